This design comes from an exercise in tuning for small area on the open sky130 flow, not from production work. Function was checked by simulation only, so behaviour that the tests miss may differ from the original. The runs stand in the order in which they began. Some may have run side by side, so a run need not build on the results above it, and the first need not be the original design. Some runs may be left out. An edit can pass the tests and still lose a function that they never use. Power and IR drop assume default switching activity.

`run.sh`:
```
#!/bin/bash
# synth_recipe.tcl (not shown) runs the flow's synth.tcl, then flattens the netlist and writes it again
# the make line also repeats each setting of config.mk as NAME=value (left out here)
make -C /OpenROAD-flow-scripts/flow DESIGN_CONFIG=/design/flow/config.mk WORK_HOME=/design/flow/orfs CLKGATE_MAP_FILE= SYNTH_SCRIPT=/design/flow/synth_recipe.tcl finish
```
`config.mk`:
```
export PLATFORM = sky130hd
export DESIGN_NAME = getOperand
export DESIGN_NICKNAME = getOperand
export VERILOG_FILES = /design/flow/design.v
export SDC_FILE = /design/flow/constraint.sdc
export NUM_CORES = 4
export LEC_CHECK = 0
export CAP_MARGIN = 20
export CORE_MARGIN = 2
export CORE_UTILIZATION = 30
export SETUP_SLACK_MARGIN = 0.3
export SLEW_MARGIN = 20
```
`constraint.sdc`:
```
create_clock -name core_clock -period 6.0 [get_ports {clk}]
set_input_delay 1.2000 -clock core_clock [delete_from_list [all_inputs] [get_ports {clk}]]
set_output_delay 1.2000 -clock core_clock [all_outputs]
set_load 0.01 [all_outputs]
```
`design.v`:
```
`timescale 1ns / 1ps
module registerfile(
 input clock, reset, regwrite,
input [4:0] RA, RB , RW,
input [31:0] busw,
output reg [31:0] busa,busb);
(* mem2reg *) reg [31:0] Registers [0:31];   
always@ (*)
begin
busa= (RA == 5'd0) ? 32'd0 : Registers[RA];   
busb= (RB == 5'd0) ? 32'd0 : Registers[RB];
end
integer i;
always @ (posedge clock)
begin
if (reset)
   for ( i=1 ; i <= 31 ; i=i+1)
        Registers[i]<= 32'd0;
else
if(regwrite)
Registers[RW] <= busw;
end
endmodule
`timescale 1ns / 1ps
module getOperand(
output [31:0] operand1,
output reg [31:0] operand2,
input [31:0] instruction,write_data,
input RegDst, clk,reset,extendopt, regwrite,ALUsrc
);
reg [4:0] mux1;
wire [31:0] ALUsrc0;
reg [31:0] extend_out;
registerfile reg1(clk,reset,regwrite,instruction[25:21],instruction[20:16],mux1,write_data,operand1,ALUsrc0);
always@(*)
begin
	if(extendopt)
		extend_out = {{16{instruction[15]}},instruction[15:0]};
	else
		extend_out = {16'd0,instruction[15:0]};
	if(RegDst)
		mux1 = instruction[15:11];
	else
		mux1 = instruction[20:16];
	if(ALUsrc)
		operand2 = extend_out;
	else 
		operand2 = ALUsrc0;
end
endmodule
```
==> impl_metrics.csv, run 1 <==
group,metric,value,unit
synthesis,avgSynthCellArea,7.60,um^2
synthesis,synth-xor-area-share,0,
pwr,leakage,19.1,nW
clock_network,clockBufferDepth,3,
timing,fmaxAchievable,172,MHz
floorplan,rows,146,
hold_path,hold_class,"reg2reg",
floorplan,core_area,159000,um^2
timing,fin_crit,5.81,ns
pwr,p_total,0.0156,W
floorplan,die_w,404,um
timing,slew_violations,0,
synthesis,synth_simple_gate_area_frac,0.214,
critical_path,critPathRequiredTime,4.80,ns
pwr,power.density,268,nW/um^2
route,drt-initial-drc-count,12187,
synthesis,synth.area.mux_share,0.0615,
clock_network,cts.sinks,992,
floorplan,io_pins,134,
route,vias,57452,
grt,grt_pass1_wl,452,mm
synthesis,syn_area,47900,um^2
synthesis,synth_compound_area_frac,0.252,
route,avgViaCountPerCell,6.71,
route,drc_errors,0,
critical_path,arrival,4.61,ns
final_layout,regMostFlops,"reg1.Registers",
route,wl_per_cell,40.1,um
place,gp_congestion,1.04,
timing,hold_viol_final,0,
clock_network,cts_root_buffer,"clkbuf_16",
critical_path,worst_setup_path_end_kind,"output pin",
route,ant_nets,0,
place,post-dp-hpwl,215,mm
grt,grt_use_met1,0.503,
floorplan,die_area,163000,um^2
clock_network,path_clk_slew,0.06,ns
final_layout,largestRegisters,"reg1.Registers (992)",
synthesis,synth_edf_count,0,
timing,fin_worst_skew,0,ns
grt,overflow,0,
synthesis,syn_nets,6377,
timing,holdWs,0.471,ns
clock_network,cts_buffers,112,
pwr,ir_worst_vdd,0.000243,V
final_layout,nets,6429,
grt,grt_max_degree,169,
synthesis,synth_top_family_by_area,"compound AO/OA/AOI/OAI gates",
clock_network,htreeDepth,3,
grt,met2_usage,0.538,
synthesis,synth.distinct_cells,73,
timing,grt_setup_unrepaired,"true",
outcome,status,"finished clean",
clock_network,cts_tree,"yes",
final_layout,fillCellCount,16353,
floorplan,die_h,404,um
final_layout,syn2layout_area_growth,21.7,%
flow_run,drv_cap,0,
critical_path,path_class,"in2out",
critical_path,start_kind,"input port",
timing,worst_pin_slew,1.18,ns
grt,antenna_found_initial,38,
route,wirelength,343,mm
grt,grt_pass1_vias,51429,
critical_path,cp-startpoint,"instruction[25]",
synthesis,ys_warn_count,2,
hold_path,worstHoldStart,"reg1.Registers[22][3]",
synthesis,synthCells,6307,
final_layout,largest_reg_flops,992,
synthesis,synthFlopType,"dfxtp_1",
route,drtPass1Iterations,13,
grt,top_usage_layer,"met2",
synthesis,ys_seq_elements,992,
synthesis,seq_area_frac_synth,0.415,
clock_network,hold_buffers,0,
final_layout,drive_gt1_frac,0.127,
floorplan,initial_core_util,0.302,
synthesis,ys_async_sr_fraction,0,
place,portBuffers,127,
final_layout,final_core_util,0.368,
grt,gr-usage-met3,0.169,
timing,fin_crit_sh,0.968,
synthesis,yosys.area_share.adder,0,
critical_path,r2r_start,"reg1.Registers[6][30]",
critical_path,cp_max_fo,22,
timing,max_slew_margin,0.211,
timing,setup_viol,0,
grt,track_usage,0.404,
clock_network,clk_latency,0.80,ns
## critical path: stages
cell,delay [ns]
clkdlybuf4s50_1,0.51
buf_12,0.22
nand2b_2,0.36
buf_4,0.22
nor3_4,0.05
buf_4,0.35
a22oi_1,0.22
nand2_1,0.07
nor4_1,0.54
a21oi_1,0.26
clkdlybuf4s50_1,0.55
## where the power goes
group	leakage (nW)	internal [W]	total, W	switching, W
clock	1.92	0.00431	0.00755	0.00325
sequential	7.99	0.00664	0.00670	0.0000576
combinational	9.14	0.000330	0.00139	0.00106
total	19.1	0.0113	0.0156	0.00436
## layout by cell type (no fill, tap or decap), types with 8 or more instances in the layout
master,n
clkinvlp_4,11
clkbuf_8,18
a22o_1,32
mux2_2,20
bufinv_16,14
a211oi_1,9
a2111oi_0,19
buf_4,334
a21oi_1,886
or2_2,28
inv_1,12
buf_12,108
o21ai_0,53
nand3b_1,11
dfxtp_1,992
clkbuf_1,18
nor4_1,20
a31oi_1,16
clkbuf_16,113
nand4_1,97
nor2_1,292
nand2b_1,12
clkdlybuf4s50_1,105
a222oi_1,30
nor2_4,78
o22ai_1,10
nand2_1,1751
clkinv_2,28
nor3_1,70
a22oi_1,727
a32oi_1,17
a221oi_1,26
and3_1,26
diode_2,27
nand3_1,47
buf_2,17
a221o_1,8
mux2i_1,272
## final timing paths
kind,endpoint,slack (ns),depth (start not counted)
max reg2reg,reg1.Registers[6][30],5.16,2
min,reg1.Registers[22][3],0.47,2
max,operand1[20],0.19,11
min reg2reg,reg1.Registers[22][3],0.47,2
## synth_stat cells (26+ instances only)
| cell type | count | share of area |
|---|---|---|
| nand2_1 | 1753 | 0.14 |
| dfxtp_1 | 992 | 0.41 |
| a21oi_1 | 888 | 0.093 |
| a22oi_1 | 727 | 0.11 |
| clkbuf_1 | 397 | 0.031 |
| nor2_1 | 353 | 0.028 |
| mux2i_1 | 272 | 0.057 |
| buf_2 | 181 | 0.019 |
| nand4_1 | 97 | 0.013 |
| nor3_1 | 76 | 0.0079 |
| o21ai_0 | 53 | 0.0055 |
| nand3_1 | 47 | 0.0049 |
| buf_4 | 39 | 0.0061 |
| a22o_1 | 32 | 0.0059 |
| a222oi_1 | 30 | 0.0063 |
| and3_1 | 27 | 0.0035 |
| or2_2 | 27 | 0.0035 |
| a221oi_1 | 26 | 0.0048 |
## per-stage QoR
stage	setup WS [ns]	std cells	instance area [um^2]	setup TNS (ns)
after floorplan	1.96	6307	47900	0
after global placement	-0.0471	8306	54200	-0.0471
after detailed placement	-0.111	8307	54100	-0.111
after CTS	0.309	8523	58200	0
after global routing	0.268	8531	58200	0
final	0.189	8556	58300	0
## layout make-up
class | instances | area, um^2 | share of cell area
Multi-Input combinational cell | 4673 | 25900 | 0.445
Sequential cell | 992 | 19900 | 0.341
Timing Repair Buffer | 568 | 5850 | 0.100
Clock buffer | 149 | 3140 | 0.0539
Tap cell | 2072 | 2590 | 0.0445
Clock inverter | 63 | 806 | 0.0138
Antenna cell | 27 | 67.6 | 0.00116
Inverter | 12 | 45.0 | 0.000773
## what timing repair did
action                                  in CTS  in global routing
hold endpoints to repair                     0                  0
gates resized for setup                      8                 12
endpoints found under the setup margin      12                 22
buffers inserted                             4                  6
pin swaps                                    1                  1
## per-layer routing
| layer | vias up | wire, um |
|---|---|---|
| met3 | 1760 | 55200 |
| met5 | - | 240 |
| met1 | 27429 | 124000 |
| met2 | 5864 | 131000 |
| met4 | 22 | 32600 |
| li1 | 22377 | - |
## cell families (layout without fill, tap and decap cells)
kind of cell	Yosys count	after routing
buffers and inverters	642	792
AOI/OAI and AO/OA	1890	1890
other	0	27
DFF	992	992
and+or+nand+nor	2491	2491
muxes	292	292
==> run 2, diff against run 1 <==
==> design.v (replaced) <==
module rf_aoi222(input a1, a2, b1, b2, c1, c2, output y);
  assign y = ~((a1 & a2) | (b1 & b2) | (c1 & c2));
endmodule
module rf_aoi22(input a1, a2, b1, b2, output y);
  assign y = ~((a1 & a2) | (b1 & b2));
endmodule
module rf_nand2(input a, b, output y);
  assign y = ~(a & b);
endmodule
module rf_nand11(input [10:0] n, output y);
  assign y = ~&n;
endmodule
module rf_readbit(input [31:1] sel, input [31:1] d, input x1, x2, output y);
  wire [10:0] n;
  genvar g;
  generate
    for (g = 0; g < 10; g = g + 1) begin : g_aoi
      rf_aoi222 u(.a1(sel[3*g+1]), .a2(d[3*g+1]),
                  .b1(sel[3*g+2]), .b2(d[3*g+2]),
                  .c1(sel[3*g+3]), .c2(d[3*g+3]), .y(n[g]));
    end
  endgenerate
  rf_aoi22 u_last(.a1(sel[31]), .a2(d[31]), .b1(x1), .b2(x2), .y(n[10]));
  rf_nand11 u_or(.n(n), .y(y));
endmodule
module rf_readbit_a(input [31:1] sel, input [31:1] d, output y);
  wire [10:0] n;
  genvar g;
  generate
    for (g = 0; g < 10; g = g + 1) begin : g_aoi
      rf_aoi222 u(.a1(sel[3*g+1]), .a2(d[3*g+1]),
                  .b1(sel[3*g+2]), .b2(d[3*g+2]),
                  .c1(sel[3*g+3]), .c2(d[3*g+3]), .y(n[g]));
    end
  endgenerate
  rf_nand2 u_last(.a(sel[31]), .b(d[31]), .y(n[10]));
  rf_nand11 u_or(.n(n), .y(y));
endmodule
module getOperand(
  output [31:0] operand1,
  output [31:0] operand2,
  input  [31:0] instruction, write_data,
  input         RegDst, clk, reset, extendopt, regwrite, ALUsrc
);
  wire [4:0]  rs   = instruction[25:21];
  wire [4:0]  rt   = instruction[20:16];
  wire [4:0]  wreg = RegDst ? instruction[15:11] : instruction[20:16];
  wire [31:0] imm  = {{16{extendopt & instruction[15]}}, instruction[15:0]};
  wire [31:0] wdata = reset ? 32'd0 : write_data;
  reg  [31:0] Registers [1:31];
  wire [31:1] selA, selB;
  wire [31:1] col [0:31];
  genvar i, b;
  generate
    for (i = 1; i < 32; i = i + 1) begin : g_reg
      wire wen = reset | (regwrite & (wreg == i));
      always @(posedge clk)
        if (wen) Registers[i] <= wdata;
      assign selA[i] = (rs == i);
      assign selB[i] = (rt == i) & ~ALUsrc;
      for (b = 0; b < 32; b = b + 1) begin : g_col
        assign col[b][i] = Registers[i][b];
      end
    end
    for (b = 0; b < 32; b = b + 1) begin : g_bit
      rf_readbit_a u_a(.sel(selA), .d(col[b]), .y(operand1[b]));
      rf_readbit   u_b(.sel(selB), .d(col[b]), .x1(ALUsrc), .x2(imm[b]),
                       .y(operand2[b]));
    end
  endgenerate
endmodule
--- a/config.mk
+++ b/config.mk
@@ -7,6 +7,6 @@
 export LEC_CHECK = 0
 export CAP_MARGIN = 20
 export CORE_MARGIN = 2
-export CORE_UTILIZATION = 30
-export SETUP_SLACK_MARGIN = 0.3
+export CORE_UTILIZATION = 50
 export SLEW_MARGIN = 20
+export SYNTH_HIERARCHICAL = 1
==> run 2 against run 1 <==
Net effect: worst setup slack worse by 0.13 ns; via count fell by 50%; sequential share of layout area up 29 points; still clean on timing, DRC and antenna; clock-buffer cell count decreased by 25; routed wire length decreased by 59%; sequential cell count stayed put; hold slack improved by 0.90 ns; combinational power decreased by about 10%; area after synthesis is 18% lower; critical path depth decreased by 3; critical path type unchanged.
==> impl_metrics.csv, run 2 <==
group,metric,value,unit
floorplan,rows,102,
floorplan,die_area,81100,um^2
final_layout,fillCellCount,5685,
synthesis,syn_area,39400,um^2
synthesis,yosys-top-cells-area,"edfxtp_1 76%, a222oi_1 16%, nand4_1 2.0%",
timing,fin_crit_sh,0.989,
final_layout,largestRegisters,"Registers (992)",
synthesis,yosysMostFrequentCell,"edfxtp_1",
clock_network,cts.sinks,992,
synthesis,seq_area_frac_synth,0.755,
flow_run,drv_cap,0,
timing,worst_pin_slew,1.15,ns
timing,fmaxAchievable,168,MHz
synthesis,synth_top_area_frac,0.755,
outcome,status,"finished clean",
final_layout,drive_gt1_frac,0.170,
final_layout,final_area,47100,um^2
pwr,switching_power,0.00374,W
clock_network,cts_tree,"yes",
synthesis,ys_seq_elements,992,
timing,fin_crit,5.94,ns
synthesis,ys_top_cells_by_count,"992 x edfxtp_1, 640 x a222oi_1, 128 x nand4_1",
place,place_area,43700,um^2
final_layout,largest_reg_flops,992,
pwr,pwr-share-comb,0.078,
final_layout,layout_common_cells,"992 x edfxtp_1, 640 x a222oi_1, 128 x nand4_1",
critical_path,arrival,4.74,ns
timing,hold_viol_final,0,
clock_network,cts_resized,0,
clock_network,htreeDepth,3,
timing,holdWs,1.37,ns
clock_network,hold_buffers,0,
synthesis,synthCells,2149,
floorplan,core_area,77700,um^2
timing,grt_setup_unrepaired,"false",
route,wl_per_cell,39.4,um
place,preCtsSetupSlack,0.151,ns
pwr,power.share.switching,0.232,
route,drt-initial-drc-count,7758,
synthesis,yosysTopAreaCell,"edfxtp_1",
synthesis,syn_nets,2219,
timing,slew_violations,0,
final_layout,final_core_util,0.606,
critical_path,path_class,"in2out",
critical_path,worst_setup_path_end_kind,"output pin",
final_layout,final_common_cell,"edfxtp_1",
critical_path,cp_max_fo,26,
pwr,p_int,0.0123,W
route,drtPass1Iterations,11,
grt,grt_max_degree,44,
pwr,p_seq_frac,0.535,
clock_network,clockBufferDepth,3,
timing,tns,0,ns
hold_path,hold_class,"in2reg",
synthesis,ys_warn_count,9,
place,portBuffers,127,
route,avgViaCountPerCell,7.94,
clock_network,cts_buffers,101,
floorplan,io_pins,134,
route,drc_errors,0,
final_layout,regMostFlops,"Registers",
route,ant_nets,0,
floorplan,initial_core_util,0.507,
final_layout,syn2layout_area_growth,19.4,%
grt,antenna_found_initial,3,
route,wirelength,142,mm
synthesis,avgSynthCellArea,18.4,um^2
pwr,leakage,15.2,nW
place,post-dp-hpwl,83.4,mm
grt,grt_pass1_vias,27529,
timing,max_slew_margin,0.232,
clock_network,path_clk_slew,0.06,ns
synthesis,synth.distinct_cells,30,
floorplan,die_h,285,um
pwr,clockPowerShare,0.387,
timing,setup_viol,0,
pwr,power.density,341,nW/um^2
synthesis,synthFlopType,"edfxtp_1",
clock_network,cts_root_buffer,"clkbuf_16",
critical_path,critPathRequiredTime,4.80,ns
clock_network,cts_setup_buffers,0,
grt,overflow,0,
timing,setup_slack,0.0635,ns
synthesis,ys_async_sr_fraction,0,
critical_path,start_kind,"input port",
grt,track_usage,0.341,
pwr,ir_worst_vdd,0.000217,V
grt,grt_pass1_wl,197,mm
synthesis,synth_edf_count,992,
place,gp_congestion,0.963,
floorplan,die_w,285,um
route,vias,28655,
final_layout,nets,2557,
==> run 2: changes by cell type in the layout (fill, tap and decap cells not counted), moves of 288 or more <==
cell | previous run | this run
nand2_1 | 1751 | 45
nor2_1 | 292 | 4
edfxtp_1 | 0 | 992
dfxtp_1 | 992 | 0
a222oi_1 | 30 | 640
a21oi_1 | 886 | 0
a22oi_1 | 727 | 0
==> run 2: stage by stage <==
stage,power [W],instances
floorplan,0.00916,2149
global placement,0.00987,3420
detailed placement,0.00994,3421
CTS,0.0161,3604
global route,0.0165,3607
finish,0.0161,3608
==> run 2: layer usage <==
layer	vias to the layer above	routed length [um]	track usage
met3	368	19900	0.0724
met5	-	23	0.00349
met1	14377	51900	0.480
met4	4	8530	0.182
li1	11360	-	-
met2	2546	61800	0.500
==> run 2: cells by family after synthesis <==
family	share of synthesized area
buf+inv	0.00292
compound gates	0.183
flops	0.755
simple gates	0.0581
mux	0.000254
==> run 2: power groups by stage <==
stage / registers [W] / logic, W / clock network [W]
after global placement: 0.00868 / 0.00118 / 0
after floorplan: 0.00865 / 0.000509 / 0
after global routing: 0.00866 / 0.00127 / 0.00653
final: 0.00861 / 0.00125 / 0.00622
after CTS: 0.00859 / 0.00121 / 0.00626
after detailed placement: 0.00874 / 0.00120 / 0
==> run 2: area by class of cell <==
type / count / area, um^2 / area share
Sequential cell: 992 / 29800 / 0.633
Multi-Input combinational cell: 1133 / 10100 / 0.215
Clock buffer: 124 / 2680 / 0.0569
Timing Repair Buffer: 255 / 2600 / 0.0552
Tap cell: 1040 / 1300 / 0.0276
Clock inverter: 59 / 562 / 0.0119
Inverter: 4 / 15.0 / 0.000319
Antenna cell: 1 / 2.50 / 0.0000531
==> run 2: worst paths after layout <==
check	end	cells after the start	slack, ns	startpoint
max	operand1[2]	8	0.06	instruction[25]
min	Registers[18][12]	2	1.37	write_data[12]
==> run 2: per-module statistics from Yosys, one instance, submodules excluded, a selection <==
module / copies in the design / cells inside / flip-flops and latches
getOperand: 1 / 1189 / 992
rf_aoi22: 32 / 1 / 0
rf_aoi222: 640 / 1 / 0
rf_nand11: 64 / 4 / 0
rf_nand2: 32 / 1 / 0
==> run 2: worst max-delay path: stages <==
cell,delay [ns]
clkdlybuf4s50_1,0.56
or3_1,0.60
nor2_4,0.86
buf_4,0.34
a222oi_1,0.15
nand4_1,0.28
or3_1,0.18
clkdlybuf4s50_1,0.54
==> run 3, diff against run 2 <==
==> flow/run.sh (new file) <==
#!/bin/bash
# Standard layout, with the smallest port buffers and a clock tree of
# clkbuf_8 leaf clusters without dummy loads.
set -euo pipefail
bash standard.sh \
  "BUFFER_PORTS_ARGS=-buffer_cell sky130_fd_sc_hd__buf_1" \
  "CTS_ARGS=-sink_clustering_enable -repair_clock_nets -dont_use_dummy_load -buf_list sky130_fd_sc_hd__clkbuf_8 -sink_clustering_size 15 -sink_clustering_max_diameter 80" \
  finish > make_finish.log 2>&1
==> standard.sh (new file) <==
#!/bin/bash
# synth_recipe.tcl (not shown) runs the flow's synth.tcl, then flattens the netlist and writes it again
# the make line also repeats each setting of config.mk as NAME=value (left out here)
make -C /OpenROAD-flow-scripts/flow DESIGN_CONFIG=/design/flow/config.mk WORK_HOME=/design/flow/orfs CLKGATE_MAP_FILE= SYNTH_SCRIPT=/design/flow/synth_recipe.tcl "${@:-finish}"
removed: run.sh
==> run 3 against run 2 <==
Net effect: worst setup slack better by 0.47 ns; total power is 20% lower; global-route usage is 0.28 points higher; sequential cell count stayed put; area after synthesis stayed put; critical endpoint is now operand2[9]; combinational power is about 10% lower; critical path depth is 1 higher; clock-buffer cell count is 48 lower; largest power group unchanged; cell area is 7.1% lower; still clean; die area stayed put.
==> impl_metrics.csv, run 3 <==
group,metric,value,unit
outcome,status,"finished clean",
synthesis,seq_area_frac_synth,0.755,
critical_path,path_common_cell,"buf_1",
floorplan,io_pins,134,
floorplan,die_w,285,um
timing,hold_viol_final,0,
synthesis,synthCells,2149,
pwr,p_total,0.0129,W
timing,tns,0,ns
grt,grt_pass1_wl,198,mm
hold_path,hold_class,"in2reg",
timing,max_slew_margin,0.247,
timing,setup_viol,0,
clock_network,cts_tree,"yes",
pwr,leakage,13.7,nW
grt,gr-usage-met3,0.0795,
final_layout,regMostFlops,"Registers",
synthesis,yosys-top-cells-area,"edfxtp_1 76%, a222oi_1 16%, nand4_1 2.0%",
final_layout,layout_common_cells,"992 x edfxtp_1, 640 x a222oi_1, 128 x nand4_1",
synthesis,avgSynthCellArea,18.4,um^2
place,post-dp-hpwl,84.3,mm
final_layout,largestRegisters,"Registers (992)",
clock_network,clockBufferDepth,3,
route,wirelength,143,mm
clock_network,hold_buffers,0,
synthesis,synthFlopType,"edfxtp_1",
route,vias,28484,
final_layout,final_core_util,0.563,
clock_network,cts_buffers,76,
synthesis,ys_top_cells_by_count,"992 x edfxtp_1, 640 x a222oi_1, 128 x nand4_1",
critical_path,arrival,4.27,ns
critical_path,path_class,"in2out",
final_layout,syn2layout_area_growth,11.0,%
clock_network,cts_resized,0,
synthesis,ys_async_sr_fraction,0,
grt,grt_pass1_vias,27017,
critical_path,path_delay_family,"simple AND/OR/NAND/NOR gates",
floorplan,die_area,81100,um^2
grt,antenna_found_initial,4,
synthesis,yosysMostFrequentCell,"edfxtp_1",
grt,track_usage,0.343,
critical_path,worst_setup_path_end_kind,"output pin",
grt,overflow,0,
flow_run,drv_cap,0,
place,portBuffers,127,
synthesis,synth_edf_count,992,
final_layout,final_common_cell,"edfxtp_1",
place,gp_congestion,1.02,
clock_network,cts.sinks,992,
critical_path,start_kind,"input port",
floorplan,rows,102,
grt,grt_use_met1,0.488,
grt,met2_usage,0.504,
timing,worst_pin_slew,1.13,ns
synthesis,syn_area,39400,um^2
floorplan,die_h,285,um
route,drt-initial-drc-count,7386,
route,wl_per_cell,41.1,um
floorplan,initial_core_util,0.507,
final_layout,nets,2521,
clock_network,path_clk_slew,0.10,ns
timing,fin_crit,5.47,ns
critical_path,critPathRequiredTime,4.80,ns
critical_path,cp_max_fo,22,
synthesis,synth.distinct_cells,30,
route,drtPass1Iterations,12,
route,avgViaCountPerCell,8.15,
route,ant_nets,0,
synthesis,syn_nets,2219,
floorplan,core_area,77700,um^2
grt,grt_max_degree,43,
timing,grt_setup_unrepaired,"false",
critical_path,path_buf_inv,3,
critical_path,crit_path_top_delay_cell,"nor2_4",
timing,fin_crit_sh,0.911,
final_layout,drive_gt1_frac,0.148,
timing,slew_violations,0,
synthesis,yosysTopAreaCell,"edfxtp_1",
grt,top_usage_layer,"met2",
final_layout,largest_reg_flops,992,
clock_network,cts_root_buffer,"clkbuf_8",
route,drc_errors,0,
clock_network,cts_setup_buffers,0,
critical_path,cpPeakStageDelay,0.83,ns
synthesis,synth_top_area_frac,0.755,
critical_path,worstPathCellList,"buf_1 -> nor2b_1 -> nand2_1 -> nor2_4 -> buf_4 -> a222oi_1 -> nand4_1 -> or3_1 -> buf_1",
pwr,ir_worst_vdd,0.000171,V
synthesis,ys_seq_elements,992,
synthesis,ys_warn_count,9,
timing,fmaxAchievable,183,MHz
clock_network,htreeDepth,3,
pwr,power.density,296,nW/um^2
-- run 3: cell count changes in the layout (fill, tap and decap cells not counted), sizes merged --
cell           before  now
clkdlybuf4s50     125    0
buf               130  242
clkbuf            124   78
clkinv             45    0
bufinv             11    0
diode               1    4
inv                 7    4
-- run 3: per-stage QoR --
| step | area (um^2) | setup WS (ns) | instances | hold WS (ns) |
|---|---|---|---|---|
| final | 43800 | 0.531 | 3493 | 0.974 |
| after global routing | 43800 | 0.531 | 3492 | 0.951 |
| after CTS | 43500 | 0.553 | 3485 | 0.947 |
| after detailed placement | 42500 | 0.565 | 3409 | 1.71 |
| after global placement | 42500 | 0.604 | 3409 | 1.83 |
| after floorplan | 39400 | 0.895 | 2149 | 1.74 |
-- run 3: kinds of logic (layout without fill, tap and decap cells) --
| logic type | after synthesis | in the layout | share of synthesized area |
|---|---|---|---|
| AND/OR/NAND/NOR | 421 | 421 | 0.0581 |
| multiplexers | 1 | 1 | 0.000254 |
| flip-flops | 992 | 992 | 0.755 |
| other | 0 | 4 | 0 |
| buffers and inverters | 24 | 324 | 0.00292 |
| AO/OA/AOI/OAI | 711 | 711 | 0.183 |
-- run 3: power by group --
part	internal, W	switching (W)	total, W
Clock	0.00114	0.00210	0.00323
Combinational	0.000278	0.000842	0.00112
Sequential	0.00829	0.000292	0.00859
Total	0.00971	0.00323	0.0129
-- run 3: worst paths after layout --
kind                        start                 to  slack (ns)  cells after the start
setup / recovery  instruction[18]        operand2[9]        0.53                      9
hold / removal     write_data[23]  Registers[18][23]        0.97                      2
-- run 3: final cells by class --
class | instances | area [um^2]
antenna | 4 | 10.0
clock buffer | 76 | 1050
tap | 1040 | 1300
fill | 6003 | 34000
multi-input combinational | 1133 | 10200
timing repair buffer | 244 | 1450
sequential | 992 | 29800
inverter | 4 | 15.0
-- run 3: layer usage --
layer	part of all wire	vias to the layer above
met2	0.44	2649
met3	0.15	361
met5	0.00052	-
li1	-	11154
met1	0.36	14314
met4	0.055	6
-- run 3: per-module statistics from Yosys, one instance, submodules excluded, excerpt --
module,cell area [um^2],copies in the design,flops+latches,cells inside
getOperand,31000,1,992,1189
rf_aoi222,10.0,640,0,1
rf_nand11,23.8,64,0,4
rf_aoi22,12.5,32,0,1
rf_nand2,3.75,32,0,1
==> run 4, diff against run 3 <==
==> design.v (replaced) <==
module rf_aoi222(input a1, a2, b1, b2, c1, c2, output y);
  assign y = ~((a1 & a2) | (b1 & b2) | (c1 & c2));
endmodule
module rf_aoi22(input a1, a2, b1, b2, output y);
  assign y = ~((a1 & a2) | (b1 & b2));
endmodule
module rf_nand2(input a, b, output y);
  assign y = ~(a & b);
endmodule
module rf_nand4(input a, b, c, d, output y);
  assign y = ~(a & b & c & d);
endmodule
module rf_nor2(input a, b, output y);
  assign y = ~(a | b);
endmodule
module rf_nor3(input a, b, c, output y);
  assign y = ~(a | b | c);
endmodule
module rf_and2(input a, b, output y);
  assign y = a & b;
endmodule
module rf_ao21(input a1, a2, b1, output y);
  assign y = (a1 & a2) | b1;
endmodule
module rf_predec2(input [1:0] a, output [3:0] y);
  assign y = 4'b0001 << a;
endmodule
module rf_predec2e(input [1:0] a, input en, output [3:0] y);
  assign y = {3'd0, en} << a;
endmodule
module rf_predec3(input [2:0] a, output [7:0] y);
  assign y = 8'b00000001 << a;
endmodule
module rf_predec3e(input [2:0] a, input en, output [7:0] y);
  assign y = {7'd0, en} << a;
endmodule
module rf_dec5(input [4:0] a, output [31:1] sel);
  wire [3:0] lo;
  wire [7:0] hi;
  rf_predec2 u_lo(.a(a[1:0]), .y(lo));
  rf_predec3 u_hi(.a(a[4:2]), .y(hi));
  genvar i;
  generate
    for (i = 1; i < 32; i = i + 1) begin : g_sel
      rf_and2 u(.a(lo[i % 4]), .b(hi[i / 4]), .y(sel[i]));
    end
  endgenerate
endmodule
module rf_dec5e(input [4:0] a, input en, output [31:1] sel);
  wire [3:0] lo;
  wire [7:0] hi;
  rf_predec2  u_lo(.a(a[1:0]), .y(lo));
  rf_predec3e u_hi(.a(a[4:2]), .en(en), .y(hi));
  genvar i;
  generate
    for (i = 1; i < 32; i = i + 1) begin : g_sel
      rf_and2 u(.a(lo[i % 4]), .b(hi[i / 4]), .y(sel[i]));
    end
  endgenerate
endmodule
module rf_wdec5(input [4:0] a, input en, input rst, output [31:1] wen);
  wire [3:0] lo;
  wire [7:0] hi;
  rf_predec2e u_lo(.a(a[1:0]), .en(en), .y(lo));
  rf_predec3  u_hi(.a(a[4:2]), .y(hi));
  genvar i;
  generate
    for (i = 1; i < 32; i = i + 1) begin : g_wen
      rf_ao21 u(.a1(lo[i % 4]), .a2(hi[i / 4]), .b1(rst), .y(wen[i]));
    end
  endgenerate
endmodule
module rf_groups(input [31:1] sel, input [31:1] d, output [9:0] n);
  genvar g;
  generate
    for (g = 0; g < 10; g = g + 1) begin : g_aoi
      rf_aoi222 u(.a1(sel[3*g+1]), .a2(d[3*g+1]),
                  .b1(sel[3*g+2]), .b2(d[3*g+2]),
                  .c1(sel[3*g+3]), .c2(d[3*g+3]), .y(n[g]));
    end
  endgenerate
endmodule
module rf_or_tree(input [9:0] n, input n10, input x, output y);
  wire x0, x1, a;
  rf_nand4 u0(.a(n[0]), .b(n[1]), .c(n[2]), .d(n[3]), .y(x0));
  rf_nand4 u1(.a(n[4]), .b(n[5]), .c(n[6]), .d(n[7]), .y(x1));
  rf_nor3  u2(.a(x0), .b(x1), .c(x), .y(a));
  rf_nand4 u3(.a(a), .b(n[8]), .c(n[9]), .d(n10), .y(y));
endmodule
module rf_or_tree2(input [9:0] n, input n10, output y);
  wire x0, x1, a;
  rf_nand4 u0(.a(n[0]), .b(n[1]), .c(n[2]), .d(n[3]), .y(x0));
  rf_nand4 u1(.a(n[4]), .b(n[5]), .c(n[6]), .d(n[7]), .y(x1));
  rf_nor2  u2(.a(x0), .b(x1), .y(a));
  rf_nand4 u3(.a(a), .b(n[8]), .c(n[9]), .d(n10), .y(y));
endmodule
module getOperand(
  output [31:0] operand1,
  output [31:0] operand2,
  input  [31:0] instruction, write_data,
  input         RegDst, clk, reset, extendopt, regwrite, ALUsrc
);
  wire [4:0]  rs   = instruction[25:21];
  wire [4:0]  rt   = instruction[20:16];
  wire [4:0]  wreg = RegDst ? instruction[15:11] : instruction[20:16];
  wire        se   = ALUsrc & extendopt & instruction[15];
  wire [31:0] wdata = reset ? 32'd0 : write_data;
  reg  [31:0] Registers [1:31];
  wire [31:1] selA, selB, wen;
  wire [31:1] col [0:31];
  rf_wdec5 u_wdec(.a(wreg), .en(regwrite), .rst(reset), .wen(wen));
  rf_dec5  u_deca(.a(rs), .sel(selA));
  rf_dec5e u_decb(.a(rt), .en(~ALUsrc), .sel(selB));
  genvar i, b;
  generate
    for (i = 1; i < 32; i = i + 1) begin : g_reg
      always @(posedge clk)
        if (wen[i]) Registers[i] <= wdata;
      for (b = 0; b < 32; b = b + 1) begin : g_col
        assign col[b][i] = Registers[i][b];
      end
    end
    for (b = 0; b < 32; b = b + 1) begin : g_bit
      wire [9:0] na, nb;
      wire       na10, nb10;
      rf_groups u_ga(.sel(selA), .d(col[b]), .n(na));
      rf_groups u_gb(.sel(selB), .d(col[b]), .n(nb));
      rf_nand2  u_la(.a(selA[31]), .b(col[b][31]), .y(na10));
      rf_or_tree2 u_oa(.n(na), .n10(na10), .y(operand1[b]));
      if (b < 16) begin : g_lo
        rf_aoi22 u_lb(.a1(selB[31]), .a2(col[b][31]), .b1(ALUsrc),
                      .b2(instruction[b]), .y(nb10));
        rf_or_tree2 u_ob(.n(nb), .n10(nb10), .y(operand2[b]));
      end else begin : g_hi
        rf_nand2 u_lb(.a(selB[31]), .b(col[b][31]), .y(nb10));
        rf_or_tree u_ob(.n(nb), .n10(nb10), .x(se), .y(operand2[b]));
      end
    end
  endgenerate
endmodule
==> flow/run.sh (replaced) <==
#!/bin/bash
# Standard layout, with the smallest port buffers, high-fanout drivers
# upsized before placement, and a clock tree of clkbuf_8 leaf clusters
# without dummy loads. Global placement keeps none of its own repair
# changes (GPL_KEEP_OVERFLOW=0): the resize step repairs the final placement.
set -euo pipefail
bash standard.sh \
  "BUFFER_PORTS_ARGS=-buffer_cell sky130_fd_sc_hd__buf_1" \
  "PRE_GLOBAL_PLACE_TCL=$(pwd)/flow/upsize.tcl" \
  "CTS_ARGS=-sink_clustering_enable -repair_clock_nets -dont_use_dummy_load -buf_list sky130_fd_sc_hd__clkbuf_8 -sink_clustering_size 15 -sink_clustering_max_diameter 80" \
  GPL_KEEP_OVERFLOW=0 ${TARGET:-finish} > make_finish.log 2>&1
==> flow/upsize.tcl (new file) <==
# Before global placement: give the high-fanout nets a driver strong enough
# for their load, so that repair does not buffer them, and return single-load
# gates that synthesis sized up to the smallest size.
set upsize_map {
  sky130_fd_sc_hd__and2_0  sky130_fd_sc_hd__and2_2
  sky130_fd_sc_hd__and2_1  sky130_fd_sc_hd__and2_2
  sky130_fd_sc_hd__nor2b_1 sky130_fd_sc_hd__nor2b_2
  sky130_fd_sc_hd__a31o_1  sky130_fd_sc_hd__a31o_2
  sky130_fd_sc_hd__a21o_1  sky130_fd_sc_hd__a21o_2
}
# and single-load gates that synthesis sized up, back to the smallest size
set downsize_map {
  sky130_fd_sc_hd__a22oi_2 sky130_fd_sc_hd__a22oi_1
  sky130_fd_sc_hd__nor3_2  sky130_fd_sc_hd__nor3_1
}
set upsized 0
set downsized 0
foreach inst [[ord::get_db_block] getInsts] {
  set master [[$inst getMaster] getName]
  if {![dict exists $upsize_map $master] && ![dict exists $downsize_map $master]} continue
  set fanout 0
  foreach it [$inst getITerms] {
    if {[$it isOutputSignal] && [$it getNet] != "NULL"} {
      set fanout [expr {[llength [[$it getNet] getITerms]] - 1}]
    }
  }
  if {[dict exists $upsize_map $master] && $fanout >= 20} {
    replace_cell [$inst getName] [dict get $upsize_map $master]
    incr upsized
  } elseif {[dict exists $downsize_map $master] && $fanout == 1} {
    replace_cell [$inst getName] [dict get $downsize_map $master]
    incr downsized
  }
}
puts "upsize.tcl: upsized $upsized high-fanout drivers, downsized $downsized gates"
--- a/config.mk
+++ b/config.mk
@@ -5,8 +5,8 @@
 export SDC_FILE = /design/flow/constraint.sdc
 export NUM_CORES = 4
 export LEC_CHECK = 0
-export CAP_MARGIN = 20
+export CAP_MARGIN = 0
 export CORE_MARGIN = 2
-export CORE_UTILIZATION = 50
-export SLEW_MARGIN = 20
+export CORE_UTILIZATION = 60
+export SLEW_MARGIN = 0
 export SYNTH_HIERARCHICAL = 1
==> run 4 against run 3 <==
Net effect: the layout now fails its checks (max-capacitance violations, max-slew violations); die area is 17% lower; sequential share of layout area up 2.8 points; largest power group unchanged; total power down 0.42%; global-route usage up 7.0 points; routed wire length decreased by 0.98%; cell area is 3.9% lower.
==> impl_metrics.csv, run 4 <==
group,metric,value,unit
outcome,status,"failed layout checks",
outcome,so.violations,"max-capacitance violations, max-slew violations",
grt,grt_max_degree,47,
critical_path,cp_max_fo,32,
final_layout,regMostFlops,"Registers",
route,drtPass1Iterations,13,
synthesis,synth_edf_count,992,
timing,fin_crit,5.78,ns
synthesis,synthFlopType,"edfxtp_1",
critical_path,worst_setup_path_end_kind,"output pin",
critical_path,start_kind,"input port",
clock_network,clockBufferDepth,3,
grt,overflow,0,
clock_network,cts_root_buffer,"clkbuf_8",
synthesis,syn_area,39300,um^2
route,wirelength,142,mm
grt,grt_pass1_vias,27900,
route,ant_nets,0,
final_layout,final_core_util,0.651,
critical_path,cp-startpoint,"ALUsrc",
synthesis,yosys-top-cells-area,"edfxtp_1 76%, a222oi_1 16%, nand4_1 3.1%",
final_layout,largest_reg_flops,992,
timing,fmaxAchievable,173,MHz
pwr,power.density,306,nW/um^2
synthesis,ys_top_cells_by_count,"992 x edfxtp_1, 640 x a222oi_1, 192 x nand4_1",
final_layout,final_common_cell,"edfxtp_1",
pwr,leakage,12.9,nW
synthesis,synth_top_area_frac,0.757,
final_layout,fillCellCount,4538,
critical_path,path_class,"in2out",
clock_network,cts_setup_buffers,0,
pwr,ir_worst_vdd,0.000250,V
final_layout,largestRegisters,"Registers (992)",
final_layout,drive_gt1_frac,0.0984,
route,met1_length,46.5,mm
grt,track_usage,0.414,
floorplan,io_pins,134,
synthesis,ys_async_sr_fraction,0,
place,post-dp-hpwl,72.9,mm
timing,holdWs,0.997,ns
synthesis,seq_area_frac_synth,0.757,
pwr,p_total,0.0129,W
timing,worst_pin_slew,1.51,ns
final_layout,syn2layout_area_growth,6.92,%
timing,slew_violations,92,
synthesis,yosysTopAreaCell,"edfxtp_1",
route,met2_length,61.4,mm
clock_network,cts.sinks,992,
route,route.met3.wl,26.5,mm
floorplan,die_w,260,um
synthesis,synth.distinct_cells,26,
clock_network,cts_tree,"yes",
route,drt-initial-drc-count,7748,
critical_path,critPathRequiredTime,4.80,ns
grt,grt_pass1_wl,195,mm
critical_path,arrival,4.58,ns
synthesis,yosysMostFrequentCell,"edfxtp_1",
route,drc_errors,0,
timing,max_slew_margin,-0.0104,
timing,hold_viol_final,0,
floorplan,die_h,260,um
timing,fin_crit_sh,0.963,
synthesis,avgSynthCellArea,18.5,um^2
hold_path,hold_class,"in2reg",
place,gp_congestion,0.888,
timing,setup_viol,0,
clock_network,htreeDepth,3,
route,vias,28501,
synthesis,synthCells,2123,
route,highest_layer,"met5",
floorplan,core_area,64600,um^2
clock_network,cts_buffers,76,
floorplan,die_area,67600,um^2
synthesis,ys_warn_count,9,
hold_path,worstHoldStart,"write_data[9]",
timing,grt_setup_unrepaired,"false",
clock_network,path_clk_slew,0.10,ns
place,portBuffers,127,
synthesis,ys_seq_elements,992,
synthesis,syn_nets,2193,
final_layout,layout_common_cells,"992 x edfxtp_1, 640 x a222oi_1, 192 x nand4_1",
final_layout,nets,2399,
route,avgViaCountPerCell,8.95,
floorplan,rows,93,
flow_run,drv_cap,3,
route,wl_per_cell,44.6,um
grt,antenna_found_initial,7,
floorplan,initial_core_util,0.609,
run 4: cell types whose count changed after synthesis, sizes merged, moves of 7 or more:
cell and delta:
a31o -31, nand4 +64, and2 +62, a21o +31
nand3 -67, nor3 +8, a22oi -16, clkbuf -15
nor3b +7, and3b +8, or3 -66
run 4: through the flow:
step	instance area (um^2)	setup WS, ns	instances	setup TNS (ns)
floorplan	39300	2.04	2123	0
global placement	40900	-0.297	3102	-3.22
detailed placement	41000	0.154	3104	0
CTS	42000	0.138	3180	0
global route	42100	0.200	3183	0
finish	42100	0.222	3184	0
run 4: final cells by class:
| cell class | instances | area [um^2] | area share |
|---|---|---|---|
| Antenna cell | 2 | 5.00 | 0.000119 |
| Clock buffer | 76 | 1050 | 0.0249 |
| Inverter | 1 | 3.75 | 0.0000893 |
| Multi-Input combinational cell | 1127 | 9570 | 0.228 |
| Sequential cell | 992 | 29800 | 0.708 |
| Tap cell | 855 | 1070 | 0.0254 |
| Timing Repair Buffer | 131 | 569 | 0.0135 |
run 4: final timing paths:
| path | endpoint | slack, ns | cells past startpoint |
|---|---|---|---|
| setup / recovery | operand2[31] | 0.22 | 10 |
| hold / removal | Registers[1][9] | 1.0 | 2 |
run 4: timing repair:
action                                  4_1_cts  5_1_grt
hold endpoints to repair                      0        0
hold buffers                                  0        0
resized for setup                             0        1
endpoints found under the setup margin        0        2
run 4: metal layers:
metal / vias to the layer above / GRT usage
li1: 10865 / -
met1: 14137 / 0.543
met2: 2976 / 0.599
met3: 517 / 0.164
met4: 6 / 0.214
met5: - / 0
run 4: worst max-delay path, stage by stage:
cell      delay (ns)
clkbuf_2        0.32
buf_16          0.20
inv_1           0.12
and4b_2         0.28
and2_2          0.55
a222oi_1        0.53
nand4_1         0.38
nor3_1          0.55
nand4_1         0.21
buf_1           0.20
run 4: modules after synthesis (local to each module, per instance), a selection:
module       times used  cells inside  flops+latches  cell area (um^2)
rf_nand4            192             1              0              6.26
rf_predec2            2             4              0              26.3
rf_predec3            2             8              0              65.1
rf_nand2             48             1              0              3.75
rf_ao21              31             1              0              7.51
rf_aoi22             16             1              0              12.5
rf_nor3              16             1              0              10.0
rf_aoi222           640             1              0              10.0
rf_and2              62             1              0              6.26
rf_predec3e           1             8              0              96.3
getOperand            1          1034            992             30100
rf_nor2              48             1              0              3.75
rf_predec2e           1             4              0              37.5
run 4: logic make-up (layout without fill, tap and decap cells):
logic type	count (synthesis)	in the layout	synth area share
DFF	992	992	0.757
and+or+nand+nor	435	435	0.0669
other	0	2	0
buffers and inverters	4	208	0.000477
muxes	5	5	0.00143
AOI/OAI and AO/OA	687	687	0.174
run 4: where the power goes:
group          internal [W]  leakage [nW]  switching, W
Sequential          0.00831          9.59      0.000296
Combinational      0.000233          2.78      0.000829
Clock               0.00114         0.546       0.00208
==> run 5, diff against run 4 <==
--- a/config.mk
+++ b/config.mk
@@ -5,8 +5,8 @@
 export SDC_FILE = /design/flow/constraint.sdc
 export NUM_CORES = 4
 export LEC_CHECK = 0
-export CAP_MARGIN = 0
+export CAP_MARGIN = 20
 export CORE_MARGIN = 2
 export CORE_UTILIZATION = 60
-export SLEW_MARGIN = 0
+export SLEW_MARGIN = 20
 export SYNTH_HIERARCHICAL = 1
==> run 5 against run 4 <==
Net effect: largest cell class unchanged; clock-buffer cell count unchanged; worst setup slack got worse by 0.075 ns; first-iteration DRC count decreased by 3.3%; highest routed layer unchanged; now clean on timing, DRC and antenna; routed wire length increased by 0.20%.
==> impl_metrics.csv, run 5 <==
group,metric,value,unit
outcome,status,"finished clean",
place,place_area,41100,um^2
final_layout,nets,2401,
route,wl_per_cell,44.6,um
route,drt-initial-drc-count,7489,
hold_path,hold_class,"in2reg",
clock_network,cts.sinks,992,
synthesis,ys_seq_elements,992,
route,wirelength,142,mm
critical_path,path_class,"in2out",
synthesis,avgSynthCellArea,18.5,um^2
synthesis,syn_area,39300,um^2
synthesis,synth.distinct_cells,26,
critical_path,start_kind,"input port",
floorplan,core_area,64600,um^2
synthesis,yosysMostFrequentCell,"edfxtp_1",
pwr,ir_worst_vdd,0.000219,V
critical_path,cp_max_fo,32,
place,post-dp-hpwl,73.2,mm
place,gp_congestion,0.888,
route,ant_nets,0,
final_layout,largestRegisters,"Registers (992)",
timing,max_slew_margin,0.133,
synthesis,synthCells,2123,
floorplan,rows,93,
pwr,power.density,305,nW/um^2
final_layout,final_common_cell,"edfxtp_1",
route,avgViaCountPerCell,9.01,
grt,track_usage,0.412,
timing,fin_crit_sh,0.975,
route,drc_errors,0,
synthesis,seq_area_frac_synth,0.757,
critical_path,critPathRequiredTime,4.80,ns
timing,slew_violations,0,
clock_network,path_clk_slew,0.10,ns
floorplan,die_w,260,um
flow_run,drv_cap,0,
synthesis,ys_warn_count,9,
final_layout,final_area,42300,um^2
synthesis,synth_edf_count,992,
clock_network,cts_root_buffer,"clkbuf_8",
grt,antenna_found_initial,7,
synthesis,synth_top_area_frac,0.757,
route,drtPass1Iterations,14,
floorplan,io_pins,134,
pwr,p_total,0.0129,W
pwr,leakage,13.1,nW
route,vias,28716,
floorplan,die_area,67600,um^2
grt,grt_pass1_wl,194,mm
timing,grt_setup_unrepaired,"false",
synthesis,ys_async_sr_fraction,0,
clock_network,cts_tree,"yes",
floorplan,die_h,260,um
synthesis,synthFlopType,"edfxtp_1",
clock_network,cts_setup_buffers,0,
timing,setup_viol,0,
place,portBuffers,127,
synthesis,syn_nets,2193,
final_layout,regMostFlops,"Registers",
synthesis,yosysTopAreaCell,"edfxtp_1",
timing,worst_pin_slew,1.30,ns
clock_network,cts_buffers,76,
clock_network,clockBufferDepth,3,
clock_network,htreeDepth,3,
final_layout,drive_gt1_frac,0.0996,
critical_path,arrival,4.65,ns
grt,grt_pass1_vias,27734,
final_layout,largest_reg_flops,992,
clock_network,hold_buffers,0,
final_layout,syn2layout_area_growth,7.64,%
critical_path,worst_setup_path_end_kind,"output pin",
floorplan,initial_core_util,0.609,
grt,overflow,0,
timing,fin_crit,5.85,ns
timing,tns,0,ns
synthesis,ys_top_cells_by_count,"992 x edfxtp_1, 640 x a222oi_1, 192 x nand4_1",
synthesis,yosys-top-cells-area,"edfxtp_1 76%, a222oi_1 16%, nand4_1 3.1%",
grt,grt_max_degree,33,
timing,hold_viol_final,0,
timing,fmaxAchievable,171,MHz
clock_network,cts_resized,0,
final_layout,layout_common_cells,"992 x edfxtp_1, 640 x a222oi_1, 192 x nand4_1",
-- run 5: cell types whose count changed in the layout (fill, tap and decap cells not counted), moves of 2 or more --
| cell | delta |
|---|---|
| nor2b_4 | +30 |
| nor2b_2 | -30 |
| diode_2 | +2 |
| a21o_2 | -14 |
| a21o_4 | +14 |
| buf_12 | +4 |
-- run 5: layout make-up --
class	count	area [um^2]
sequential	992	29800
fill	4567	22200
multi-input combinational	1127	9810
tap	855	1070
clock buffer	76	1050
timing repair buffer	133	609
antenna	4	10.0
inverter	1	3.75
-- run 5: modules after synthesis, one instance, submodules excluded, a selection --
module	copies in the design	cell area, um^2
getOperand	1	30100
rf_predec3e	1	96.3
rf_predec3	2	65.1
rf_predec2e	1	37.5
rf_predec2	2	26.3
rf_aoi22	16	12.5
rf_aoi222	640	10.0
rf_nor3	16	10.0
rf_ao21	31	7.51
rf_and2	62	6.26
rf_nand4	192	6.26
rf_nand2	48	3.75
rf_nor2	48	3.75
-- run 5: final timing paths --
check	cells after the start	slack (ns)	from	to
worst min-delay path	2	0.97	write_data[12]	Registers[2][12]
worst max-delay path	9	0.15	ALUsrc	operand2[31]
-- run 5: cells by family after synthesis --
group / Yosys count / share of synthesized area
AOI/OAI and AO/OA: 687 / 0.174
buffers and inverters: 4 / 0.000477
DFF: 992 / 0.757
muxes: 5 / 0.00143
and+or+nand+nor: 435 / 0.0669
-- run 5: metrics by stage --
step | std cells | worst slack (ns) | util | hold WS (ns)
after floorplan | 2123 | 2.04 | - | 1.64
after global placement | 3102 | -0.297 | 0.633 | 1.80
after detailed placement | 3106 | 0.295 | 0.637 | 1.72
after CTS | 3182 | 0.290 | 0.653 | 0.946
after global routing | 3186 | 0.220 | 0.656 | 0.977
final | 3188 | 0.148 | 0.656 | 0.970
-- run 5: metal layers --
metal	track usage	up-vias	part of all wire
met5	0	-	0.00018
met4	0.209	4	0.051
met3	0.151	539	0.19
met2	0.594	3130	0.43
met1	0.552	14174	0.33
li1	-	10869	-
-- run 5: worst max-delay path, cell delays in order --
cell and delay (ns):
clkbuf_4 0.40, inv_1 0.22, and4bb_2 0.31, and2_2 0.50, a222oi_1 0.56, nand4_1 0.44, nor3_1 0.57, nand4_1 0.19
buf_1 0.21
-- run 5: power by group --
part	switching (W)	internal, W	leakage (nW)	total (W)
Combinational	0.000843	0.000248	2.93	0.00109
Sequential	0.000295	0.00831	9.59	0.00860
Clock	0.00208	0.00114	0.546	0.00322
==> run 6, diff against run 5 <==
--- a/flow/upsize.tcl
+++ b/flow/upsize.tcl
@@ -4,7 +4,6 @@
 set upsize_map {
   sky130_fd_sc_hd__and2_0  sky130_fd_sc_hd__and2_2
   sky130_fd_sc_hd__and2_1  sky130_fd_sc_hd__and2_2
-  sky130_fd_sc_hd__nor2b_1 sky130_fd_sc_hd__nor2b_2
   sky130_fd_sc_hd__a31o_1  sky130_fd_sc_hd__a31o_2
   sky130_fd_sc_hd__a21o_1  sky130_fd_sc_hd__a21o_2
 }
@@ -32,4 +31,26 @@
     incr downsized
   }
 }
+# The reset gates of the write data (nor2b: Y = !A & B_N) load reset with the
+# large A input of a strong nor2b; and2b (X = !A_N & B) computes the same with
+# small inputs, so rebuild each high-fanout one as an and2b_2.
+set block [ord::get_db_block]
+set and2b [[ord::get_db] findMaster sky130_fd_sc_hd__and2b_2]
+set swapped 0
+foreach inst [$block getInsts] {
+  if {[[$inst getMaster] getName] ne "sky130_fd_sc_hd__nor2b_1"} continue
+  set na [[$inst findITerm A] getNet]
+  set nb [[$inst findITerm B_N] getNet]
+  set ny [[$inst findITerm Y] getNet]
+  if {$na eq "NULL" || $nb eq "NULL" || $ny eq "NULL"} continue
+  if {[llength [$ny getITerms]] - 1 < 20} continue
+  set name [$inst getName]
+  odb::dbInst_destroy $inst
+  set new [odb::dbInst_create $block $and2b $name]
+  [$new findITerm A_N] connect $na
+  [$new findITerm B] connect $nb
+  [$new findITerm X] connect $ny
+  incr swapped
+}
+puts "upsize.tcl: rebuilt $swapped reset gates as and2b_2"
 puts "upsize.tcl: upsized $upsized high-fanout drivers, downsized $downsized gates"
==> run 6 against run 5 <==
Net effect: still clean on timing, DRC and antenna; worst setup slack better by 0.018 ns; utilization down 0.31 points; routed wire length down 0.47%; area after synthesis unchanged; combinational power about the same; global-route usage about the same; via count down 1.3%; clock-buffer cell count unchanged; non-clock buffer count down 3; die area unchanged; critical endpoint is now operand2[22]; highest routed layer unchanged.
==> impl_metrics.csv, run 6 <==
group,metric,value,unit
outcome,status,"finished clean",
critical_path,worst_setup_path_end_kind,"output pin",
final_layout,regMostFlops,"Registers",
critical_path,path_common_cell,"nand4_1",
critical_path,critPathRequiredTime,4.80,ns
pwr,power.density,306,nW/um^2
place,preCtsSetupSlack,0.354,ns
final_layout,final_common_cell,"edfxtp_1",
clock_network,cts_root_buffer,"clkbuf_8",
synthesis,synth_top_family_by_area,"compound AO/OA/AOI/OAI gates",
flow_run,drv_cap,0,
synthesis,synthFlopType,"edfxtp_1",
grt,grt_use_met1,0.559,
route,ant_nets,0,
route,avgViaCountPerCell,8.90,
final_layout,layout_common_cells,"992 x edfxtp_1, 640 x a222oi_1, 192 x nand4_1",
synthesis,synth-xor-area-share,0,
critical_path,crit_path_top_delay_cell,"buf_2",
critical_path,cp_max_fo,32,
final_layout,largest_reg_flops,992,
synthesis,syn_nets,2193,
synthesis,seq_area_frac_synth,0.757,
final_layout,syn2layout_area_growth,7.13,%
timing,slew_violations,0,
synthesis,yosysTopAreaCell,"edfxtp_1",
place,gp_congestion,0.872,
clock_network,hold_buffers,0,
synthesis,synth_simple_gate_area_frac,0.0669,
floorplan,die_h,260,um
synthesis,synthCells,2123,
clock_network,cts_tree,"yes",
synthesis,ys_warn_count,9,
place,portBuffers,127,
grt,grt_pass1_vias,27570,
timing,fin_crit,5.83,ns
synthesis,synth.distinct_cells,26,
final_layout,nets,2398,
grt,track_usage,0.412,
critical_path,worstPathCellList,"buf_2 -> inv_1 -> and4b_2 -> and2_2 -> a222oi_1 -> nand4_1 -> nor3_1 -> nand4_1 -> buf_1",
critical_path,arrival,4.63,ns
timing,worst_pin_slew,1.25,ns
grt,grt_pass1_wl,194,mm
critical_path,path_class,"in2out",
synthesis,ys_top_cells_by_count,"992 x edfxtp_1, 640 x a222oi_1, 192 x nand4_1",
pwr,ir_worst_vdd,0.000225,V
final_layout,largestRegisters,"Registers (992)",
hold_path,worstHoldStart,"write_data[16]",
critical_path,cpPeakStageDelay,0.53,ns
critical_path,path_delay_family,"simple AND/OR/NAND/NOR gates",
floorplan,die_area,67600,um^2
synthesis,yosys.area_share.adder,0,
timing,tns,0,ns
clock_network,cts_buffers,76,
clock_network,path_clk_slew,0.10,ns
final_layout,drive_gt1_frac,0.0985,
clock_network,cts_setup_buffers,0,
clock_network,cts_resized,0,
place,post-dp-hpwl,73.1,mm
grt,overflow,0,
floorplan,initial_core_util,0.609,
timing,setup_viol,0,
grt,met2_usage,0.600,
clock_network,htreeDepth,3,
floorplan,die_w,260,um
grt,gr-usage-met3,0.148,
floorplan,core_area,64600,um^2
critical_path,start_kind,"input port",
final_layout,fin_cells,3184,
hold_path,hold_depth,2,
synthesis,avgSynthCellArea,18.5,um^2
synthesis,synth_edf_count,992,
synthesis,ys_seq_elements,992,
timing,max_slew_margin,0.165,
hold_path,hold_class,"in2reg",
clock_network,cts.sinks,992,
synthesis,syn_area,39300,um^2
timing,fin_crit_sh,0.972,
grt,antenna_found_initial,5,
route,vias,28334,
route,wl_per_cell,44.5,um
pwr,leakage,13.0,nW
synthesis,ys_async_sr_fraction,0,
timing,setup_slack,0.166,ns
timing,holdWs,1.19,ns
route,drt-initial-drc-count,7284,
route,drtPass1Iterations,14,
grt,top_usage_layer,"met2",
critical_path,cp-startpoint,"ALUsrc",
synthesis,synth_top_area_frac,0.757,
floorplan,rows,93,
synthesis,synth.area.mux_share,0.00143,
timing,hold_viol_final,0,
critical_path,path_buf_inv,3,
floorplan,io_pins,134,
grt,grt_max_degree,44,
clock_network,clockBufferDepth,3,
route,wirelength,142,mm
place,dp.cells,3104,
synthesis,synth_compound_area_frac,0.174,
route,drc_errors,0,
synthesis,yosysMostFrequentCell,"edfxtp_1",
timing,fmaxAchievable,171,MHz
timing,grt_setup_unrepaired,"false",
synthesis,yosys-top-cells-area,"edfxtp_1 76%, a222oi_1 16%, nand4_1 3.1%",
critical_path,crit_cells,9,
## run 6: per-stage QoR
step / util / area [um^2] / power [W]
floorplan: - / 39300 / 0.00916
global placement: 0.633 / 40900 / 0.00967
detailed placement: 0.635 / 41000 / 0.00974
CTS: 0.651 / 42100 / 0.0128
global route: 0.652 / 42100 / 0.0132
finish: 0.653 / 42100 / 0.0129
## run 6: modules after synthesis (local to each module, per instance), excerpt
module       area [um^2]  copies in the design  flip-flops and latches  cells inside
rf_nor3             10.0                    16                       0             1
rf_predec3e         96.3                     1                       0             8
rf_predec2e         37.5                     1                       0             4
rf_aoi222           10.0                   640                       0             1
rf_nand2            3.75                    48                       0             1
rf_ao21             7.51                    31                       0             1
getOperand         30100                     1                     992          1034
## run 6: path summary, 6_finish.rpt
| path | slack, ns | endpoint |
|---|---|---|
| setup / recovery | 0.17 | operand2[22] |
| hold / removal | 1.19 | Registers[30][16] |
## run 6: where the power goes
group | switching (W) | internal (W)
registers | 0.000294 | 0.00831
logic | 0.000826 | 0.000239
clock network | 0.00209 | 0.00114
total | 0.00321 | 0.00968
## run 6: logic make-up (layout without fill, tap and decap cells)
logic type	Yosys count	count (layout)
AND/OR/NAND/NOR	435	435
AO/OA/AOI/OAI	687	687
buffers and inverters	4	207
other	0	3
multiplexers	5	5
flip-flops	992	992
## run 6: layer usage
| layer | part of all wire | routed length [um] | up-vias |
|---|---|---|---|
| met5 | 0.0015 | 218 | - |
| met2 | 0.44 | 62200 | 2960 |
| met1 | 0.33 | 47000 | 14036 |
| met4 | 0.045 | 6370 | 8 |
| met3 | 0.18 | 25800 | 469 |
| li1 | - | - | 10861 |
## run 6: layout make-up
type	count	area (um^2)
flip-flops and latches	992	29800
fillers	4487	22400
multi-input cells	1127	9680
well taps	855	1070
clock buffers	76	1050
repair buffers	130	547
diodes	3	7.51
inverters	1	3.75
==> run 7, diff against run 6 <==
--- a/config.mk
+++ b/config.mk
@@ -7,6 +7,6 @@
 export LEC_CHECK = 0
 export CAP_MARGIN = 20
 export CORE_MARGIN = 2
-export CORE_UTILIZATION = 60
+export CORE_UTILIZATION = 70
 export SLEW_MARGIN = 20
 export SYNTH_HIERARCHICAL = 1
==> run 7 against run 6 <==
Net effect: clock power is 2% lower; sequential power hardly changed; sequential cell count unchanged; now fails the layout checks on negative setup slack; fmax is 3.9% lower.
==> impl_metrics.csv, run 7 <==
group,metric,value,unit
synthesis,synth.distinct_cells,26,
route,vias,29042,
route,drtPass1Iterations,11,
place,post-dp-hpwl,70.6,mm
timing,hold_viol_final,0,
flow_run,drv_cap,0,
grt,grt_max_degree,46,
hold_path,hold_class,"in2reg",
place,portBuffers,127,
synthesis,ys_seq_elements,992,
synthesis,yosysMostFrequentCell,"edfxtp_1",
timing,setup_viol,2,
critical_path,path_class,"in2out",
grt,track_usage,0.462,
route,avgViaCountPerCell,9.44,
final_layout,fillCellCount,3226,
pwr,leakage,13.0,nW
clock_network,cts.sinks,992,
floorplan,initial_core_util,0.711,
critical_path,crit_path_top_delay_cell,"buf_2",
pwr,ir_worst_vdd,0.000288,V
final_layout,multi_input_area,9630,um^2
clock_network,clockBufferDepth,3,
final_layout,layout_common_cells,"992 x edfxtp_1, 640 x a222oi_1, 192 x nand4_1",
place,preCtsSetupSlack,0.361,ns
clock_network,htreeDepth,3,
floorplan,die_h,241,um
synthesis,seq_area_frac_synth,0.757,
critical_path,arrival,4.87,ns
final_layout,final_common_cell,"edfxtp_1",
clock_network,cts_buffers,76,
critical_path,start_kind,"input port",
synthesis,yosysTopAreaCell,"edfxtp_1",
floorplan,io_pins,134,
synthesis,synth_edf_count,992,
timing,fin_crit_sh,1.01,
synthesis,ys_async_sr_fraction,0,
outcome,so.violations,"negative setup slack",
floorplan,die_w,241,um
timing,setup_slack,-0.0697,ns
route,drc_errors,0,
grt,overflow,0,
grt,grt_pass1_vias,28079,
route,wl_per_cell,44.1,um
place,gp_congestion,0.884,
grt,grt_pass1_wl,186,mm
timing,fin_crit,6.07,ns
clock_network,cts_resized,0,
critical_path,cp_max_fo,32,
synthesis,synthCells,2123,
timing,grt_setup_unrepaired,"false",
final_layout,nets,2397,
timing,fmaxAchievable,165,MHz
critical_path,path_delay_family,"simple AND/OR/NAND/NOR gates",
route,wirelength,136,mm
critical_path,worst_setup_path_end_kind,"output pin",
clock_network,cts_tree,"yes",
critical_path,path_buf_inv,3,
final_layout,drive_gt1_frac,0.0981,
final_layout,regMostFlops,"Registers",
synthesis,syn_area,39300,um^2
pwr,power.density,307,nW/um^2
synthesis,yosys-top-cells-area,"edfxtp_1 76%, a222oi_1 16%, nand4_1 3.1%",
critical_path,cpPeakStageDelay,0.63,ns
final_layout,regArea,29800,um^2
final_layout,syn2layout_area_growth,6.60,%
final_layout,largest_reg_flops,992,
timing,slew_violations,0,
synthesis,synthFlopType,"edfxtp_1",
timing,holdWs,1.18,ns
final_layout,largestRegisters,"Registers (992)",
synthesis,ys_top_cells_by_count,"992 x edfxtp_1, 640 x a222oi_1, 192 x nand4_1",
floorplan,rows,86,
route,drt-initial-drc-count,7956,
critical_path,path_common_cell,"nand4_1",
grt,antenna_found_initial,4,
floorplan,die_area,58100,um^2
outcome,status,"failed layout checks",
critical_path,worstPathCellList,"buf_2 -> inv_1 -> and4bb_2 -> and2_2 -> a222oi_1 -> nand4_1 -> nor3_1 -> nand4_1 -> buf_1",
synthesis,synth_top_area_frac,0.757,
pwr,p_total,0.0129,W
clock_network,hold_buffers,0,
timing,worst_pin_slew,1.28,ns
clock_network,cts_setup_buffers,0,
clock_network,cts_root_buffer,"clkbuf_8",
clock_network,path_clk_slew,0.10,ns
timing,max_slew_margin,0.148,
synthesis,avgSynthCellArea,18.5,um^2
place,dp.cells,2996,
synthesis,syn_nets,2193,
critical_path,critPathRequiredTime,4.80,ns
route,ant_nets,0,
synthesis,ys_warn_count,9,
final_layout,fin_cells,3076,
floorplan,core_area,55300,um^2
-- run 7: final timing paths --
path | depth (start not counted) | to | slack [ns] | from
worst max-delay path | 9 | operand2[21] | -0.07 | ALUsrc
worst min-delay path | 2 | Registers[25][26] | 1.18 | write_data[26]
-- run 7: power by group --
group          total (W)  leakage [nW]  internal, W  switching, W
registers        0.00862          9.59      0.00831      0.000306
clock network    0.00318         0.546      0.00114       0.00205
logic            0.00106          2.82     0.000234      0.000822
-- run 7: final cells by class --
class,instances,share of cell area
timing repair buffer,129,0.0124
clock buffer,76,0.0249
multi-input combinational,1127,0.230
tap,748,0.0223
sequential,992,0.710
inverter,1,0.0000895
antenna,3,0.000179
-- run 7: cells by family (layout without fill, tap and decap cells) --
group           Yosys count  in the layout  synth area share
flops                   992            992             0.757
simple gates            435            435            0.0669
other cells               0              3                 0
compound gates          687            687             0.174
buf+inv                   4            206          0.000477
mux                       5              5           0.00143
-- run 7: modules after synthesis (local to each module, per instance), a selection --
module	cells inside	flip-flops and latches	cell area, um^2
rf_nand4	1	0	6.26
rf_predec3e	8	0	96.3
rf_aoi22	1	0	12.5
rf_and2	1	0	6.26
rf_predec3	8	0	65.1
rf_nor2	1	0	3.75
rf_predec2	4	0	26.3
rf_predec2e	4	0	37.5
getOperand	1034	992	30100
rf_ao21	1	0	7.51
rf_aoi222	1	0	10.0
rf_nand2	1	0	3.75
-- run 7: through the flow --
step                      cell area (um^2)   util  TNS [ns]
after CTS                            41800  0.756         0
after detailed placement             40800  0.738         0
after global routing                 41900  0.758         0
final                                41900  0.758    -0.115
after global placement               40800  0.737    -0.975
after floorplan                      39300      -         0
-- run 7: layer usage --
| metal | routed length [um] | vias to the layer above | global-route usage |
|---|---|---|---|
| li1 | - | 10850 | - |
| met1 | 41300 | 13924 | 0.606 |
| met2 | 56900 | 3586 | 0.644 |
| met3 | 29700 | 674 | 0.231 |
| met4 | 7490 | 8 | 0.226 |
| met5 | 110 | - | 0.00337 |
==> run 8, diff against run 7 <==
--- a/flow/run.sh
+++ b/flow/run.sh
@@ -7,5 +7,5 @@
 bash standard.sh \
   "BUFFER_PORTS_ARGS=-buffer_cell sky130_fd_sc_hd__buf_1" \
   "PRE_GLOBAL_PLACE_TCL=$(pwd)/flow/upsize.tcl" \
-  "CTS_ARGS=-sink_clustering_enable -repair_clock_nets -dont_use_dummy_load -buf_list sky130_fd_sc_hd__clkbuf_8 -sink_clustering_size 15 -sink_clustering_max_diameter 80" \
+  "CTS_ARGS=-sink_clustering_enable -repair_clock_nets -dont_use_dummy_load -buf_list sky130_fd_sc_hd__clkbuf_8 -sink_clustering_size 16 -sink_clustering_max_diameter 70" \
   GPL_KEEP_OVERFLOW=0 ${TARGET:-finish} > make_finish.log 2>&1
--- a/config.mk
+++ b/config.mk
@@ -7,6 +7,6 @@
 export LEC_CHECK = 0
 export CAP_MARGIN = 20
 export CORE_MARGIN = 2
-export CORE_UTILIZATION = 70
+export CORE_UTILIZATION = 60
 export SLEW_MARGIN = 20
 export SYNTH_HIERARCHICAL = 1
==> run 8 against run 7 <==
Net effect: the run now finishes clean; clock power shrank 1%; hold slack better by 0.022 ns; sequential power hardly changed; global-route usage down 5.1 points; critical endpoint is now operand2[27]; largest cell class unchanged; largest power group unchanged.
==> impl_metrics.csv, run 8 <==
group,metric,value,unit
timing,grt_setup_unrepaired,"false",
synthesis,ys_warn_count,9,
place,dp.cells,3104,
grt,grt_max_degree,44,
route,wl_per_cell,44.5,um
pwr,power.density,304,nW/um^2
synthesis,yosys-top-cells-area,"edfxtp_1 76%, a222oi_1 16%, nand4_1 3.1%",
place,portBuffers,127,
pwr,power.share.switching,0.248,
synthesis,synth_edf_count,992,
final_layout,layout_common_cells,"992 x edfxtp_1, 640 x a222oi_1, 192 x nand4_1",
synthesis,seq_area_frac_synth,0.757,
floorplan,rows,93,
synthesis,synthFlopType,"edfxtp_1",
floorplan,core_area,64600,um^2
pwr,switching_power,0.00318,W
timing,hold_viol_final,0,
timing,fmaxAchievable,171,MHz
final_layout,nets,2394,
grt,track_usage,0.410,
route,ant_nets,0,
grt,grt_pass1_wl,193,mm
final_layout,syn2layout_area_growth,6.99,%
route,vias,28406,
critical_path,path_class,"in2out",
critical_path,crit_path_top_delay_cell,"buf_2",
final_layout,final_common_cell,"edfxtp_1",
pwr,clockPowerShare,0.245,
final_layout,largest_reg_flops,992,
hold_path,worstHoldStart,"write_data[7]",
synthesis,synth_top_area_frac,0.757,
critical_path,cp_max_fo,32,
critical_path,cpPeakStageDelay,0.53,ns
timing,tns,0,ns
flow_run,drv_cap,0,
final_layout,fillCellCount,4517,
clock_network,cts_root_buffer,"clkbuf_8",
final_layout,largestRegisters,"Registers (992)",
timing,setup_viol,0,
pwr,pwr-share-comb,0.083,
floorplan,die_h,260,um
synthesis,ys_top_cells_by_count,"992 x edfxtp_1, 640 x a222oi_1, 192 x nand4_1",
clock_network,cts_buffers,72,
critical_path,path_buf_inv,3,
final_layout,multi_input_area,9670,um^2
floorplan,io_pins,134,
clock_network,hold_buffers,0,
critical_path,arrival,4.64,ns
critical_path,worstPathCellList,"buf_2 -> inv_1 -> and4bb_2 -> and2_2 -> a222oi_1 -> nand4_1 -> nor3_1 -> nand4_1 -> buf_1",
timing,fin_crit,5.84,ns
outcome,status,"finished clean",
clock_network,cts_setup_buffers,0,
synthesis,yosysMostFrequentCell,"edfxtp_1",
final_layout,fin_cells,3182,
place,gp_congestion,0.872,
clock_network,cts.sinks,992,
floorplan,die_area,67600,um^2
clock_network,cts_resized,0,
route,drtPass1Iterations,12,
timing,worst_pin_slew,1.25,ns
grt,grt_pass1_vias,27625,
floorplan,initial_core_util,0.609,
synthesis,avgSynthCellArea,18.5,um^2
clock_network,clockBufferDepth,3,
pwr,leakage,12.9,nW
route,avgViaCountPerCell,8.93,
synthesis,ys_async_sr_fraction,0,
critical_path,path_common_cell,"nand4_1",
synthesis,synth.distinct_cells,26,
critical_path,cp-startpoint,"ALUsrc",
route,drt-initial-drc-count,7273,
final_layout,regMostFlops,"Registers",
critical_path,path_delay_family,"simple AND/OR/NAND/NOR gates",
pwr,p_seq_frac,0.672,
final_layout,regArea,29800,um^2
synthesis,syn_area,39300,um^2
clock_network,path_clk_slew,0.10,ns
final_layout,drive_gt1_frac,0.0969,
synthesis,yosysTopAreaCell,"edfxtp_1",
pwr,p_int,0.00963,W
grt,antenna_found_initial,9,
timing,max_slew_margin,0.170,
clock_network,htreeDepth,3,
place,post-dp-hpwl,73.1,mm
hold_path,hold_class,"in2reg",
floorplan,die_w,260,um
synthesis,synthCells,2123,
critical_path,critPathRequiredTime,4.80,ns
route,wirelength,141,mm
critical_path,start_kind,"input port",
timing,fin_crit_sh,0.974,
clock_network,cts_tree,"yes",
critical_path,worst_setup_path_end_kind,"output pin",
timing,slew_violations,0,
grt,overflow,0,
pwr,ir_worst_vdd,0.000246,V
route,drc_errors,0,
synthesis,ys_seq_elements,992,
synthesis,syn_nets,2193,
## run 8: cell counts after synthesis
No cell type changed its count.
## run 8: through the flow
step | power, W | util | cell area [um^2] | setup WS (ns) | hold WS, ns
6_report | 0.0128 | 0.652 | 42100 | 0.159 | 1.20
5_1_grt | 0.0131 | 0.652 | 42100 | 0.141 | 1.19
4_1_cts | 0.0127 | 0.650 | 42000 | 0.348 | 1.16
3_5_place_dp | 0.00974 | 0.635 | 41000 | 0.354 | 1.81
3_3_place_gp | 0.00967 | 0.633 | 40900 | -0.268 | 1.81
2_1_floorplan | 0.00916 | - | 39300 | 2.04 | 1.64
## run 8: worst paths after layout
kind / end / slack (ns) / depth (start not counted)
worst max-delay path: operand2[27] / 0.16 / 9
worst min-delay path: Registers[28][7] / 1.20 / 2
## run 8: cells by family (layout without fill, tap and decap cells)
family / Yosys count / after routing / share of synthesized area
flops: 992 / 992 / 0.757
other cells: 0 / 5 / 0
mux: 5 / 5 / 0.00143
simple gates: 435 / 435 / 0.0669
compound gates: 687 / 687 / 0.174
buf+inv: 4 / 203 / 0.000477
## run 8: modules after synthesis (local to each module, per instance), excerpt
| module | flops+latches | cells inside | copies in the design |
|---|---|---|---|
| rf_predec3 | 0 | 8 | 2 |
| getOperand | 992 | 1034 | 1 |
| rf_nor3 | 0 | 1 | 16 |
| rf_predec3e | 0 | 8 | 1 |
| rf_predec2 | 0 | 4 | 2 |
| rf_aoi22 | 0 | 1 | 16 |
| rf_and2 | 0 | 1 | 62 |
| rf_aoi222 | 0 | 1 | 640 |
| rf_nand2 | 0 | 1 | 48 |
| rf_predec2e | 0 | 4 | 1 |
| rf_nor2 | 0 | 1 | 48 |
| rf_nand4 | 0 | 1 | 192 |
| rf_ao21 | 0 | 1 | 31 |
## run 8: routing by layer
layer,global-route usage,share of wire
met3,0.156,0.18
met5,0.0164,0.0013
met2,0.598,0.44
met4,0.191,0.045
met1,0.549,0.33
## run 8: final cells by class
class,instances,area share
Inverter,1,0.0000892
Tap cell,855,0.0254
Multi-Input combinational cell,1127,0.230
Clock buffer,72,0.0235
Timing Repair Buffer,130,0.0130
Antenna cell,5,0.000297
Sequential cell,992,0.708
## run 8: power groups by stage
stage,Combinational [W],Clock (W),Sequential [W]
floorplan,0.000500,0,0.00866
global placement,0.000974,0,0.00869
detailed placement,0.000998,0,0.00875
CTS,0.000999,0.00313,0.00859
global route,0.00108,0.00336,0.00866
finish,0.00106,0.00314,0.00860
==> run 9, diff against run 8 <==
--- a/design.v
+++ b/design.v
@@ -3,6 +3,9 @@
 endmodule
 module rf_aoi22(input a1, a2, b1, b2, output y);
   assign y = ~((a1 & a2) | (b1 & b2));
+endmodule
+module rf_aoi21(input a1, a2, b1, output y);
+  assign y = ~((a1 & a2) | b1);
 endmodule
 module rf_nand2(input a, b, output y);
   assign y = ~(a & b);
@@ -12,9 +15,6 @@
 endmodule
 module rf_nor2(input a, b, output y);
   assign y = ~(a | b);
-endmodule
-module rf_nor3(input a, b, c, output y);
-  assign y = ~(a | b | c);
 endmodule
 module rf_and2(input a, b, output y);
   assign y = a & b;
@@ -80,14 +80,7 @@
     end
   endgenerate
 endmodule
-module rf_or_tree(input [9:0] n, input n10, input x, output y);
-  wire x0, x1, a;
-  rf_nand4 u0(.a(n[0]), .b(n[1]), .c(n[2]), .d(n[3]), .y(x0));
-  rf_nand4 u1(.a(n[4]), .b(n[5]), .c(n[6]), .d(n[7]), .y(x1));
-  rf_nor3  u2(.a(x0), .b(x1), .c(x), .y(a));
-  rf_nand4 u3(.a(a), .b(n[8]), .c(n[9]), .d(n10), .y(y));
-endmodule
-module rf_or_tree2(input [9:0] n, input n10, output y);
+module rf_or_tree(input [9:0] n, input n10, output y);
   wire x0, x1, a;
   rf_nand4 u0(.a(n[0]), .b(n[1]), .c(n[2]), .d(n[3]), .y(x0));
   rf_nand4 u1(.a(n[4]), .b(n[5]), .c(n[6]), .d(n[7]), .y(x1));
@@ -126,15 +119,14 @@
       rf_groups u_ga(.sel(selA), .d(col[b]), .n(na));
       rf_groups u_gb(.sel(selB), .d(col[b]), .n(nb));
       rf_nand2  u_la(.a(selA[31]), .b(col[b][31]), .y(na10));
-      rf_or_tree2 u_oa(.n(na), .n10(na10), .y(operand1[b]));
+      rf_or_tree u_oa(.n(na), .n10(na10), .y(operand1[b]));
       if (b < 16) begin : g_lo
         rf_aoi22 u_lb(.a1(selB[31]), .a2(col[b][31]), .b1(ALUsrc),
                       .b2(instruction[b]), .y(nb10));
-        rf_or_tree2 u_ob(.n(nb), .n10(nb10), .y(operand2[b]));
       end else begin : g_hi
-        rf_nand2 u_lb(.a(selB[31]), .b(col[b][31]), .y(nb10));
-        rf_or_tree u_ob(.n(nb), .n10(nb10), .x(se), .y(operand2[b]));
+        rf_aoi21 u_lb(.a1(selB[31]), .a2(col[b][31]), .b1(se), .y(nb10));
       end
+      rf_or_tree u_ob(.n(nb), .n10(nb10), .y(operand2[b]));
     end
   endgenerate
 endmodule
--- a/flow/upsize.tcl
+++ b/flow/upsize.tcl
@@ -11,6 +11,7 @@
 set downsize_map {
   sky130_fd_sc_hd__a22oi_2 sky130_fd_sc_hd__a22oi_1
   sky130_fd_sc_hd__nor3_2  sky130_fd_sc_hd__nor3_1
+  sky130_fd_sc_hd__a21oi_2 sky130_fd_sc_hd__a21oi_1
 }
 set upsized 0
 set downsized 0
==> run 9 against run 8 <==
Net effect: final cell count shrank 0.16%; fmax increased by 3.0%; sequential cell count unchanged; clock power barely moved; global-route usage shrank 0.073 points; still clean; worst setup slack improved by 0.17 ns; critical path depth unchanged; sequential share of layout area up 0.084 points; critical path type unchanged; sequential power about the same; via count is 0.31% higher; combinational power about the same.
==> impl_metrics.csv, run 9 <==
group,metric,value,unit
outcome,status,"finished clean",
route,drt-initial-drc-count,7752,
critical_path,cp_max_fo,32,
synthesis,synth.distinct_cells,26,
clock_network,htreeDepth,3,
critical_path,critPathRequiredTime,4.80,ns
timing,worst_pin_slew,1.29,ns
floorplan,die_area,67600,um^2
timing,setup_viol,0,
critical_path,crit_cells,9,
place,post-dp-hpwl,73.0,mm
route,drtPass1Iterations,14,
timing,max_slew_margin,0.140,
final_layout,largestRegisters,"Registers (992)",
critical_path,cpPeakStageDelay,0.52,ns
route,wirelength,141,mm
synthesis,synthFlopType,"edfxtp_1",
pwr,p_int,0.00962,W
critical_path,cp-endpoint,"operand2[16]",
clock_network,cts.sinks,992,
route,met2_length,60.2,mm
pwr,ir_worst_vdd,0.000248,V
route,route.met3.wl,25.4,mm
route,highest_layer,"met5",
final_layout,drive_gt1_frac,0.0965,
synthesis,synthCells,2123,
final_layout,largest_reg_flops,992,
grt,grt_pass1_vias,27380,
synthesis,avgSynthCellArea,18.5,um^2
timing,fin_crit,5.67,ns
clock_network,clockBufferDepth,3,
final_layout,regMostFlops,"Registers",
synthesis,ys_warn_count,9,
critical_path,path_common_cell,"nand4_1",
synthesis,syn_nets,2193,
synthesis,seq_area_frac_synth,0.758,
pwr,leakage,12.9,nW
route,wl_per_cell,44.3,um
grt,antenna_found_initial,5,
pwr,clockPowerShare,0.245,
floorplan,initial_core_util,0.609,
grt,grt_pass1_wl,193,mm
floorplan,die_w,260,um
clock_network,path_clk_slew,0.10,ns
synthesis,yosysMostFrequentCell,"edfxtp_1",
clock_network,cts_resized,0,
critical_path,path_delay_family,"simple AND/OR/NAND/NOR gates",
hold_path,hold_class,"in2reg",
critical_path,start_kind,"input port",
critical_path,worst_setup_path_end_kind,"output pin",
final_layout,final_common_cell,"edfxtp_1",
pwr,p_total,0.0128,W
pwr,power.density,305,nW/um^2
synthesis,synth_top_area_frac,0.758,
floorplan,die_h,260,um
clock_network,hold_buffers,0,
timing,grt_setup_unrepaired,"false",
synthesis,yosys-top-cells-area,"edfxtp_1 76%, a222oi_1 16%, nand4_1 3.1%",
floorplan,core_area,64600,um^2
final_layout,syn2layout_area_growth,6.92,%
synthesis,ys_seq_elements,992,
flow_run,drv_cap,0,
clock_network,cts_setup_buffers,0,
grt,track_usage,0.410,
final_layout,fillCellCount,4514,
clock_network,cts_root_buffer,"clkbuf_8",
critical_path,path_class,"in2out",
synthesis,syn_area,39300,um^2
timing,fin_crit_sh,0.945,
place,portBuffers,127,
synthesis,yosysTopAreaCell,"edfxtp_1",
route,drc_errors,0,
timing,fmaxAchievable,176,MHz
grt,grt_max_degree,48,
final_layout,nets,2393,
pwr,pwr-share-comb,0.082,
floorplan,rows,93,
critical_path,worstPathCellList,"buf_2 -> inv_1 -> and4b_2 -> and2_2 -> a222oi_1 -> nand4_1 -> nor2_1 -> nand4_1 -> buf_1",
route,avgViaCountPerCell,8.97,
synthesis,ys_top_cells_by_count,"992 x edfxtp_1, 640 x a222oi_1, 192 x nand4_1",
final_layout,layout_common_cells,"992 x edfxtp_1, 640 x a222oi_1, 192 x nand4_1",
synthesis,synth_edf_count,992,
grt,overflow,0,
floorplan,io_pins,134,
synthesis,ys_async_sr_fraction,0,
timing,tns,0,ns
route,ant_nets,0,
timing,hold_viol_final,0,
critical_path,path_buf_inv,3,
route,met1_length,48.8,mm
final_layout,final_core_util,0.651,
clock_network,cts_tree,"yes",
pwr,power.share.switching,0.248,
clock_network,cts_buffers,72,
timing,slew_violations,0,
critical_path,crit_path_top_delay_cell,"and2_2",
route,vias,28493,
critical_path,cp-startpoint,"ALUsrc",
place,gp_congestion,0.859,
pwr,switching_power,0.00318,W
pwr,p_seq_frac,0.672,
critical_path,arrival,4.47,ns
-- run 9: cell count changes after synthesis, sizes merged --
| cell | previous run | this run |
|---|---|---|
| a21oi | 0 | 16 |
| nand2 | 48 | 32 |
| nor2 | 50 | 66 |
| nor3 | 18 | 2 |
-- run 9: per-module statistics from Yosys, one instance, submodules excluded, excerpt --
module | copies in the design | cells inside | flip-flops and latches | area, um^2
rf_aoi222 | 640 | 1 | 0 | 10.0
rf_predec3e | 1 | 8 | 0 | 96.3
rf_predec2 | 2 | 4 | 0 | 26.3
rf_predec2e | 1 | 4 | 0 | 37.5
rf_nand4 | 192 | 1 | 0 | 6.26
rf_ao21 | 31 | 1 | 0 | 7.51
getOperand | 1 | 1034 | 992 | 30100
rf_nand2 | 32 | 1 | 0 | 3.75
rf_nor2 | 64 | 1 | 0 | 3.75
rf_predec3 | 2 | 8 | 0 | 65.1
rf_and2 | 62 | 1 | 0 | 6.26
rf_aoi21 | 16 | 1 | 0 | 8.76
rf_aoi22 | 16 | 1 | 0 | 12.5
-- run 9: final cells by class --
class                      instances  area, um^2  area share
antenna                            1        2.50   0.0000595
clock buffer                      72         991      0.0236
inverter                           1        3.75   0.0000893
multi-input combinational       1127        9660       0.230
sequential                       992       29800       0.709
tap                              855        1070      0.0254
timing repair buffer             129         519      0.0124
-- run 9: cells by family (layout without fill, tap and decap cells) --
| family | count (synthesis) | in the layout | synth area share |
|---|---|---|---|
| flops | 992 | 992 | 0.758 |
| mux | 5 | 5 | 0.00143 |
| buf+inv | 4 | 202 | 0.000477 |
| compound gates | 703 | 703 | 0.178 |
| other cells | 0 | 1 | 0 |
| simple gates | 419 | 419 | 0.0629 |
-- run 9: worst min path at each step --
stage / start / end / slack (ns) / cells past startpoint
floorplan: reset / Registers[10][29] / 1.64 / 1
global placement: Registers[31][17] / operand1[17] / 1.81 / 3
detailed placement: Registers[31][4] / operand1[4] / 1.81 / 3
CTS: write_data[21] / Registers[10][21] / 1.14 / 2
global route: write_data[14] / Registers[8][14] / 1.17 / 2
finish: write_data[9] / Registers[6][9] / 1.18 / 2
-- run 9: power by group through the flow --
stage	Sequential (W)	Combinational, W	Clock (W)
floorplan	0.00866	0.000495	0
global placement	0.00869	0.000967	0
detailed placement	0.00875	0.000987	0
CTS	0.00859	0.000989	0.00313
global route	0.00867	0.00107	0.00336
finish	0.00861	0.00106	0.00314
-- run 9: per-stage QoR --
stage | area (um^2) | hold WS, ns | setup slack (ns) | std cells
final | 42000 | 1.18 | 0.330 | 3177
after global routing | 42000 | 1.17 | 0.388 | 3177
after CTS | 41900 | 1.14 | 0.532 | 3175
after detailed placement | 40900 | 1.81 | 0.543 | 3103
after global placement | 40900 | 1.81 | -0.0342 | 3102
after floorplan | 39300 | 1.64 | 1.78 | 2123
-- run 9: routing by layer --
| layer | global-route usage | vias up |
|---|---|---|
| met4 | 0.156 | 4 |
| li1 | - | 10851 |
| met2 | 0.596 | 2954 |
| met1 | 0.579 | 14210 |
| met5 | 0 | - |
| met3 | 0.136 | 474 |
==> run 10, diff against run 9 <==
--- a/config.mk
+++ b/config.mk
@@ -7,6 +7,6 @@
 export LEC_CHECK = 0
 export CAP_MARGIN = 20
 export CORE_MARGIN = 2
-export CORE_UTILIZATION = 60
+export CORE_UTILIZATION = 70
 export SLEW_MARGIN = 20
 export SYNTH_HIERARCHICAL = 1
==> run 10 against run 9 <==
Net effect: global-route usage rose by 5.1 points; synthesized cell count did not move; total power fell by 0.16%; fmax fell by 2.2%; via count rose by 1.5%; critical path type unchanged; sequential cell count did not move; highest routed layer unchanged.
==> impl_metrics.csv, run 10 <==
group,metric,value,unit
synthesis,ys_seq_elements,992,
final_layout,final_core_util,0.757,
hold_path,worstHoldStart,"write_data[23]",
critical_path,arrival,4.60,ns
grt,grt_max_degree,46,
final_layout,largest_reg_flops,992,
timing,tns,0,ns
grt,grt_pass1_vias,28267,
timing,fmaxAchievable,172,MHz
timing,hold_viol_final,0,
pwr,ir_worst_vdd,0.000223,V
timing,setup_slack,0.202,ns
timing,fin_crit_sh,0.966,
synthesis,syn_nets,2193,
timing,worst_pin_slew,1.26,ns
clock_network,clockBufferDepth,3,
critical_path,crit_path_top_delay_cell,"buf_2",
final_layout,drive_gt1_frac,0.0969,
route,drtPass1Iterations,13,
synthesis,ys_top_cells_by_count,"992 x edfxtp_1, 640 x a222oi_1, 192 x nand4_1",
synthesis,seq_area_frac_synth,0.758,
clock_network,cts.sinks,992,
synthesis,ys_async_sr_fraction,0,
critical_path,path_class,"in2out",
floorplan,core_area,55300,um^2
floorplan,die_h,241,um
critical_path,worstPathCellList,"buf_2 -> inv_1 -> and4b_2 -> and2_2 -> a222oi_1 -> nand4_1 -> nor2_1 -> nand4_1 -> buf_1",
flow_run,drv_cap,0,
place,post-dp-hpwl,70.7,mm
critical_path,cp_max_fo,32,
synthesis,synthFlopType,"edfxtp_1",
final_layout,layout_common_cells,"992 x edfxtp_1, 640 x a222oi_1, 192 x nand4_1",
place,preCtsSetupSlack,0.523,ns
synthesis,avgSynthCellArea,18.5,um^2
route,drc_errors,0,
grt,track_usage,0.460,
final_layout,largestRegisters,"Registers (992)",
synthesis,ys_warn_count,9,
final_layout,regMostFlops,"Registers",
floorplan,rows,86,
route,vias,28929,
synthesis,synth_top_area_frac,0.758,
hold_path,min_to,"Registers[10][23]",
clock_network,cts_resized,0,
critical_path,critPathRequiredTime,4.80,ns
grt,grt_pass1_wl,187,mm
timing,max_slew_margin,0.160,
critical_path,worst_setup_path_end_kind,"output pin",
route,ant_nets,0,
synthesis,synthCells,2123,
final_layout,nets,2394,
critical_path,start_kind,"input port",
synthesis,synth_edf_count,992,
critical_path,cpPeakStageDelay,0.56,ns
grt,antenna_found_initial,6,
place,place_area,40800,um^2
clock_network,hold_buffers,0,
place,gp_congestion,0.887,
final_layout,final_area,41900,um^2
floorplan,die_w,241,um
hold_path,hold_class,"in2reg",
synthesis,syn_area,39300,um^2
route,avgViaCountPerCell,9.42,
timing,setup_viol,0,
pwr,power.density,305,nW/um^2
synthesis,yosysMostFrequentCell,"edfxtp_1",
clock_network,cts_setup_buffers,0,
route,wl_per_cell,44.0,um
critical_path,path_common_cell,"nand4_1",
timing,grt_setup_unrepaired,"false",
clock_network,htreeDepth,3,
floorplan,die_area,58100,um^2
synthesis,yosys-top-cells-area,"edfxtp_1 76%, a222oi_1 16%, nand4_1 3.1%",
clock_network,cts_buffers,72,
clock_network,path_clk_slew,0.09,ns
outcome,status,"finished clean",
timing,slew_violations,0,
final_layout,fillCellCount,3254,
synthesis,synth.distinct_cells,26,
final_layout,final_common_cell,"edfxtp_1",
hold_path,hold_depth,2,
clock_network,cts_root_buffer,"clkbuf_8",
pwr,leakage,12.9,nW
floorplan,initial_core_util,0.711,
timing,fin_crit,5.80,ns
synthesis,yosysTopAreaCell,"edfxtp_1",
place,portBuffers,127,
final_layout,syn2layout_area_growth,6.56,%
floorplan,io_pins,134,
route,drt-initial-drc-count,7738,
route,wirelength,135,mm
grt,overflow,0,
clock_network,cts_tree,"yes",
run 10: cell counts after synthesis:
No cell type changed its count.
run 10: through the flow:
stage	hold WS [ns]	std cells	power, W
detailed placement	1.81	2996	0.00972
finish	1.19	3072	0.0128
global route	1.18	3071	0.0130
global placement	1.81	2995	0.00963
CTS	1.14	3068	0.0126
floorplan	1.64	2123	0.00916
run 10: logic make-up (layout without fill, tap and decap cells):
| group | count (synthesis) | after routing | share of synthesized area |
|---|---|---|---|
| AOI/OAI and AO/OA | 703 | 703 | 0.178 |
| and+or+nand+nor | 419 | 419 | 0.0629 |
| DFF | 992 | 992 | 0.758 |
| muxes | 5 | 5 | 0.00143 |
| buffers and inverters | 4 | 203 | 0.000477 |
| other | 0 | 2 | 0 |
run 10: per-layer routing:
| layer | track usage | routed length [um] |
|---|---|---|
| met1 | 0.605 | 41100 |
| met2 | 0.666 | 58700 |
| met3 | 0.196 | 28200 |
| met4 | 0.227 | 7260 |
| met5 | 0 | 57 |
run 10: how the worst max path moves through the flow:
stage           start  cells past startpoint      endpoint
2_1_floorplan  ALUsrc                      5   operand2[0]
3_3_place_gp   ALUsrc                      9  operand2[30]
3_5_place_dp   ALUsrc                      9  operand2[30]
4_1_cts        ALUsrc                      9  operand2[30]
5_1_grt        ALUsrc                      9  operand2[30]
6_report       ALUsrc                      9   operand2[4]
run 10: layout make-up:
cell class / count / area, um^2 / area share
Clock buffer: 72 / 991 / 0.0237
Antenna cell: 2 / 5.00 / 0.000119
Multi-Input combinational cell: 1127 / 9620 / 0.230
Sequential cell: 992 / 29800 / 0.711
Inverter: 1 / 3.75 / 0.0000896
Timing Repair Buffer: 130 / 547 / 0.0131
Tap cell: 748 / 936 / 0.0223
run 10: worst max-delay path: cells and delay by family:
kind	cells	cell delay (ns)
buffers and inverters	3	1.09
AOI/OAI and AO/OA	1	0.53
and+or+nand+nor	5	1.69
run 10: modules after synthesis, one instance, submodules excluded, a selection:
| module | flops+latches | copies in the design | cells |
|---|---|---|---|
| getOperand | 992 | 1 | 1034 |
| rf_and2 | 0 | 62 | 1 |
| rf_ao21 | 0 | 31 | 1 |
| rf_aoi21 | 0 | 16 | 1 |
| rf_aoi22 | 0 | 16 | 1 |
| rf_aoi222 | 0 | 640 | 1 |
| rf_nand2 | 0 | 32 | 1 |
| rf_nand4 | 0 | 192 | 1 |
| rf_nor2 | 0 | 64 | 1 |
| rf_predec2 | 0 | 2 | 4 |
| rf_predec2e | 0 | 1 | 4 |
| rf_predec3 | 0 | 2 | 8 |
| rf_predec3e | 0 | 1 | 8 |
run 10: power breakdown:
group / internal (W) / total (W) / switching [W]
registers: 0.00831 / 0.00862 / 0.000307
clock network: 0.00108 / 0.00311 / 0.00203
logic: 0.000235 / 0.00105 / 0.000820
total: 0.00963 / 0.0128 / 0.00315
==> run 11, diff against run 10 <==
--- a/config.mk
+++ b/config.mk
@@ -5,8 +5,8 @@
 export SDC_FILE = /design/flow/constraint.sdc
 export NUM_CORES = 4
 export LEC_CHECK = 0
-export CAP_MARGIN = 20
+export CAP_MARGIN = 10
 export CORE_MARGIN = 2
 export CORE_UTILIZATION = 70
-export SLEW_MARGIN = 20
+export SLEW_MARGIN = 10
 export SYNTH_HIERARCHICAL = 1
==> run 11 against run 10 <==
Net effect: still clean on timing, DRC and antenna; clock power about the same; first-iteration DRC count down 1.2%; die area unchanged; highest routed layer unchanged.
==> impl_metrics.csv, run 11 <==
group,metric,value,unit
outcome,status,"finished clean",
floorplan,die_w,241,um
critical_path,path_buf_inv,3,
flow_run,drv_cap,0,
route,wl_per_cell,44.0,um
hold_path,hold_class,"in2reg",
synthesis,syn_nets,2193,
clock_network,clockBufferDepth,3,
floorplan,io_pins,134,
critical_path,worst_setup_path_end_kind,"output pin",
timing,setup_viol,0,
floorplan,die_h,241,um
grt,overflow,0,
clock_network,htreeDepth,3,
route,wirelength,135,mm
grt,grt_pass1_wl,187,mm
synthesis,synth.distinct_cells,26,
grt,antenna_found_initial,6,
final_layout,syn2layout_area_growth,6.29,%
critical_path,path_common_cell,"nand4_1",
timing,max_slew_margin,0.106,
pwr,ir_worst_vdd,0.000225,V
final_layout,nets,2392,
final_layout,fin_cells,3069,
critical_path,path_class,"in2out",
critical_path,cpPeakStageDelay,0.58,ns
synthesis,synthFlopType,"edfxtp_1",
timing,setup_slack,0.193,ns
synthesis,synth_edf_count,992,
route,avgViaCountPerCell,9.45,
pwr,power.density,306,nW/um^2
grt,grt_pass1_vias,28267,
pwr,p_total,0.0128,W
clock_network,cts_root_buffer,"clkbuf_8",
pwr,leakage,12.9,nW
synthesis,synth_top_area_frac,0.758,
clock_network,cts_tree,"yes",
clock_network,cts_buffers,72,
timing,fmaxAchievable,172,MHz
synthesis,ys_warn_count,9,
timing,worst_pin_slew,1.34,ns
critical_path,path_delay_family,"simple AND/OR/NAND/NOR gates",
timing,slew_violations,0,
place,dp.cells,2996,
clock_network,cts_resized,0,
synthesis,ys_seq_elements,992,
final_layout,layout_common_cells,"992 x edfxtp_1, 640 x a222oi_1, 192 x nand4_1",
floorplan,rows,86,
synthesis,syn_area,39300,um^2
timing,fin_crit,5.81,ns
grt,grt_max_degree,46,
final_layout,final_common_cell,"edfxtp_1",
route,ant_nets,0,
floorplan,initial_core_util,0.711,
route,drtPass1Iterations,12,
final_layout,regMostFlops,"Registers",
synthesis,yosysMostFrequentCell,"edfxtp_1",
grt,track_usage,0.460,
clock_network,cts_setup_buffers,0,
clock_network,hold_buffers,0,
timing,tns,0,ns
critical_path,start_kind,"input port",
route,drt-initial-drc-count,7642,
final_layout,largest_reg_flops,992,
synthesis,synthCells,2123,
floorplan,core_area,55300,um^2
place,portBuffers,127,
critical_path,cp_max_fo,32,
timing,grt_setup_unrepaired,"false",
synthesis,yosysTopAreaCell,"edfxtp_1",
timing,hold_viol_final,0,
critical_path,arrival,4.61,ns
critical_path,crit_path_top_delay_cell,"buf_2",
floorplan,die_area,58100,um^2
critical_path,worstPathCellList,"buf_2 -> inv_1 -> and4bb_2 -> and2_2 -> a222oi_1 -> nand4_1 -> nor2_1 -> nand4_1 -> buf_1",
final_layout,drive_gt1_frac,0.0961,
synthesis,ys_top_cells_by_count,"992 x edfxtp_1, 640 x a222oi_1, 192 x nand4_1",
place,gp_congestion,0.887,
synthesis,seq_area_frac_synth,0.758,
clock_network,path_clk_slew,0.10,ns
route,drc_errors,0,
route,vias,28988,
synthesis,yosys-top-cells-area,"edfxtp_1 76%, a222oi_1 16%, nand4_1 3.1%",
synthesis,avgSynthCellArea,18.5,um^2
timing,fin_crit_sh,0.968,
critical_path,critPathRequiredTime,4.80,ns
clock_network,cts.sinks,992,
place,post-dp-hpwl,70.7,mm
place,preCtsSetupSlack,0.522,ns
final_layout,largestRegisters,"Registers (992)",
synthesis,ys_async_sr_fraction,0,
## run 11: path summary, 6_finish.rpt
check | from | to | slack, ns | depth (start not counted)
setup / recovery | ALUsrc | operand2[3] | 0.19 | 9
hold / removal | write_data[22] | Registers[8][22] | 1.19 | 2
## run 11: layer usage
| layer | track usage | share of wire | vias up |
|---|---|---|---|
| li1 | - | - | 10857 |
| met1 | 0.605 | 0.30 | 13937 |
| met2 | 0.666 | 0.43 | 3531 |
| met3 | 0.196 | 0.21 | 653 |
| met4 | 0.227 | 0.057 | 10 |
| met5 | 0 | 0.00050 | - |
## run 11: layout make-up
class / count / area [um^2]
antenna: 1 / 2.50
tap: 748 / 936
clock buffer: 72 / 991
multi-input combinational: 1127 / 9570
fill: 3264 / 13500
timing repair buffer: 128 / 499
inverter: 1 / 3.75
sequential: 992 / 29800
## run 11: cell families after synthesis
kind of cell | after synthesis | share of synthesized area
flops | 992 | 0.758
compound gates | 703 | 0.178
simple gates | 419 | 0.0629
mux | 5 | 0.00143
buf+inv | 4 | 0.000477
## run 11: modules after synthesis (local to each module, per instance), excerpt
module | times used | flip-flops and latches | cell area (um^2) | cells
rf_predec3 | 2 | 0 | 65.1 | 8
rf_nor2 | 64 | 0 | 3.75 | 1
getOperand | 1 | 992 | 30100 | 1034
rf_predec3e | 1 | 0 | 96.3 | 8
rf_aoi222 | 640 | 0 | 10.0 | 1
rf_aoi22 | 16 | 0 | 12.5 | 1
rf_predec2e | 1 | 0 | 37.5 | 4
rf_ao21 | 31 | 0 | 7.51 | 1
rf_and2 | 62 | 0 | 6.26 | 1
rf_nand2 | 32 | 0 | 3.75 | 1
rf_aoi21 | 16 | 0 | 8.76 | 1
rf_nand4 | 192 | 0 | 6.26 | 1
rf_predec2 | 2 | 0 | 26.3 | 4
## run 11: metrics by stage
| stage | hold slack [ns] | cell area (um^2) | util |
|---|---|---|---|
| 2_1_floorplan | 1.64 | 39300 | - |
| 3_3_place_gp | 1.81 | 40800 | 0.737 |
| 3_5_place_dp | 1.81 | 40800 | 0.738 |
| 4_1_cts | 1.14 | 41800 | 0.755 |
| 5_1_grt | 1.18 | 41800 | 0.756 |
| 6_report | 1.19 | 41800 | 0.756 |
## run 11: where the power goes
group	total [W]	internal (W)	switching [W]	leakage [nW]
clock	0.00310	0.00108	0.00202	0.518
sequential	0.00862	0.00831	0.000307	9.59
combinational	0.00105	0.000228	0.000817	2.81

-- re-timing with driven ports --
Ports are ideal in the flow. The routed layouts listed here were re-timed in OpenROAD. Step 1 assumes that a clkbuf_16 drives the clock port and a buf_2 every other input. Step 2 times the ports against the registers' clock, not the clock port: input delays grow and output delays shrink by t, the midpoint of the rising clock arrivals with the driver on. Slacks: no drivers / after step 1 / after step 2; pairs: no drivers / after step 1.
| run | t (ns) | setup slack, ns | worst hold slack (ns) | slew at the worst register clock pin (ns) | worst data-port slew with drivers (ns) |
|---|---|---|---|---|---|
| run 1 | 0.897 | 0.189 / 0.161 / 0.161 | 0.471 / 0.471 / 0.471 | 0.07 / 0.07 | 0.14 |
| run 2 | 0.721 | 0.064 / 0.036 / 0.036 | 1.366 / 1.323 / 2.044 | 0.06 / 0.06 | 0.15 |
| run 3 | 0.754 | 0.531 / 0.509 / 0.509 | 0.974 / 0.930 / 1.684 | 0.10 / 0.10 | 0.25 |
| run 4 | 0.757 | 0.222 / 0.195 / 0.195 | 0.997 / 0.958 / 1.715 | 0.10 / 0.10 | 0.10 |
| run 5 | 0.758 | 0.148 / 0.117 / 0.117 | 0.970 / 0.926 / 1.684 | 0.10 / 0.10 | 0.13 |
| run 6 | 0.759 | 0.166 / 0.137 / 0.137 | 1.187 / 1.154 / 1.848 | 0.10 / 0.10 | 0.11 |
| run 7 | 0.740 | -0.070 / -0.093 / -0.093 | 1.179 / 1.140 / 1.823 | 0.11 / 0.11 | 0.11 |
| run 8 | 0.739 | 0.159 / 0.130 / 0.130 | 1.201 / 1.164 / 1.844 | 0.11 / 0.11 | 0.12 |
| run 9 | 0.760 | 0.330 / 0.305 / 0.305 | 1.183 / 1.133 / 1.852 | 0.11 / 0.11 | 0.09 |
| run 10 | 0.734 | 0.202 / 0.175 / 0.175 | 1.187 / 1.145 / 1.861 | 0.11 / 0.11 | 0.14 |
| run 11 | 0.734 | 0.193 / 0.166 / 0.166 | 1.194 / 1.151 / 1.857 | 0.11 / 0.11 | 0.14 |
The setup slack of run 5, which loses most, moves by -0.031 ns with the drivers and by -0.031 ns with both steps.
